Source: an optimization exercise on an open RTL-to-GDS flow (aim: small area). Production flows keep margins and buffers that such runs may drop. At most, simulation tests tie the RTL to the original design; equivalence was not proved. The runs stand in the order in which they began. Some may have run side by side, so a run need not build on the results above it, and the first need not be the original design. Some runs may be left out. An edit can pass the tests and still lose a function that they never use. The RTL of run 1 was laid out without a check of its function. In runs 9 to 18 the design's own scripts or RTL, not TritonCTS, make the clock network. No driver is modelled on the clock port, so clock power and skew are understated where the tree is cut down; a real chip needs a root buffer or a tree.

[flow/design.v]
module seg_decoder
(
    input[3:0]      bin_data,
    output reg[6:0] seg_data
);
wire A,B,C,D;
assign A = bin_data[3];
assign B = bin_data[2];
assign C = bin_data[1];
assign D = bin_data[0];
always@(*)
begin
	seg_data[6] = (~A&~B&~C) | ~A&B&C&D | A&B&~C&~D;
	seg_data[5] = (~A&~B&D) | (~A&~B&C) | (~A&C&D) | (A&B&~C&D);
	seg_data[4] = (~A&D) | (~A&B&~C) | (~B&~C&D);
	seg_data[3] = (~A&~B&~C&D) | (~A&B&~C&~D) + (B&C&D) + (A&~B&C&~D);
	seg_data[2] = (~A&~B&C&~D) | (A&B&~D) | (A&B&C);
	seg_data[1] = (~A&B&~C&D) | (B&C&~D) | (A&B&~D) | (A&C&D);
	seg_data[0] = (~A&~B&~C&D) | (~A&B&~C&~D) | (A&B&~C&D) | (A&~B&C&D);
end
endmodule
module display(
	input           clk,
	input           rst_n,
	output reg[5:0] seg_sel,       
	output reg[7:0] seg_data,      
	input[7:0]      seg_data_0,
	input[7:0]      seg_data_1
);
parameter SCAN_FREQ = 200;      
parameter CLK_FREQ = 50000000;  
parameter SCAN_COUNT = CLK_FREQ /(SCAN_FREQ * 6) - 1;
reg[31:0] scan_timer;   
reg[3:0] scan_sel;      
always@(posedge clk or negedge rst_n)
begin
	if(rst_n == 1'b0)
	begin
		scan_timer <= 32'd0;
		scan_sel <= 4'd0;
	end
	else if(scan_timer >= SCAN_COUNT)
	begin
		scan_timer <= 32'd0;
		if(scan_sel == 4'd5)
			scan_sel <= 4'd0;
		else
			scan_sel <= scan_sel + 4'd1;
	end
	else
		begin
			scan_timer <= scan_timer + 32'd1;
		end
end
always@(posedge clk or negedge rst_n)
begin
	if(rst_n == 1'b0)
	begin
		seg_sel <= 6'b111111;
		seg_data <= 8'hff;
	end
	else
	begin
		case(scan_sel)
			4'd0:
			begin
				seg_sel <= 6'b11_1110;
				seg_data <= seg_data_0;
			end
			4'd1:
			begin
				seg_sel <= 6'b11_1101;
				seg_data <= seg_data_1;
			end
			default:
			begin
				seg_sel <= 6'b11_1111;
				seg_data <= 8'hff;
			end
		endcase
	end
end
endmodule
module uart_rx(
	input clk,
	input rst_n,
	input rx,
	output done,
	output [7:0] rx_data,
	output [2:0] rx_state
);
parameter IDLE = 3'd0;
parameter START = 3'd1;
parameter TRANSMIT = 3'd2;
parameter STOP = 3'd3;
parameter CLEANUP = 3'd4;
reg[2:0] state;
reg[2:0] bit_index;
reg r_done;
assign done = r_done;
assign rx_state = state;
parameter CLKS_PER_BIT = 434;
reg[11:0] clk_counter;
reg rx_reg;
reg rx_r;
reg [7:0] rx_buffer;
always@(posedge clk or negedge rst_n)
begin
	if(rst_n == 1'b0)
	begin
		rx_r <= 1;
		rx_reg <= 1;
	end
	else
	begin
		rx_r <= rx;
		rx_reg <= rx_r;
	end
end
always@(posedge clk or negedge rst_n)
begin
	if(rst_n == 1'b0)
	begin
		state <= 0;
		r_done <= 0;
		clk_counter <= 0;
		bit_index <= 0;
		rx_buffer <= 0;
	end
	else
	case(state)
		IDLE:
		begin
			r_done <= 0;
			clk_counter <= 0;
			bit_index <= 0;
			if (rx_reg == 0)
				state <= START;
			else
				state <= IDLE;
		end
		START:
		begin
			if(clk_counter == (CLKS_PER_BIT-1)/2)
			begin
				if(rx_reg == 0)
				begin
					clk_counter <= 0;
					state <= TRANSMIT;
				end
				else
					state <= IDLE;
			end
			else
			begin
				clk_counter <= clk_counter + 1;
				state <= START;
			end
		end
		TRANSMIT:
		begin
			if(clk_counter < CLKS_PER_BIT-1)
			begin
				clk_counter <= clk_counter + 1;
				state <= TRANSMIT;
			end
			else
			begin
				clk_counter <= 0;
				rx_buffer[bit_index] <= rx_reg;
				if(bit_index < 7)
				begin
					bit_index <= bit_index + 1;
					state <= TRANSMIT;
				end
				else
				begin
					bit_index <= 0;
					state <= STOP;
				end
			end
		end
		STOP:
		begin
			if(clk_counter < CLKS_PER_BIT-1)
			begin
				clk_counter <= clk_counter + 1;
				state <= STOP;
			end
			else
			begin
				r_done <= 1;
				clk_counter <= 0;
				state <= CLEANUP;
			end
		end
		CLEANUP:
		begin
			rx_buffer <= rx_buffer ^ 8'h11;
			state <= IDLE;
			r_done <= 0;
		end
	endcase
end
assign rx_data = rx_buffer;
endmodule
module uart_tx(
	input clk,
	input rst_n,
	input activate,
	input [7:0] data,
	output reg active,
	output reg tx,
	output reg done,
	output [2:0] tx_state
);
parameter IDLE = 3'd0;
parameter START = 3'd1;
parameter TRANSMIT = 3'd2;
parameter STOP = 3'd3;
parameter CLEANUP = 3'd4;
reg[2:0] state; 
reg[2:0] bit_index;
assign tx_state = state;
reg[7:0] tx_data;
parameter CLKS_PER_BIT = 434;
reg[11:0] clk_counter;
always @(posedge clk or negedge rst_n)
begin
	if(rst_n == 1'b0)
	begin
		state <= IDLE;
		bit_index <= 0;
		tx_data <= 0;
		clk_counter <= 0;
		active <= 0;
		tx <= 1;
		done <= 0;
	end
	else
	case (state)
		IDLE:
		begin
			tx <= 1;
			done <= 0;
			bit_index <= 0;
			clk_counter <= 0;
			if(activate == 1)
			begin
				active <= 1;
				tx_data <= data;
				state <= START;
			end
			else
				state <= IDLE;
		end
		START:
		begin
			tx <= 0;
			if (clk_counter < CLKS_PER_BIT-1)
			begin
				clk_counter <= clk_counter + 1;
				state <= START;
			end
			else
			begin
				clk_counter <= 0;
				state <= TRANSMIT;
			end
		end
		TRANSMIT:
		begin
			tx <= tx_data[bit_index];
			state <= TRANSMIT;
			if (clk_counter < CLKS_PER_BIT-1)
			begin
				clk_counter <= clk_counter + 1;
				state <= TRANSMIT;
			end
			else
			begin
				clk_counter <= 0;
				if(bit_index < 7)
				begin
					bit_index <= bit_index + 1;
					state <= TRANSMIT;
				end
				else
				begin
					bit_index <= 0;
					state <= STOP;
				end	
			end
		end
		STOP:
		begin
			tx <= 1;
			if (clk_counter < CLKS_PER_BIT-1)
			begin
				clk_counter <= clk_counter + 1;
				state <= STOP;
			end
			else
			begin
				clk_counter <= 0;
				done <= 1;
				state <= CLEANUP;
				active <= 0;
			end
		end
		CLEANUP:
		begin
			done <= 1;
			state <= IDLE;
			tx_data <= 0;
		end
		default: 
			state <= IDLE;
	endcase
end
endmodule
module uart_display(
	input 		clk,
	input 		rst_n,
	input			rx,
	input			rx_key,
	output		tx,
	output		done,
	output 		active,
	output[5:0] seg_sel,
	output[7:0]	seg_data
);
wire activate;
wire [7:0] data, data_out;
wire [7:0] key;
uart_rx uart_rx0(
	.clk(clk),
	.rst_n(rst_n),
	.rx(rx),
	.done(activate),
	.rx_data(data),
	.rx_state()
);
uart_rx uart_rx1(
	.clk(clk),
	.rst_n(rst_n),
	.rx(rx_key),
	.done(),
	.rx_data(key),
	.rx_state()
);
uart_tx uart_tx0(
	.clk(clk),
	.rst_n(rst_n),
	.activate(activate),
	.data(data^key),
	.active(active),
	.tx(tx),
	.done(done),
	.tx_state()
);
wire[6:0] seg_data_0;
seg_decoder seg_decoder_m0(
    .bin_data  (data[7:4]),
    .seg_data  (seg_data_0)
);
wire[6:0] seg_data_1;
seg_decoder seg_decoder_m1(
    .bin_data  (data[3:0]),
    .seg_data  (seg_data_1)
);
display seg_scan_m0(
    .clk        (clk),
    .rst_n      (rst_n),
    .seg_sel    (seg_sel),
    .seg_data   (seg_data),
    .seg_data_0 ({1'b1,seg_data_0}),
    .seg_data_1 ({1'b1,seg_data_1})  
);
endmodule
[flow/run.sh]
#!/bin/bash
# synth_recipe.tcl (not shown) runs the flow's synth.tcl, then flattens the netlist and writes it again
# the make line also repeats each setting of config.mk as NAME=value (left out here)
make -C /OpenROAD-flow-scripts/flow DESIGN_CONFIG=/design/flow/config.mk WORK_HOME=/design/flow/orfs CLKGATE_MAP_FILE= SYNTH_SCRIPT=/design/flow/synth_recipe.tcl finish
[flow/config.mk]
export PLATFORM = sky130hd
export DESIGN_NAME = uart_display
export DESIGN_NICKNAME = uart_display
export VERILOG_FILES = /design/flow/design.v
export SDC_FILE = /design/flow/constraint.sdc
export NUM_CORES = 4
export LEC_CHECK = 0
export CAP_MARGIN = 20
export CORE_MARGIN = 2
export CORE_UTILIZATION = 40
export PLACE_DENSITY = 0.6
export SLEW_MARGIN = 20
[flow/constraint.sdc]
create_clock -name core_clock -period 20.0 [get_ports {clk}]
set_input_delay 4.0000 -clock core_clock [delete_from_list [all_inputs] [get_ports {clk}]]
set_output_delay 4.0000 -clock core_clock [all_outputs]
set_load 0.01 [all_outputs]
==> results of run 1 <==
metrics by stage:
stage	setup slack, ns	util	hold WS (ns)	instance area (um2)
floorplan	15.47	-	0.345	7020
global placement	14.48	0.424	0.346	7260
detailed placement	14.43	0.424	0.348	7260
CTS	14.50	0.457	0.356	7830
global route	14.47	0.457	0.362	7830
finish	14.52	0.457	0.355	7830
worst paths after layout:
check	start	to	slack, ns	cells past startpoint
worst max-delay path	uart_tx0.tx	tx	14.52	1
worst min-delay path	uart_rx1.rx_r	uart_rx1.rx_reg	0.36	0
worst max register to register	uart_rx0.clk_counter[0]	uart_rx0.rx_buffer[0]	17.26	7
worst min register to register	uart_rx1.rx_r	uart_rx1.rx_reg	0.36	0
max in group asynchronous	rst_n	uart_tx0.clk_counter[0]	15.01	2
min in group asynchronous	rst_n	uart_rx0.bit_index[2]	3.68	1
cell usage after synthesis (all sizes together), types with 15 or more instances:
master / instances
nand4: 15
dfrtp: 117
ha: 16
a21oi: 29
inv: 34
xnor2: 22
nor3: 17
nand3: 37
clkbuf: 29
nand2: 59
nor4: 15
o21ai: 37
nor2: 70
xor2: 20
buf: 15
or3: 17
layer usage:
metal | share of wire | track usage | vias up | routed length, um
li1 | - | - | 2604 | -
met1 | 0.49 | 0.218 | 2584 | 6660
met2 | 0.47 | 0.253 | 76 | 6420
met3 | 0.029 | 0.0438 | 11 | 401
met4 | 0.010 | 0.0492 | 0 | 138
met5 | 0 | 0 | - | 0
cell type report:
| cell class | instances | area, um2 | share of cell area |
|---|---|---|---|
| multi-input combinational | 533 | 3390 | 0.433 |
| timing repair buffer | 17 | 163 | 0.0208 |
| inverter | 34 | 128 | 0.0163 |
| clock buffer | 18 | 429 | 0.0548 |
| tap | 225 | 282 | 0.0360 |
| clock inverter | 14 | 141 | 0.0181 |
| sequential | 131 | 3300 | 0.421 |
cell families after synthesis:
kind of cell    after synthesis  synth area share
other cells                   2           0.00108
flops                       131             0.475
fa+ha+maj                    16            0.0288
mux                          11            0.0205
buf+inv                      78            0.0476
simple gates                289             0.221
xor+xnor                     42            0.0530
compound gates              154             0.154
==> impl_metrics.tcl, run 1 <==
set metrics [dict create \
    htree_num_levels 4 \
    antenna_found_initial 0 \
    drive_gt1_frac 0.103 \
    track_usage 0.161 \
    largest_reg_flops 32 \
    synth_seq_area_share 0.475 \
    fin_skew_ns 0.0119 \
    num_rows 48 \
    vias 5275 \
    synthArstFlopShare 1.00 \
    synth_edf_count 0 \
    die-area_um2 18400 \
    hold_path.class "flop to flop" \
    rsz0062_at_grt "no" \
    worstSetupEndpointType "output pin" \
    critPathLaunchType "flop" \
    slew-limit-headroom 0.412 \
    detail-route-antenna-nets 0 \
    critPathMaxStageDelay_ns 0.53 \
    io_buffers 15 \
    stdcell_count 972 \
    gr-total-overflow 0 \
    grt_pass1_wl_um 23900 \
    numCtsBuffers 17 \
    final-setup-viol-count 0 \
    grt_max_degree 68 \
    crit_arrival_ns 1.48 \
    ys_top_cells_by_area "dfrtp_1, dfstp_2, nor2_1" \
    drv_slew 0 \
    dieWidth_um 136 \
    io-pin-count 21 \
    place_inst 940 \
    post_cts_buffers 0 \
    nFillCells 1609 \
    syn_inst 723 \
    setup_tns_ns 0 \
    nets 754 \
    crit_path_cell_trace "clkdlybuf4s50_1" \
    initial_utilization 0.406 \
    diodes 0 \
    final_common_cell "dfrtp_1" \
    clk_latency_ns 0.42 \
    place_hpwl_um 9340 \
    wl_um 13600 \
    cp_max_fo 2 \
    cts_tree "done" \
    grt_pass1_vias 4980 \
    areaGrowthSynthToFinish_pct 12.7 \
    cts_sinks 131 \
    netlist.top_cell.by_area "dfrtp_1" \
    vias_per_cell 5.43 \
    critPathTopFamily "flip-flops" \
    path_clk_slew_ns 0.06 \
    worst_pin_slew_ns 0.878 \
    hold_viol 0 \
    synth_area_um2 6940 \
    syn_avg_cell_area_um2 9.60 \
    cp_num_buf_inv 1 \
    holdBufCountCts 0 \
    period_needed_ns 5.48 \
    die_h_um 136 \
    cts_resized 0 \
    finalCritPeriodShare 0.274 \
    cts_buffer_depth 2 \
    cts-root-buf "clkbuf_16" \
    ys_ff_latch 131 \
    dr.pass1.iters 5 \
    required_ns 16.00 \
    routedWlPerCell_um 14.0 \
    top_register "seg_scan_m0.scan_timer" \
    place.gp.congestion 0.812 \
    drc 0 \
    drt_iter0_drc 440 \
    most-common-layout-cells "dfrtp_1, nor2_1, nand2_1, nand3_1, inv_1" \
    fmax_ghz 0.182 \
    synth_top_area_share 0.422 \
    maxCapViolations 0 \
    yosys_warnings 4 \
    criticalPathCategory "flop to output pin" \
    outcome "timing/DRC/antenna clean" \
    cpMaxStageDelayCell "dfstp_2" \
    coreArea_um2 17100 \
    yosysUniqueCellTypes 73 \
    ys.flop_type "dfrtp_1" \
]
Power of run 1 is not shown: the default activity estimate is doubtful for this run.
==> run 2, diff against run 1 <==
==> flow/design.v (replaced) <==
module seg_decoder
(
    input[3:0]      bin_data,
    output reg[6:0] seg_data
);
wire A,B,C,D;
assign A = bin_data[3];
assign B = bin_data[2];
assign C = bin_data[1];
assign D = bin_data[0];
always@(*)
begin
	seg_data[6] = (~A&~B&~C) | ~A&B&C&D | A&B&~C&~D;
	seg_data[5] = (~A&~B&D) | (~A&~B&C) | (~A&C&D) | (A&B&~C&D);
	seg_data[4] = (~A&D) | (~A&B&~C) | (~B&~C&D);
	seg_data[3] = (~A&~B&~C&D) | (~A&B&~C&~D) + (B&C&D) + (A&~B&C&~D);
	seg_data[2] = (~A&~B&C&~D) | (A&B&~D) | (A&B&C);
	seg_data[1] = (~A&B&~C&D) | (B&C&~D) | (A&B&~D) | (A&C&D);
	seg_data[0] = (~A&~B&~C&D) | (~A&B&~C&~D) | (A&B&~C&D) | (A&~B&C&D);
end
endmodule
module display(
	input        clk,
	input        rst_n,
	input  [7:0] data,
	output [5:0] seg_sel,
	output [7:0] seg_data
);
localparam [15:0] TERM = 16'd61807;
reg [15:0] timer;
reg [2:0]  slot;
wire term = timer == TERM;
wire fb   = ~(timer[15] ^ timer[2]);
wire slot0 = ~slot[2] & ~slot[0];
wire slot1 = ~slot[1] & slot[0];
wire [6:0] seg;
seg_decoder dec(
	.bin_data (slot0 ? data[7:4] : data[3:0]),
	.seg_data (seg)
);
assign seg_sel  = {4'b1111, ~slot1, ~slot0};
assign seg_data = {1'b1, (slot0 | slot1) ? seg : 7'h7f};
always @(posedge clk or negedge rst_n)
begin
	if (!rst_n)
	begin
		timer <= TERM;
		slot <= 3'b100;
	end
	else
	begin
		timer <= {timer[14:0], fb ^ term};
		if (term)
			slot <= {slot[1:0], ~slot[2]};
	end
end
endmodule
module uart_rx #(
	parameter SYNC = 2           
)(
	input        clk,
	input        rst_n,
	input        rx,
	output [7:0] rx_data,
	output       last            
);
localparam [8:0] S217 = 9'd261;
reg [SYNC-1:0] sync;
reg [3:0]      phase;
reg [8:0]      cnt;
reg [7:0]      rx_buffer;
wire rxs  = sync[SYNC-1];
wire term = cnt[7:0] == 8'hd5;    
wire fb   = ~(cnt[8] ^ cnt[4]);
wire idle = ~phase[3] & (phase[1:0] == 2'd0);
assign rx_data = rx_buffer;
assign last    = ~phase[3] & (phase[1:0] == 2'd2) & term;
always @(posedge clk or negedge rst_n)
	if (!rst_n)
		sync <= {SYNC{1'b1}};
	else
		sync <= {sync[SYNC-2:0], rx};
always @(posedge clk)
	cnt <= idle ? S217 : {cnt[7:0], fb ^ term};
always @(posedge clk or negedge rst_n)
begin
	if (!rst_n)
	begin
		phase <= 4'd0;
		rx_buffer <= 8'd0;
	end
	else if (phase[3])
	begin
		if (term)
		begin
			rx_buffer[phase[2:0]] <= rxs;
			phase <= (phase[2:0] == 3'd7) ? 4'd2 : phase + 4'd1;
		end
	end
	else
	case (phase[1:0])
		2'd0: if (!rxs) phase <= 4'd1;
		2'd1: if (term) phase <= rxs ? 4'd0 : 4'd8;
		2'd2: if (term) phase <= 4'd3;
		2'd3:
		begin
			rx_buffer <= rx_buffer ^ 8'h11;
			phase <= 4'd0;
		end
	endcase
end
endmodule
module uart_tx(
	input        clk,
	input        rst_n,
	input        activate,
	input  [7:0] data,
	output       active,
	output       tx,
	output       done
);
localparam [8:0] S0 = 9'd426;
reg [3:0] phase;
reg [8:0] cnt;
reg [7:0] tx_data;
wire term = cnt[7:0] == 8'hd5;
wire fb   = ~(cnt[8] ^ cnt[4]);
wire ready = ~phase[3] & ~phase[2] & ~phase[1];    
wire capt  = ~phase[3] & phase[2] & ~phase[0];
wire start = ~phase[3] & phase[2] & phase[0];
wire stop  = ~phase[3] & ~phase[2] & phase[1];
assign tx     = phase[3] ? tx_data[phase[2:0]] : ~start;
assign active = phase[3] | phase[2] | (stop & ~term);
assign done   = (ready & phase[0]) | (stop & term);
always @(posedge clk)
	cnt <= capt ? S0 : {cnt[7:0], fb ^ term};
always @(posedge clk)
	if (ready & activate)
		tx_data <= data;
always @(posedge clk or negedge rst_n)
begin
	if (!rst_n)
		phase <= 4'd0;
	else if (phase[3])
	begin
		if (term)
			phase <= (phase[2:0] == 3'd7) ? 4'd2 : phase + 4'd1;
	end
	else if (ready)
		phase <= activate ? 4'd4 : 4'd0;
	else if (capt)
		phase <= 4'd5;
	else if (term)
		phase <= start ? 4'd8 : 4'd1;
end
endmodule
module uart_display(
	input 		clk,
	input 		rst_n,
	input			rx,
	input			rx_key,
	output		tx,
	output		done,
	output 		active,
	output[5:0] seg_sel,
	output[7:0]	seg_data
);
wire        last;
wire [7:0]  data;
wire [7:0]  key;
uart_rx #(.SYNC(3)) uart_rx0(
	.clk(clk),
	.rst_n(rst_n),
	.rx(rx),
	.rx_data(data),
	.last(last)
);
uart_rx #(.SYNC(2)) uart_rx1(
	.clk(clk),
	.rst_n(rst_n),
	.rx(rx_key),
	.rx_data(key),
	.last()
);
uart_tx uart_tx0(
	.clk(clk),
	.rst_n(rst_n),
	.activate(last),
	.data(data ^ key),
	.active(active),
	.tx(tx),
	.done(done)
);
display seg_scan_m0(
	.clk(clk),
	.rst_n(rst_n),
	.data(data),
	.seg_sel(seg_sel),
	.seg_data(seg_data)
);
endmodule
==> impl_metrics.tcl, run 2 <==
set metrics [dict create \
    cp_max_fo 11 \
    antenna_found_initial 0 \
    netlist.top_cell.by_area "dfrtp_1" \
    synth.most_common_cell "dfrtp_1" \
    die_h_um 107 \
    detail-route-antenna-nets 0 \
    synth_top_area_share 0.207 \
    critPathLaunchType "flop" \
    routedWlPerCell_um 13.9 \
    ys_top_cells_by_count "dfrtp_1, dfxtp_1, nor2_1, nand2_1, o21ai_0" \
    grt_pass1_wl_um 12800 \
    nFillCells 988 \
    maxCapViolations 0 \
    drc 0 \
    most-common-layout-cells "dfrtp_1, dfxtp_1, nor2_1, nand2_1, o21ai_0" \
    finalCritPeriodShare 0.331 \
    finish.utilization 0.446 \
    cts_resized 0 \
    hold_path.class "flop to flop" \
    hold_viol 0 \
    path_clk_slew_ns 0.09 \
    gr-total-overflow 0 \
    nets 420 \
    synth-compound-area-share 0.113 \
    io-pin-count 21 \
    diodes 0 \
    rsz0062_at_grt "no" \
    track_usage 0.141 \
    synth-xor-area-share 0.0477 \
    numCtsBuffers 9 \
    place.gp.congestion 0.873 \
    htree_num_levels 3 \
    io_buffers 15 \
    grt_max_degree 53 \
    clk_latency_ns 0.35 \
    fin_skew_ns 0.0121 \
    areaGrowthSynthToFinish_pct 8.68 \
    holdBufCountCts 0 \
    top_register "seg_scan_m0.timer" \
    worstSetupEndpointType "output pin" \
    synth_top_family_by_area "simple AND/OR/NAND/NOR gates" \
    synthMuxAreaShare 0.0513 \
    fmax_ghz 0.151 \
    ys_ff_latch 87 \
    synth_area_um2 4220 \
    outcome "timing/DRC/antenna clean" \
    period_needed_ns 6.63 \
    ys.flop_type "dfrtp_1" \
    criticalPathCategory "flop to output pin" \
    hold_slack_ns 0.357 \
    syn_avg_cell_area_um2 10.9 \
    drt_iter0_drc 108 \
    cts-root-buf "clkbuf_8" \
    dieWidth_um 107 \
    cts_buffer_depth 2 \
    synth_seq_area_share 0.498 \
    num_rows 37 \
    final_common_cell "dfrtp_1" \
    vias 2803 \
    drv_slew 0 \
    vias_per_cell 5.18 \
    final-setup-viol-count 0 \
    synthAdderAreaFrac 0.0474 \
    synthArstFlopShare 0.598 \
    worst_pin_slew_ns 0.667 \
    place_hpwl_um 5260 \
    post_cts_buffers 0 \
    largest_reg_flops 16 \
    coreArea_um2 10300 \
    wl_um 7540 \
    syn_inst 389 \
    cts_tree "done" \
    ys_top_cells_by_area "dfrtp_1, dfxtp_1, dfstp_2" \
    grt_pass1_vias 2635 \
    initial_utilization 0.411 \
    required_ns 16.00 \
    die-area_um2 11400 \
    yosys_warnings 5 \
    cts_sinks 87 \
    dr.pass1.iters 6 \
    slew-limit-headroom 0.553 \
    yosysUniqueCellTypes 65 \
    crit_arrival_ns 2.63 \
    synth-simple-area-share 0.192 \
    drive_gt1_frac 0.138 \
    synth_edf_count 8 \
    setup_tns_ns 0 \
]
[run 2: cell types whose count changed after synthesis, sizes merged, moves of 12 or more]
cell,previous run,this run
a21oi,29,6
a22o,13,0
clkbuf,29,10
dfrtp,117,35
dfxtp,0,27
inv,34,15
nand2,59,22
nand3,37,17
nand4,15,3
nor2,70,25
o21ai,37,22
or3,17,1
xnor2,22,9
[run 2: path summary, 6_finish.rpt]
check                                         start                    end  slack [ns]  depth (start not counted)
max in group asynchronous                     rst_n      uart_rx1.phase[1]       15.80                          2
worst min register to register     uart_rx0.sync[1]       uart_rx0.sync[2]        0.36                          0
worst max-delay path            seg_scan_m0.slot[0]            seg_data[4]       13.37                          6
worst min-delay path               uart_rx0.sync[1]       uart_rx0.sync[2]        0.36                          0
min in group asynchronous                     rst_n  uart_rx0.rx_buffer[3]        3.74                          2
worst max register to register    uart_rx0.phase[0]      uart_rx0.phase[1]       17.86                          6
[run 2: logic make-up (layout without fill, tap and decap cells)]
kind of cell | Yosys count | count (layout)
and+or+nand+nor | 141 | 141
DFF | 87 | 87
AOI/OAI and AO/OA | 67 | 67
buffers and inverters | 36 | 48
xor gates and xnor gates | 23 | 23
muxes | 18 | 18
adders and majority gates | 16 | 16
other | 1 | 5
[run 2: final cells by class]
cell class	instances	area [um2]	share of cell area
clock buffers	11	131	0.0286
multi-input cells	270	1930	0.421
clock inverters	5	35.0	0.00764
inverters	15	56.3	0.0123
repair buffers	17	160	0.0349
well taps	136	170	0.0371
flip-flops and latches	87	2100	0.458
[run 2: worst max-delay path, cell delays in order (launching register included)]
cell and delay, ns:
dfrtp_1 0.48, nor2_2 0.38, inv_2 0.17, mux2i_1 0.33, inv_1 0.11, o221ai_1 0.22, clkdlybuf4s50_1 0.57
[run 2: through the flow]
stage	instances	setup WS (ns)	cell area [um2]
after floorplan	393	14.51	4240
after global placement	525	13.82	4420
after detailed placement	525	13.79	4420
after CTS	541	13.35	4580
after global routing	541	13.14	4590
final	541	13.37	4590
[run 2: per-layer routing]
metal  global-route usage  part of all wire  vias to the layer above
li1                     -                 -                     1400
met1                0.188              0.50                     1339
met2                0.221              0.44                       53
met3               0.0462             0.041                       11
met4               0.0417             0.012                        0
met5                    0                 0                        -
Power of run 2 is not shown: the default activity estimate is doubtful for this run.
==> run 3, diff against run 2 <==
--- a/flow/config.mk
+++ b/flow/config.mk
@@ -8,5 +8,8 @@
 export CAP_MARGIN = 20
 export CORE_MARGIN = 2
 export CORE_UTILIZATION = 40
+export CTS_BUF_LIST = sky130_fd_sc_hd__clkbuf_16
+export CTS_CLUSTER_DIAMETER = 200
+export CTS_CLUSTER_SIZE = 50
 export PLACE_DENSITY = 0.6
 export SLEW_MARGIN = 20
==> impl_metrics.tcl, run 3 <==
set metrics [dict create \
    htree_num_levels 3 \
    place_hpwl_um 5260 \
    worst_pin_slew_ns 0.692 \
    drv_slew 0 \
    crit_path_cell_trace "nor2_2, inv_2, mux2i_1, inv_1, o221ai_1, clkdlybuf4s50_1" \
    grt_pass1_wl_um 12800 \
    fin_skew_ns 0.00819 \
    coreArea_um2 10300 \
    path_clk_slew_ns 0.06 \
    synth_top_area_share 0.207 \
    hold_depth 0 \
    finalCritPeriodShare 0.330 \
    outcome "timing/DRC/antenna clean" \
    nFillCells 981 \
    dieWidth_um 107 \
    critPathLaunchType "flop" \
    ys_top_cells_by_count "dfrtp_1, dfxtp_1, nor2_1, nand2_1, o21ai_0" \
    track_usage 0.141 \
    synth_edf_count 8 \
    ys_ff_latch 87 \
    post_cts_buffers 0 \
    antenna_found_initial 0 \
    maxCapViolations 0 \
    slew-limit-headroom 0.536 \
    cts_resized 0 \
    initial_utilization 0.411 \
    place.gp.congestion 0.873 \
    vias 2795 \
    drt_iter0_drc 147 \
    die-area_um2 11400 \
    worst_r2r_endpoint "uart_rx0.phase[1]" \
    synth_area_um2 4220 \
    hold_viol 0 \
    cts_buffer_depth 2 \
    holdBufCountCts 0 \
    period_needed_ns 6.61 \
    rrSetupSlack_ns 17.85 \
    reg2reg_depth 6 \
    finish.utilization 0.456 \
    synthArstFlopShare 0.598 \
    yosys_warnings 5 \
    cts_tree "done" \
    required_ns 16.00 \
    detail-route-antenna-nets 0 \
    cts_sinks 87 \
    netlist.top_cell.by_area "dfrtp_1" \
    criticalPathCategory "flop to output pin" \
    r2r-start "uart_rx0.phase[0]" \
    diodes 0 \
    largest_reg_flops 16 \
    most-common-layout-cells "dfrtp_1, dfxtp_1, nor2_1, nand2_1, o21ai_0" \
    gr-total-overflow 0 \
    dr.pass1.iters 4 \
    yosysUniqueCellTypes 65 \
    areaGrowthSynthToFinish_pct 11.1 \
    routedWlPerCell_um 14.0 \
    worstSetupEndpointType "output pin" \
    final_common_cell "dfrtp_1" \
    cp_max_fo 11 \
    crit_arrival_ns 2.61 \
    cpMaxStageDelayCell "clkdlybuf4s50_1" \
    hold_path.class "flop to flop" \
    wl_um 7550 \
    die_h_um 107 \
    drive_gt1_frac 0.138 \
    fmax_ghz 0.151 \
    numCtsBuffers 9 \
    grt_max_degree 53 \
    drc 0 \
    synth.most_common_cell "dfrtp_1" \
    io-pin-count 21 \
    setup.worst_path.end "seg_data[4]" \
    final-setup-viol-count 0 \
    num_rows 37 \
    synth_seq_area_share 0.498 \
    vias_per_cell 5.17 \
    nets 420 \
    setup_tns_ns 0 \
    crit_start "seg_scan_m0.slot[0]" \
    syn_inst 389 \
    grt_pass1_vias 2640 \
    ys_top_cells_by_area "dfrtp_1, dfxtp_1, dfstp_2" \
    clk_latency_ns 0.33 \
    io_buffers 15 \
    hold_start "uart_rx0.sync[1]" \
    top_register "seg_scan_m0.timer" \
    critPathMaxStageDelay_ns 0.58 \
    ys.flop_type "dfrtp_1" \
    rsz0062_at_grt "no" \
    syn_avg_cell_area_um2 10.9 \
    cts-root-buf "clkbuf_16" \
]
run 3: how the worst min path moves through the flow:
| stage | endpoint | slack, ns |
|---|---|---|
| global route | uart_rx0.sync[1] | 0.36 |
| CTS | uart_rx0.sync[1] | 0.36 |
| global placement | uart_rx1.sync[1] | 0.35 |
| detailed placement | uart_rx0.sync[2] | 0.35 |
| finish | uart_rx0.sync[2] | 0.36 |
| floorplan | uart_rx0.sync[1] | 0.35 |
run 3: through the flow:
step	setup WS, ns	area (um2)	std cells	hold slack (ns)
floorplan	14.51	4240	393	0.345
CTS	13.39	4680	541	0.357
finish	13.39	4690	541	0.355
global route	13.18	4690	541	0.359
global placement	13.82	4420	525	0.346
detailed placement	13.79	4420	525	0.347
run 3: critical path, delay by kind of cell, from the launching register on:
kind                   cells  cell delay (ns)
muxes                      1             0.33
AOI/OAI and AO/OA          1             0.23
and+or+nand+nor            1             0.38
buffers and inverters      3             0.86
DFF                        1             0.47
run 3: metal layers:
metal / track usage / vias to the layer above / routed length (um) / share of wire
met5: 0 / - / 0 / 0
met4: 0.0445 / 0 / 80 / 0.011
met3: 0.0426 / 8 / 266 / 0.035
met2: 0.221 / 47 / 3350 / 0.44
met1: 0.188 / 1338 / 3850 / 0.51
li1: - / 1402 / - / -
run 3: area by class of cell:
cell class,count,area [um2],area share
clock buffer,9,225,0.0480
clock inverter,7,42.5,0.00907
inverter,15,56.3,0.0120
multi-input combinational,270,1930,0.412
sequential,87,2100,0.449
tap,136,170,0.0363
timing repair buffer,17,160,0.0342
run 3: cells by family (layout without fill, tap and decap cells):
group                      after synthesis  count (layout)  share of synthesized area
other                                    1               5                   0.000888
AOI/OAI and AO/OA                       67              67                      0.113
and+or+nand+nor                        141             141                      0.192
muxes                                   18              18                     0.0513
adders and majority gates               16              16                     0.0474
buffers and inverters                   36              48                     0.0489
DFF                                     87              87                      0.498
xor gates and xnor gates                23              23                     0.0477
Power of run 3 is not shown: the default activity estimate is doubtful for this run.
==> run 4, diff against run 3 <==
--- a/flow/config.mk
+++ b/flow/config.mk
@@ -8,8 +8,8 @@
 export CAP_MARGIN = 20
 export CORE_MARGIN = 2
 export CORE_UTILIZATION = 40
-export CTS_BUF_LIST = sky130_fd_sc_hd__clkbuf_16
+export CTS_BUF_LIST = sky130_fd_sc_hd__clkbuf_8
 export CTS_CLUSTER_DIAMETER = 200
-export CTS_CLUSTER_SIZE = 50
+export CTS_CLUSTER_SIZE = 30
 export PLACE_DENSITY = 0.6
 export SLEW_MARGIN = 20
==> impl_metrics.tcl, run 4 <==
set metrics [dict create \
    cp_max_fo 11 \
    ys_ff_latch 87 \
    track_usage 0.141 \
    crit_start "seg_scan_m0.slot[0]" \
    netlist.top_cell.by_area "dfrtp_1" \
    io-pin-count 21 \
    gr-total-overflow 0 \
    areaGrowthSynthToFinish_pct 8.68 \
    crit_path_cell_trace "nor2_2, inv_2, mux2i_1, inv_1, o221ai_1, clkdlybuf4s50_1" \
    synth_edf_count 8 \
    worst_pin_slew_ns 0.667 \
    place_hpwl_um 5260 \
    cts_tree "done" \
    clk_latency_ns 0.35 \
    io_buffers 15 \
    post-place-ws_ns 13.79 \
    r2r-start "uart_rx0.phase[0]" \
    dieWidth_um 107 \
    num_rows 37 \
    routedWlPerCell_um 14.0 \
    diodes 0 \
    synthArstFlopShare 0.598 \
    post_cts_buffers 0 \
    layout_setup_ws_ns 13.37 \
    cp_num_buf_inv 3 \
    synth.most_common_cell "dfrtp_1" \
    nets 420 \
    reg2reg_depth 6 \
    cts_resized 0 \
    criticalPathCategory "flop to output pin" \
    cpMaxStageDelayCell "clkdlybuf4s50_1" \
    yosysUniqueCellTypes 65 \
    fmax_ghz 0.151 \
    die_h_um 107 \
    dr.pass1.iters 4 \
    htree_num_levels 3 \
    cts_sinks 87 \
    grt_max_degree 53 \
    setup_tns_ns 0 \
    outcome "timing/DRC/antenna clean" \
    worstSetupEndpointType "output pin" \
    period_needed_ns 6.63 \
    slew-limit-headroom 0.553 \
    drc 0 \
    hold_viol 0 \
    crit_arrival_ns 2.63 \
    stdcell_area_um2 4590 \
    yosys_warnings 5 \
    initial_utilization 0.411 \
    rsz0062_at_grt "no" \
    detail-route-antenna-nets 0 \
    worst_r2r_endpoint "uart_rx0.phase[1]" \
    cts-root-buf "clkbuf_8" \
    finalCritPeriodShare 0.331 \
    critPathTopFamily "buffers and inverters" \
    most-common-layout-cells "dfrtp_1, dfxtp_1, nor2_1, nand2_1, o21ai_0" \
    grt_pass1_vias 2635 \
    top_register "seg_scan_m0.timer" \
    critPathLaunchType "flop" \
    fin_skew_ns 0.0121 \
    required_ns 16.00 \
    wl_um 7550 \
    critPathMaxStageDelay_ns 0.57 \
    cp.depth 6 \
    rrSetupSlack_ns 17.86 \
    dpl_cell_area_um2 4420 \
    antenna_found_initial 0 \
    vias 2798 \
    drv_slew 0 \
    drt_iter0_drc 108 \
    synth_top_area_share 0.207 \
    largest_reg_flops 16 \
    path_clk_slew_ns 0.09 \
    final_common_cell "dfrtp_1" \
    syn_inst 389 \
    drive_gt1_frac 0.138 \
    hold_path.class "flop to flop" \
    final-setup-viol-count 0 \
    setup.worst_path.end "seg_data[4]" \
    maxCapViolations 0 \
    holdBufCountCts 0 \
    ys_top_cells_by_count "dfrtp_1, dfxtp_1, nor2_1, nand2_1, o21ai_0" \
    numCtsBuffers 9 \
    vias_per_cell 5.17 \
    syn_avg_cell_area_um2 10.9 \
    grt_pass1_wl_um 12800 \
    ys.flop_type "dfrtp_1" \
    die-area_um2 11400 \
    synth_seq_area_share 0.498 \
    coreArea_um2 10300 \
    synth_area_um2 4220 \
    ys_top_cells_by_area "dfrtp_1, dfxtp_1, dfstp_2" \
    cts_buffer_depth 2 \
    place.gp.congestion 0.873 \
]
-- run 4: final cells by class --
cell class	count	area, um2
clock buffer	9	124
clock inverter	7	42.5
fill	988	5690
inverter	15	56.3
multi-input combinational	270	1930
sequential	87	2100
tap	136	170
timing repair buffer	17	160
-- run 4: per-layer routing --
layer / track usage / wire (um) / vias to the layer above
met3: 0.0462 / 311 / 11
met1: 0.188 / 3800 / 1332
met4: 0.0417 / 91 / 0
met2: 0.221 / 3340 / 55
met5: 0 / 0 / -
li1: - / - / 1400
-- run 4: metrics by stage --
| stage | std cells | hold WS, ns | utilization |
|---|---|---|---|
| after floorplan | 393 | 0.345 | - |
| after global placement | 525 | 0.346 | 0.430 |
| after detailed placement | 525 | 0.347 | 0.430 |
| after CTS | 541 | 0.361 | 0.446 |
| after global routing | 541 | 0.363 | 0.446 |
| final | 541 | 0.359 | 0.446 |
-- run 4: kinds of logic after synthesis --
kind of cell,synth area share
compound gates,0.113
xor+xnor,0.0477
fa+ha+maj,0.0474
buf+inv,0.0489
flops,0.498
mux,0.0513
other cells,0.000888
simple gates,0.192
-- run 4: worst min-delay path by stage --
stage	from	depth (start not counted)	slack (ns)	to
detailed placement	uart_rx0.sync[1]	0	0.35	uart_rx0.sync[2]
global placement	uart_rx1.sync[0]	0	0.35	uart_rx1.sync[1]
floorplan	uart_rx0.sync[0]	0	0.35	uart_rx0.sync[1]
finish	uart_rx0.sync[1]	0	0.36	uart_rx0.sync[2]
global route	uart_rx0.sync[0]	0	0.36	uart_rx0.sync[1]
CTS	uart_rx1.sync[0]	0	0.36	uart_rx1.sync[1]
Power of run 4 is not shown: the default activity estimate is doubtful for this run.
==> run 5, diff against run 4 <==
==> flow/flow/run.sh (new file) <==
#!/bin/bash
# Own flow: the standard layout (standard.sh), with
#  - synthesis: flow/synth.tcl, the standard synthesis with an area-oriented
#    ABC script (flow/area.abc) for the final mapping;
#  - port buffers: sky130_fd_sc_hd__buf_1 instead of the resizer's default.
# All tool output goes to flow_standard.log here and ORFS's logs under orfs/logs.
set -euo pipefail
W=$(pwd)
bash standard.sh \
  SYNTH_SCRIPT="$W/flow/synth.tcl" \
  AREA_ABC_SCRIPT="$W/flow/area.abc" \
  "BUFFER_PORTS_ARGS=-buffer_cell sky130_fd_sc_hd__buf_1" \
  finish > "$W/flow_standard.log" 2>&1
==> flow/flow/area.abc (new file) <==
strash
&get -n
&deepsyn -T 20
&put
&get -n
&dch -f
&nf -a -R 1000
&put
topo
dnsize -c
==> flow/flow/synth.tcl (new file) <==
# The standard synthesis (synth_recipe.tcl), with the final ABC mapping
# run with an area-oriented script (flow/area.abc) instead of ORFS's speed
# script. Registers are mapped before ABC and are not touched by it.
proc synth {args} { yosys synth -nofsm -noshare {*}$args }
proc abc {args} {
  set i [lsearch -exact $args -script]
  if { $i >= 0 } { lset args [expr { $i + 1 }] $::env(AREA_ABC_SCRIPT) }
  yosys abc {*}$args
}
source $::env(SCRIPTS_DIR)/synth.tcl
# left out here: clear keep_hierarchy, flatten, clean up, hide names made inside functions, write 1_2_yosys.v
==> flow/standard.sh (new file) <==
#!/bin/bash
# synth_recipe.tcl (not shown) runs the flow's synth.tcl, then flattens the netlist and writes it again
# the make line also repeats each setting of config.mk as NAME=value (left out here)
make -C /OpenROAD-flow-scripts/flow DESIGN_CONFIG=/design/flow/config.mk WORK_HOME=/design/flow/orfs CLKGATE_MAP_FILE= SYNTH_SCRIPT=/design/flow/synth_recipe.tcl "${@:-finish}"
--- a/flow/config.mk
+++ b/flow/config.mk
@@ -8,8 +8,5 @@
 export CAP_MARGIN = 20
 export CORE_MARGIN = 2
 export CORE_UTILIZATION = 40
-export CTS_BUF_LIST = sky130_fd_sc_hd__clkbuf_8
-export CTS_CLUSTER_DIAMETER = 200
-export CTS_CLUSTER_SIZE = 30
 export PLACE_DENSITY = 0.6
 export SLEW_MARGIN = 20
removed: flow/run.sh
==> impl_metrics.tcl, run 5 <==
set metrics [dict create \
    outcome "timing/DRC/antenna clean" \
    cts_buffer_depth 2 \
    dr.pass1.iters 4 \
    synth_top_area_share 0.234 \
    num_rows 35 \
    synth-simple-area-share 0.203 \
    cp_max_fo 6 \
    synth_area_um2 3740 \
    hold_path.class "flop to flop" \
    die_h_um 101 \
    antenna_found_initial 0 \
    clk_latency_ns 0.35 \
    hold_viol 0 \
    worst_pin_slew_ns 0.774 \
    path_clk_slew_ns 0.08 \
    yosys_warnings 5 \
    crit_arrival_ns 2.72 \
    cts_sinks 87 \
    ys_ff_latch 87 \
    most-common-layout-cells "nand2_1, dfrtp_1, dfxtp_1, nor2_1, dfstp_2" \
    coreArea_um2 9150 \
    numCtsBuffers 9 \
    final-setup-viol-count 0 \
    crit_path_cell_trace "nor2_1, mux2i_1, xor2_1, clkinv_1, o21ai_0, or2_0, nand2_1, nand2_1, buf_1" \
    nFillCells 843 \
    drt_iter0_drc 91 \
    critPathMaxStageDelay_ns 0.55 \
    setup_tns_ns 0 \
    diodes 0 \
    netlist.top_cell.by_area "dfrtp_1" \
    met1_usage 0.199 \
    io-pin-count 21 \
    initial_utilization 0.409 \
    syn_avg_cell_area_um2 10.8 \
    top_register "seg_scan_m0.timer" \
    place_hpwl_um 4470 \
    drc 0 \
    fmax_ghz 0.149 \
    synth-xor-area-share 0.0304 \
    dieWidth_um 101 \
    areaGrowthSynthToFinish_pct 9.46 \
    fin_skew_ns 0.0108 \
    ys_top_cells_by_count "nand2_1, dfrtp_1, dfxtp_1, nor2_1, dfstp_2" \
    io_buffers 15 \
    htree_num_levels 3 \
    slew-limit-headroom 0.479 \
    drive_gt1_frac 0.0928 \
    met2_usage 0.207 \
    holdBufCountCts 0 \
    final_common_cell "nand2_1" \
    synthArstFlopShare 0.598 \
    synth_top_family_by_area "simple AND/OR/NAND/NOR gates" \
    criticalPathCategory "flop to output pin" \
    top_usage_layer "met2" \
    synthAdderAreaFrac 0.0535 \
    synthMuxAreaShare 0.0227 \
    required_ns 16.00 \
    period_needed_ns 6.72 \
    worstSetupEndpointType "output pin" \
    critPathLaunchType "flop" \
    detail-route-antenna-nets 0 \
    vias_per_cell 5.09 \
    use_met3 0.0437 \
    syn_inst 346 \
    multi_input_area_um2 1570 \
    seq_area_um2 2100 \
    post_cts_buffers 0 \
    ys.flop_type "dfrtp_1" \
    drv_slew 0 \
    wl_um 6470 \
    cts_tree "done" \
    largest_reg_flops 16 \
    nets 392 \
    cts-root-buf "clkbuf_8" \
    maxCapViolations 0 \
    cts_resized 0 \
    ys_top_cells_by_area "dfrtp_1, dfxtp_1, dfstp_2" \
    track_usage 0.143 \
    routedWlPerCell_um 13.3 \
    die-area_um2 10100 \
    grt_max_degree 53 \
    rsz0062_at_grt "no" \
    synth_edf_count 8 \
    grt_pass1_wl_um 11300 \
    synth.most_common_cell "nand2_1" \
    synth-compound-area-share 0.104 \
    cpMostUsedCell "nand2_1" \
    finalCritPeriodShare 0.336 \
    gr-total-overflow 0 \
    synth_seq_area_share 0.562 \
    grt_pass1_vias 2354 \
    yosysUniqueCellTypes 53 \
    cpMaxStageDelayCell "mux2i_1" \
    vias 2486 \
    place.gp.congestion 0.833 \
]
-- run 5: changes by cell type after synthesis, sizes merged, moves of 8 or more --
cell     delta
clkbuf     -10
nand3       -8
inv        -15
nor2b      +11
o2bb2ai     -8
nand2      +24
clkinv     +13
o21ai       -9
-- run 5: cell type report --
type	count	share of cell area
clock buffer	10	0.0311
clock inverter	6	0.0110
inverter	13	0.0119
multi-input combinational	245	0.383
sequential	87	0.513
tap	111	0.0339
timing repair buffer	16	0.0159
-- run 5: final timing paths --
check	endpoint	from	slack (ns)	depth (start not counted)
max	seg_data[5]	seg_scan_m0.slot[0]	13.28	9
min in group asynchronous	seg_scan_m0.slot[1]	rst_n	3.76	2
max reg2reg	uart_rx0.phase[0]	uart_rx0.phase[0]	17.48	7
min reg2reg	uart_rx0.sync[1]	uart_rx0.sync[0]	0.36	0
min	uart_rx0.sync[1]	uart_rx0.sync[0]	0.36	0
max in group asynchronous	uart_tx0.phase[0]	rst_n	15.82	2
-- run 5: per-stage QoR --
| stage | cell area (um2) | util | std cells | hold slack [ns] | worst slack (ns) |
|---|---|---|---|---|---|
| after floorplan | 3760 | - | 350 | 0.345 | 13.89 |
| after global placement | 3930 | 0.429 | 472 | 0.346 | 13.78 |
| after detailed placement | 3930 | 0.429 | 472 | 0.347 | 13.66 |
| after CTS | 4100 | 0.448 | 488 | 0.360 | 13.27 |
| after global routing | 4100 | 0.448 | 488 | 0.363 | 13.03 |
| final | 4100 | 0.448 | 488 | 0.359 | 13.28 |
-- run 5: kinds of logic after synthesis --
family                     count (synthesis)
AOI/OAI and AO/OA                         56
xor gates and xnor gates                  13
adders and majority gates                 16
buffers and inverters                     18
DFF                                       87
muxes                                      7
other                                      1
and+or+nand+nor                          148
-- run 5: worst max-delay path: cells and delay by family (launching register included) --
kind | cells | cell delay [ns]
AO/OA/AOI/OAI | 1 | 0.19
XOR/XNOR | 1 | 0.29
buffers and inverters | 2 | 0.24
flip-flops | 1 | 0.41
multiplexers | 1 | 0.55
AND/OR/NAND/NOR | 4 | 0.70
-- run 5: layer usage --
layer / wire length, um / up-vias / share of wire
li1: - / 1266 / -
met4: 67 / 0 / 0.010
met1: 3360 / 1177 / 0.52
met2: 2840 / 39 / 0.44
met5: 0 / - / 0
met3: 205 / 4 / 0.032
Power of run 5 is not shown: the default activity estimate is doubtful for this run.
==> run 6, diff against run 5 <==
--- a/flow/flow/run.sh
+++ b/flow/flow/run.sh
@@ -10,4 +10,6 @@
   SYNTH_SCRIPT="$W/flow/synth.tcl" \
   AREA_ABC_SCRIPT="$W/flow/area.abc" \
   "BUFFER_PORTS_ARGS=-buffer_cell sky130_fd_sc_hd__buf_1" \
+  ADDER_MAP_FILE= \
+  "CTS_ARGS=-repair_clock_nets -buf_list sky130_fd_sc_hd__clkbuf_16 -root_buf sky130_fd_sc_hd__clkbuf_16" \
   finish > "$W/flow_standard.log" 2>&1
==> impl_metrics.tcl, run 6 <==
set metrics [dict create \
    htree_num_levels 3 \
    syn_inst 312 \
    place_hpwl_um 3980 \
    required_ns 16.00 \
    setup_tns_ns 0 \
    ys_ff_latch 87 \
    maxCapViolations 0 \
    grt_pass1_vias 2149 \
    critPathTopFamily "compound AO/OA/AOI/OAI gates" \
    synth.most_common_cell "dfrtp_1" \
    drt_iter0_drc 102 \
    largest_reg_flops 16 \
    cpMaxStageDelayCell "mux2i_1" \
    synthAdderAreaFrac 0 \
    cts_resized 0 \
    synthMuxAreaShare 0.0606 \
    numCtsBuffers 9 \
    syn_avg_cell_area_um2 11.1 \
    drc 0 \
    setup.worst_path.end "seg_data[6]" \
    critPathLaunchType "flop" \
    dieWidth_um 97.2 \
    slew-limit-headroom 0.245 \
    synth_top_area_share 0.252 \
    cp_max_fo 7 \
    place.gp.congestion 0.826 \
    detail-route-antenna-nets 0 \
    worstSetupEndpointType "output pin" \
    grt_pass1_wl_um 9960 \
    nets 342 \
    reg2reg_depth 4 \
    routedWlPerCell_um 13.1 \
    final_common_cell "dfrtp_1" \
    gr-total-overflow 0 \
    final-setup-viol-count 0 \
    vias 2296 \
    rrSetupSlack_ns 17.72 \
    die_h_um 97.2 \
    ys.flop_type "dfrtp_1" \
    num_rows 33 \
    hold_viol 0 \
    yosys_warnings 5 \
    yosysUniqueCellTypes 42 \
    rsz0062_at_grt "no" \
    grt_max_degree 53 \
    synth-xor-area-share 0.0303 \
    synth-compound-area-share 0.0829 \
    r2r-start "uart_rx0.cnt[4]" \
    netlist.top_cell.by_area "dfrtp_1" \
    finish.utilization 0.472 \
    cts_sinks 87 \
    critPathMaxStageDelay_ns 0.59 \
    fin_skew_ns 0.00912 \
    top_register "seg_scan_m0.timer" \
    areaGrowthSynthToFinish_pct 12.9 \
    synth_edf_count 8 \
    hold_path.class "flop to flop" \
    outcome "timing/DRC/antenna clean" \
    finalCritPeriodShare 0.349 \
    nFillCells 757 \
    path_clk_slew_ns 0.06 \
    post_cts_buffers 0 \
    holdBufCountCts 0 \
    drv_slew 0 \
    cp_num_buf_inv 1 \
    most-common-layout-cells "dfrtp_1, nand2_1, nor2_1, dfxtp_1, nor2b_1" \
    criticalPathCategory "flop to output pin" \
    clk_latency_ns 0.33 \
    drive_gt1_frac 0.0991 \
    wl_um 5880 \
    track_usage 0.132 \
    synthArstFlopShare 0.598 \
    hold_slack_ns 0.357 \
    initial_utilization 0.418 \
    worst_pin_slew_ns 1.12 \
    cts_buffer_depth 2 \
    cts-root-buf "clkbuf_16" \
    cts_tree "done" \
    cpMostUsedCell "nand2_1" \
    synth-simple-area-share 0.201 \
    stdcell_count 448 \
    crit_start "seg_scan_m0.slot[0]" \
    io_buffers 15 \
    ys_top_cells_by_area "dfrtp_1, dfxtp_1, dfstp_2" \
    vias_per_cell 5.13 \
    fmax_ghz 0.143 \
    io-pin-count 21 \
    diodes 0 \
    crit_arrival_ns 2.97 \
    worst_r2r_endpoint "uart_tx0.tx_data[0]" \
    synth_seq_area_share 0.606 \
    die-area_um2 9440 \
    place_inst 432 \
    period_needed_ns 6.97 \
    antenna_found_initial 0 \
    dr.pass1.iters 4 \
    cp.depth 9 \
    ys_top_cells_by_count "dfrtp_1, nand2_1, nor2_1, dfxtp_1, nor2b_1" \
    coreArea_um2 8300 \
    synth_top_family_by_area "simple AND/OR/NAND/NOR gates" \
    synth_area_um2 3470 \
    crit_path_cell_trace "nor2_1, mux2i_1, nand2_1, nand2_1, o211ai_1, o21ai_0, a21oi_1, a311o_1, buf_1" \
]
==> run 6: cell types whose count changed in the layout (fill, tap and decap cells not counted), sizes merged, moves of 3 or more <==
cell and delta:
a22o -6, clkinv -8, o21ai -4, nor2 +6, ha -16, inv +3
and2 -8, a21oi +5, nor2b +4, mux2 +12, o22ai +3, nor3 +4
nand2 -14
==> run 6: cells by family after synthesis <==
kind of cell / after synthesis
xor+xnor: 12
compound gates: 46
flops: 87
other cells: 1
simple gates: 136
buf+inv: 12
mux: 18
==> run 6: how the worst min path moves through the flow <==
stage                      from                to  depth (start not counted)
2_1_floorplan  uart_rx0.sync[0]  uart_rx0.sync[1]                          0
3_3_place_gp   uart_rx1.sync[0]  uart_rx1.sync[1]                          0
3_5_place_dp   uart_rx0.sync[0]  uart_rx0.sync[1]                          0
4_1_cts        uart_rx0.sync[0]  uart_rx0.sync[1]                          0
5_1_grt        uart_rx0.sync[0]  uart_rx0.sync[1]                          0
6_report       uart_rx1.sync[0]  uart_rx1.sync[1]                          0
==> run 6: layout make-up <==
type	count	area [um2]	area share
Clock buffer	9	225	0.0575
Multi-Input combinational cell	217	1320	0.337
Tap cell	105	131	0.0335
Inverter	7	26.3	0.00671
Clock inverter	7	47.5	0.0121
Timing Repair Buffer	16	65.1	0.0166
Sequential cell	87	2100	0.537
==> run 6: per-stage QoR <==
stage	worst slack, ns	instance area, um2
CTS	13.04	3920
detailed placement	13.43	3640
global placement	13.58	3640
global route	12.80	3920
finish	13.03	3920
floorplan	13.88	3490
==> run 6: worst register-to-register path, delay by kind of cell, from the launching register on <==
kind,cells,cell delay (ns)
simple gates,4,1.52
flops,1,0.38
==> run 6: routing by layer <==
layer  track usage  vias to the layer above  routed length (um)  part of all wire
li1              -                     1152                   -                 -
met1         0.184                     1108                2940              0.50
met2         0.192                       28                2650              0.45
met3        0.0374                        8                 173             0.029
met4        0.0574                        0                 109             0.019
met5             0                        -                   0                 0
Power of run 6 is not shown: the default activity estimate is doubtful for this run.
==> run 7, diff against run 6 <==
--- a/flow/flow/run.sh
+++ b/flow/flow/run.sh
@@ -11,5 +11,5 @@
   AREA_ABC_SCRIPT="$W/flow/area.abc" \
   "BUFFER_PORTS_ARGS=-buffer_cell sky130_fd_sc_hd__buf_1" \
   ADDER_MAP_FILE= \
-  "CTS_ARGS=-repair_clock_nets -buf_list sky130_fd_sc_hd__clkbuf_16 -root_buf sky130_fd_sc_hd__clkbuf_16" \
+  "CTS_ARGS=-sink_clustering_enable -repair_clock_nets -buf_list sky130_fd_sc_hd__clkbuf_16 -root_buf sky130_fd_sc_hd__clkbuf_16 -sink_clustering_size 100 -sink_clustering_max_diameter 1000 -distance_between_buffers 1000" \
   finish > "$W/flow_standard.log" 2>&1
==> impl_metrics.tcl, run 7 <==
set metrics [dict create \
    stdcell_area_um2 3920 \
    grt_max_degree 53 \
    coreArea_um2 8300 \
    syn_avg_cell_area_um2 11.1 \
    drive_gt1_frac 0.0991 \
    period_needed_ns 6.97 \
    die-area_um2 9440 \
    cpMostUsedCell "nand2_1" \
    synth.most_common_cell "dfrtp_1" \
    largest_reg_flops 16 \
    nFillCells 757 \
    syn_inst 312 \
    antenna_found_initial 0 \
    drt_iter0_drc 102 \
    worst_r2r_endpoint "uart_tx0.tx_data[0]" \
    dr.pass1.iters 4 \
    cts_tree "done" \
    areaGrowthSynthToFinish_pct 12.9 \
    most-common-layout-cells "dfrtp_1, nand2_1, nor2_1, dfxtp_1, nor2b_1" \
    num_rows 33 \
    hold_end "uart_rx1.sync[1]" \
    critPathLaunchType "flop" \
    ys.flop_type "dfrtp_1" \
    top_register "seg_scan_m0.timer" \
    hold_slack_ns 0.357 \
    hold_start "uart_rx1.sync[0]" \
    setup_tns_ns 0 \
    wl_um 5880 \
    post_cts_buffers 0 \
    r2r-start "uart_rx0.cnt[4]" \
    routedWlPerCell_um 13.1 \
    final_common_cell "dfrtp_1" \
    hold_depth 0 \
    gr-total-overflow 0 \
    htree_num_levels 3 \
    synthArstFlopShare 0.598 \
    cts_buffer_depth 2 \
    criticalPathCategory "flop to output pin" \
    ys_top_cells_by_count "dfrtp_1, nand2_1, nor2_1, dfxtp_1, nor2b_1" \
    drc 0 \
    ys_ff_latch 87 \
    netlist.top_cell.by_area "dfrtp_1" \
    cts-root-buf "clkbuf_16" \
    nets 342 \
    synth_top_area_share 0.252 \
    cp_num_buf_inv 1 \
    outcome "timing/DRC/antenna clean" \
    synth_edf_count 8 \
    rrSetupSlack_ns 17.72 \
    cpMaxStageDelayCell "mux2i_1" \
    critPathMaxStageDelay_ns 0.59 \
    worst_pin_slew_ns 1.12 \
    fmax_ghz 0.143 \
    crit_arrival_ns 2.97 \
    place_hpwl_um 3980 \
    cp_max_fo 7 \
    synth_seq_area_share 0.606 \
    final-setup-viol-count 0 \
    vias_per_cell 5.13 \
    rsz0062_at_grt "no" \
    grt_pass1_wl_um 9960 \
    required_ns 16.00 \
    finish.utilization 0.472 \
    cts_resized 0 \
    synth_area_um2 3470 \
    maxCapViolations 0 \
    finalCritPeriodShare 0.349 \
    worstSetupEndpointType "output pin" \
    ys_top_cells_by_area "dfrtp_1, dfxtp_1, dfstp_2" \
    yosysUniqueCellTypes 42 \
    slew-limit-headroom 0.245 \
    vias 2296 \
    cts_sinks 87 \
    crit_path_cell_trace "nor2_1, mux2i_1, nand2_1, nand2_1, o211ai_1, o21ai_0, a21oi_1, a311o_1, buf_1" \
    io_buffers 15 \
    diodes 0 \
    place.gp.congestion 0.826 \
    holdBufCountCts 0 \
    numCtsBuffers 9 \
    grt_pass1_vias 2149 \
    initial_utilization 0.418 \
    clk_latency_ns 0.33 \
    critPathTopFamily "compound AO/OA/AOI/OAI gates" \
    hold_viol 0 \
    hold_path.class "flop to flop" \
    drv_slew 0 \
    io-pin-count 21 \
    reg2reg_depth 4 \
    dpl_cell_area_um2 3640 \
    path_clk_slew_ns 0.06 \
    track_usage 0.132 \
    die_h_um 97.2 \
    detail-route-antenna-nets 0 \
    yosys_warnings 5 \
    dieWidth_um 97.2 \
    fin_skew_ns 0.00912 \
]
-- run 7: cell counts after synthesis --
No cell type changed its count.
-- run 7: layout make-up --
class,count,area [um2],area share
repair buffers,16,65.1,0.0166
flip-flops and latches,87,2100,0.537
clock inverters,7,47.5,0.0121
inverters,7,26.3,0.00671
multi-input cells,217,1320,0.337
well taps,105,131,0.0335
clock buffers,9,225,0.0575
-- run 7: metrics by stage --
step	std cells	setup slack, ns
floorplan	316	13.88
global placement	432	13.58
detailed placement	432	13.43
CTS	448	13.04
global route	448	12.80
finish	448	13.03
-- run 7: per-layer routing --
metal  GRT usage  part of all wire
met2       0.192              0.45
met1       0.184              0.50
met5           0                 0
met3      0.0374             0.029
met4      0.0574             0.019
-- run 7: cell families (layout without fill, tap and decap cells) --
| kind of cell | after synthesis | after routing | synth area share |
|---|---|---|---|
| AO/OA/AOI/OAI | 46 | 46 | 0.0829 |
| XOR/XNOR | 12 | 12 | 0.0303 |
| buffers and inverters | 12 | 39 | 0.0184 |
| flip-flops | 87 | 87 | 0.606 |
| multiplexers | 18 | 18 | 0.0606 |
| other | 1 | 5 | 0.00108 |
| AND/OR/NAND/NOR | 136 | 136 | 0.201 |
-- run 7: worst max-delay path by stage --
stage                              from          end  slack (ns)  depth (start not counted)
finish              seg_scan_m0.slot[0]  seg_data[6]       13.03                          9
global route        seg_scan_m0.slot[0]  seg_data[6]       12.80                          9
detailed placement  seg_scan_m0.slot[0]  seg_data[6]       13.43                          9
global placement    seg_scan_m0.slot[0]  seg_data[6]       13.58                          9
CTS                 seg_scan_m0.slot[0]  seg_data[6]       13.04                          9
floorplan           seg_scan_m0.slot[0]  seg_data[6]       13.88                          8
Power of run 7 is not shown: the default activity estimate is doubtful for this run.
==> run 8, diff against run 7 <==
==> flow/flow/run.sh (replaced) <==
#!/bin/bash
# Own flow: the standard layout (standard.sh), with
#  - synthesis: flow/synth.tcl, the standard synthesis with an area-oriented
#    ABC script (flow/area.abc) for the final mapping;
#  - no adder extraction before ABC (ADDER_MAP_FILE empty), so ABC maps
#    all of the logic;
#  - port buffers: sky130_fd_sc_hd__buf_1 instead of the resizer's default.
# All tool output goes to flow_standard.log here and ORFS's logs under orfs/logs.
set -euo pipefail
W=$(pwd)
bash standard.sh \
  SYNTH_SCRIPT="$W/flow/synth.tcl" \
  AREA_ABC_SCRIPT="$W/flow/area.abc" \
  "BUFFER_PORTS_ARGS=-buffer_cell sky130_fd_sc_hd__buf_1" \
  ADDER_MAP_FILE= \
  finish > "$W/flow_standard.log" 2>&1
==> impl_metrics.tcl, run 8 <==
set metrics [dict create \
    outcome "timing/DRC/antenna clean" \
    crit_arrival_ns 2.96 \
    critPathMaxStageDelay_ns 0.57 \
    crit_path_cell_trace "nor2_1, mux2i_1, nand2_1, nand2_1, o211ai_1, o21ai_0, a21oi_1, a311o_1, buf_1" \
    worstSetupEndpointType "output pin" \
    numCtsBuffers 9 \
    initial_utilization 0.418 \
    ys.flop_type "dfrtp_1" \
    crit_start "seg_scan_m0.slot[0]" \
    synth_seq_area_share 0.606 \
    synth.most_common_cell "dfrtp_1" \
    hold_viol 0 \
    synth_top_area_share 0.252 \
    hold_start "uart_rx1.sync[0]" \
    syn_inst 312 \
    vias_per_cell 5.13 \
    r2r-start "uart_rx0.cnt[4]" \
    cpMostUsedCell "nand2_1" \
    syn_avg_cell_area_um2 11.1 \
    routedWlPerCell_um 13.1 \
    final-setup-viol-count 0 \
    grt_pass1_vias 2113 \
    finalCritPeriodShare 0.348 \
    nets 342 \
    drc 0 \
    cts_tree "done" \
    place_hpwl_um 3980 \
    setup_tns_ns 0 \
    wl_um 5870 \
    io_buffers 15 \
    maxCapViolations 0 \
    wl_met3_um 231 \
    areaGrowthSynthToFinish_pct 9.95 \
    hold_path.class "flop to flop" \
    place.gp.congestion 0.826 \
    multi_input_area_um2 1320 \
    yosys_warnings 5 \
    worst_pin_slew_ns 1.12 \
    coreArea_um2 8300 \
    drt_iter0_drc 106 \
    rsz0062_at_grt "no" \
    rrSetupSlack_ns 17.71 \
    die_h_um 97.2 \
    fin_skew_ns 0.0140 \
    cp_max_fo 7 \
    routedLengthMet1_um 2910 \
    worst_r2r_endpoint "uart_tx0.tx_data[0]" \
    period_needed_ns 6.96 \
    synth-simple-area-share 0.201 \
    largest_reg_flops 16 \
    grt_pass1_wl_um 9890 \
    fmax_ghz 0.144 \
    io-pin-count 21 \
    synth_area_um2 3470 \
    holdBufCountCts 0 \
    cts-root-buf "clkbuf_8" \
    ys_top_cells_by_area "dfrtp_1, dfxtp_1, dfstp_2" \
    diodes 0 \
    path_clk_slew_ns 0.09 \
    ys_top_cells_by_count "dfrtp_1, nand2_1, nor2_1, dfxtp_1, nor2b_1" \
    cpMaxStageDelayCell "mux2i_1" \
    track_usage 0.131 \
    clk_latency_ns 0.35 \
    htree_num_levels 3 \
    netlist.top_cell.by_area "dfrtp_1" \
    synthArstFlopShare 0.598 \
    dieWidth_um 97.2 \
    drive_gt1_frac 0.0991 \
    grt_max_degree 53 \
    yosysUniqueCellTypes 42 \
    nFillCells 774 \
    die-area_um2 9440 \
    synthAdderAreaFrac 0 \
    cts_sinks 87 \
    num_rows 33 \
    top_register "seg_scan_m0.timer" \
    criticalPathCategory "flop to output pin" \
    drv_slew 0 \
    final_common_cell "dfrtp_1" \
    synth_edf_count 8 \
    synthMuxAreaShare 0.0606 \
    dr.pass1.iters 4 \
    top_layer_used "met4" \
    critPathLaunchType "flop" \
    hold_depth 0 \
    seq_area_um2 2100 \
    reg2reg_depth 4 \
    gr-total-overflow 0 \
    required_ns 16.00 \
    antenna_found_initial 0 \
    synth_top_family_by_area "simple AND/OR/NAND/NOR gates" \
    wl_met2_um 2650 \
    most-common-layout-cells "dfrtp_1, nand2_1, nor2_1, dfxtp_1, nor2b_1" \
    slew-limit-headroom 0.246 \
    post_cts_buffers 0 \
    vias 2300 \
    hold_end "uart_rx1.sync[1]" \
    synth-compound-area-share 0.0829 \
    cts_buffer_depth 2 \
    detail-route-antenna-nets 0 \
    synth-xor-area-share 0.0303 \
    cts_resized 0 \
    ys_ff_latch 87 \
]
run 8: changes by cell type in the layout (fill, tap and decap cells not counted), sizes merged:
cell,delta
clkbuf,+2
inv,-2
run 8: cell families after synthesis:
family / after synthesis
compound gates: 46
other cells: 1
flops: 87
xor+xnor: 12
mux: 18
buf+inv: 12
simple gates: 136
run 8: worst max-delay path by stage:
| stage | cells past startpoint | slack (ns) | end |
|---|---|---|---|
| 2_1_floorplan | 8 | 13.88 | seg_data[6] |
| 4_1_cts | 9 | 13.01 | seg_data[6] |
| 6_report | 9 | 13.05 | seg_data[6] |
| 5_1_grt | 9 | 12.77 | seg_data[6] |
| 3_3_place_gp | 9 | 13.58 | seg_data[6] |
| 3_5_place_dp | 9 | 13.43 | seg_data[6] |
run 8: metrics by stage:
stage	setup WS, ns	util	cell area (um2)	cells	hold WS [ns]
after global routing	12.77	0.460	3820	448	0.365
final	13.05	0.460	3820	448	0.361
after detailed placement	13.43	0.439	3640	432	0.348
after floorplan	13.88	-	3490	316	0.345
after global placement	13.58	0.439	3640	432	0.346
after CTS	13.01	0.460	3820	448	0.361
run 8: critical path, delay by kind of cell, from the launching register on:
family	cells	cell delay (ns)
AO/OA/AOI/OAI	4	0.80
AND/OR/NAND/NOR	3	0.67
multiplexers	1	0.57
flip-flops	1	0.42
buffers and inverters	1	0.15
run 8: cell type report:
type,instances,share of cell area
Inverter,7,0.00689
Timing Repair Buffer,16,0.0170
Clock buffer,11,0.0344
Sequential cell,87,0.551
Tap cell,105,0.0344
Clock inverter,5,0.0105
Multi-Input combinational cell,217,0.346
run 8: routing by layer:
metal / vias up / global-route usage
li1: 1152 / -
met1: 1103 / 0.182
met2: 38 / 0.191
met3: 7 / 0.0417
met4: 0 / 0.0477
met5: - / 0
Power of run 8 is not shown: the default activity estimate is doubtful for this run.
==> run 9, diff against run 8 <==
--- a/flow/flow/run.sh
+++ b/flow/flow/run.sh
@@ -13,4 +13,8 @@
   AREA_ABC_SCRIPT="$W/flow/area.abc" \
   "BUFFER_PORTS_ARGS=-buffer_cell sky130_fd_sc_hd__buf_1" \
   ADDER_MAP_FILE= \
+  PRE_CTS_TCL="$W/flow/clock_tree.tcl" \
+  CLOCK_TREE_NBUF=3 \
+  CLOCK_TREE_BUF=sky130_fd_sc_hd__clkbuf_16 \
+  CLOCK_TREE_ROOT= \
   finish > "$W/flow_standard.log" 2>&1
==> flow/flow/clock_tree.tcl (new file) <==
# Clock tree for this small design, used in place of TritonCTS: sourced as
# PRE_CTS_TCL, it redefines clock_tree_synthesis to build the tree below.
# The flip-flops are split into CLOCK_TREE_NBUF groups by k-means on their
# placed locations; each group is driven by one CLOCK_TREE_BUF buffer at its
# centre. The leaf buffers are driven by the clock port, or, with
# CLOCK_TREE_ROOT set, by one buffer of that type at the centre of the leaves.
# Every flip-flop is the same number of buffers away from the port.
proc clock_tree_kmeans { pts k } {
  # pts: list of {item x y}; returns list of k groups (lists of pts)
  set n [llength $pts]
  set sorted [lsort -integer -index 1 $pts]
  set cents {}
  for { set c 0 } { $c < $k } { incr c } {
    set p [lindex $sorted [expr { ($c * $n + $n / 2) / $k }]]
    lappend cents [list [lindex $p 1] [lindex $p 2]]
  }
  set cap [expr { ($n + $k - 1) / $k + 2 }]
  for { set iter 0 } { $iter < 30 } { incr iter } {
    # balanced assignment: points in order of their best distance, each to
    # the nearest centre with room left
    set cand {}
    foreach p $pts {
      set ds {}
      for { set c 0 } { $c < $k } { incr c } {
        set cx [lindex $cents $c 0]
        set cy [lindex $cents $c 1]
        lappend ds [list $c [expr { abs([lindex $p 1] - $cx) + abs([lindex $p 2] - $cy) }]]
      }
      set ds [lsort -integer -index 1 $ds]
      lappend cand [list $p $ds [lindex $ds 0 1]]
    }
    set cand [lsort -integer -index 2 $cand]
    set groups {}
    set fill {}
    for { set c 0 } { $c < $k } { incr c } {
      lappend groups {}
      lappend fill 0
    }
    foreach e $cand {
      foreach d [lindex $e 1] {
        set c [lindex $d 0]
        if { [lindex $fill $c] < $cap } {
          lset groups $c [concat [lindex $groups $c] [list [lindex $e 0]]]
          lset fill $c [expr { [lindex $fill $c] + 1 }]
          break
        }
      }
    }
    set newc {}
    for { set c 0 } { $c < $k } { incr c } {
      set g [lindex $groups $c]
      if { [llength $g] == 0 } {
        lappend newc [lindex $cents $c]
        continue
      }
      set sx 0
      set sy 0
      foreach p $g {
        incr sx [lindex $p 1]
        incr sy [lindex $p 2]
      }
      lappend newc [list [expr { $sx / [llength $g] }] [expr { $sy / [llength $g] }]]
    }
    if { $newc == $cents } { break }
    set cents $newc
  }
  return $groups
}

proc clock_tree_synthesis { args } {
  set nbuf 4
  if { [info exists ::env(CLOCK_TREE_NBUF)] } { set nbuf $::env(CLOCK_TREE_NBUF) }
  set bufname sky130_fd_sc_hd__clkbuf_8
  if { [info exists ::env(CLOCK_TREE_BUF)] } { set bufname $::env(CLOCK_TREE_BUF) }
  set rootname ""
  if { [info exists ::env(CLOCK_TREE_ROOT)] } { set rootname $::env(CLOCK_TREE_ROOT) }
  set block [ord::get_db_block]
  set master [[ord::get_db] findMaster $bufname]
  set clk_port_net [[$block findBTerm clk] getNet]
  set sinks {}
  foreach it [$clk_port_net getITerms] {
    set inst [$it getInst]
    set box [$inst getBBox]
    lappend sinks [list $it [expr { ([$box xMin] + [$box xMax]) / 2 }] \
      [expr { ([$box yMin] + [$box yMax]) / 2 }]]
  }
  puts "clock tree: [llength $sinks] sinks, $nbuf x $bufname, root '$rootname'"
  set drv_net $clk_port_net
  if { $rootname != "" } {
    set rinst [odb::dbInst_create $block [[ord::get_db] findMaster $rootname] clkbuf_tree_root]
    set drv_net [odb::dbNet_create $block clk_tree_root]
    $drv_net setSigType CLOCK
    [$rinst findITerm A] connect $clk_port_net
    [$rinst findITerm X] connect $drv_net
  }
  set groups [clock_tree_kmeans $sinks $nbuf]
  set bx 0
  set by 0
  set b 0
  foreach group $groups {
    if { [llength $group] == 0 } { continue }
    set inst [odb::dbInst_create $block $master "clkbuf_tree_$b"]
    set net [odb::dbNet_create $block "clk_tree_$b"]
    $net setSigType CLOCK
    set sx 0
    set sy 0
    foreach s $group {
      set it [lindex $s 0]
      $it disconnect
      $it connect $net
      incr sx [lindex $s 1]
      incr sy [lindex $s 2]
    }
    set cnt [llength $group]
    [$inst findITerm A] connect $drv_net
    [$inst findITerm X] connect $net
    set x [expr { $sx / $cnt }]
    set y [expr { $sy / $cnt }]
    $inst setLocation $x $y
    $inst setPlacementStatus PLACED
    incr bx $x
    incr by $y
    puts "clock tree: clkbuf_tree_$b drives $cnt flip-flops"
    incr b
  }
  if { $rootname != "" } {
    $rinst setLocation [expr { $bx / $b }] [expr { $by / $b }]
    $rinst setPlacementStatus PLACED
  }
  set_propagated_clock [all_clocks]
}
==> impl_metrics.tcl, run 9 <==
set metrics [dict create \
    wl_um 5580 \
    place.gp.congestion 0.826 \
    ys_top_cells_by_count "dfrtp_1, nand2_1, nor2_1, dfxtp_1, nor2b_1" \
    final-setup-viol-count 0 \
    setup_tns_ns 0 \
    nFillCells 782 \
    maxCapViolations 0 \
    initial_utilization 0.418 \
    fmax_ghz 0.147 \
    post_cts_buffers 0 \
    holdBufCountCts 0 \
    outcome "timing/DRC/antenna clean" \
    antenna_found_initial 0 \
    critPathLaunchType "flop" \
    synth.most_common_cell "dfrtp_1" \
    coreArea_um2 8300 \
    stdcell_area_um2 3720 \
    hold_path.class "flop to flop" \
    top_register "seg_scan_m0.timer" \
    period_needed_ns 6.79 \
    io-pin-count 21 \
    crit_start "seg_scan_m0.slot[0]" \
    slew-limit-headroom 0.235 \
    worst_pin_slew_ns 1.14 \
    hold_viol 0 \
    gr-total-overflow 0 \
    vias 2228 \
    required_ns 16.00 \
    worstSetupEndpointType "output pin" \
    syn_avg_cell_area_um2 11.1 \
    cp_max_fo 7 \
    hold_depth 0 \
    path_clk_slew_ns 0.11 \
    yosys_warnings 5 \
    die_h_um 97.2 \
    crit_path_cell_trace "nor2_1, mux2i_1, nand2_1, nand2_1, o211ai_1, o21ai_0, a21oi_1, a311o_1, buf_1" \
    dieWidth_um 97.2 \
    ys_ff_latch 87 \
    reg2reg_depth 4 \
    drv_slew 0 \
    cts_resized 0 \
    setup.worst_path.end "seg_data[6]" \
    netlist.top_cell.by_area "dfrtp_1" \
    syn_inst 312 \
    worst_r2r_endpoint "uart_tx0.tx_data[2]" \
    nets 336 \
    ys_top_cells_by_area "dfrtp_1, dfxtp_1, dfstp_2" \
    hold_slack_ns 0.345 \
    crit_arrival_ns 2.79 \
    routedWlPerCell_um 12.8 \
    vias_per_cell 5.12 \
    cp_num_buf_inv 1 \
    dpl_cell_area_um2 3640 \
    track_usage 0.114 \
    r2r-start "uart_rx0.cnt[4]" \
    die-area_um2 9440 \
    drive_gt1_frac 0.0697 \
    synth_top_area_share 0.252 \
    io_buffers 15 \
    final_common_cell "dfrtp_1" \
    cp.depth 9 \
    grt_pass1_wl_um 9410 \
    drc 0 \
    areaGrowthSynthToFinish_pct 7.17 \
    cpMostUsedCell "nand2_1" \
    drt_iter0_drc 81 \
    rrSetupSlack_ns 17.74 \
    finalCritPeriodShare 0.339 \
    dr.pass1.iters 4 \
    grt_max_degree 53 \
    ys.flop_type "dfrtp_1" \
    criticalPathCategory "flop to output pin" \
    most-common-layout-cells "dfrtp_1, nand2_1, nor2_1, dfxtp_1, nor2b_1" \
    num_rows 33 \
    yosysUniqueCellTypes 42 \
    cpMaxStageDelayCell "mux2i_1" \
    grt_pass1_vias 2043 \
    critPathMaxStageDelay_ns 0.56 \
    synth_seq_area_share 0.606 \
    largest_reg_flops 16 \
    synth_area_um2 3470 \
    rsz0062_at_grt "no" \
    synth_edf_count 8 \
    synthArstFlopShare 0.598 \
    fin_skew_ns 0.0183 \
    diodes 0 \
    detail-route-antenna-nets 0 \
    critPathTopFamily "compound AO/OA/AOI/OAI gates" \
    clk_latency_ns 0.17 \
    place_hpwl_um 3980 \
]
## run 9: worst min path at each step
stage                startpoint          endpoint
3_5_place_dp   uart_rx0.sync[0]  uart_rx0.sync[1]
6_report       uart_rx1.sync[0]  uart_rx1.sync[1]
3_3_place_gp   uart_rx1.sync[0]  uart_rx1.sync[1]
4_1_cts        uart_rx0.sync[0]  uart_rx0.sync[1]
2_1_floorplan  uart_rx0.sync[0]  uart_rx0.sync[1]
5_1_grt        uart_rx0.sync[0]  uart_rx0.sync[1]
## run 9: final cells by class
class                   count  area (um2)  share of cell area
plain buffers               3        75.1              0.0202
inverters                   7        26.3             0.00706
multi-input cells         217        1320               0.355
flip-flops and latches     87        2100               0.565
well taps                 105         131              0.0353
repair buffers             16        65.1              0.0175
## run 9: per-layer routing
| metal | share of wire | track usage |
|---|---|---|
| met1 | 0.52 | 0.174 |
| met2 | 0.45 | 0.184 |
| met4 | 0.011 | 0.0119 |
| met3 | 0.024 | 0.00863 |
| met5 | 0 | 0 |
## run 9: worst reg2reg max path, cell delays in order (launching register included)
cell and delay (ns):
dfxtp_1 0.39, and4b_1 0.23, and4_1 0.26, nand3_1 0.15, nor3_1 0.87
## run 9: logic make-up (layout without fill, tap and decap cells)
kind of cell,after synthesis,in the layout,share of synthesized area
buffers and inverters,12,26,0.0184
other,1,5,0.00108
AOI/OAI and AO/OA,46,46,0.0829
xor gates and xnor gates,12,12,0.0303
DFF,87,87,0.606
muxes,18,18,0.0606
and+or+nand+nor,136,136,0.201
## run 9: per-stage QoR
step                      cells  utilization  setup slack (ns)
after global routing        435        0.448             12.94
after floorplan             316            -             13.88
final                       435        0.448             13.21
after global placement      432        0.439             13.58
after CTS                   435        0.448             13.19
after detailed placement    432        0.439             13.43
Power of run 9 is not shown: the default activity estimate is doubtful for this run.
==> run 10, diff against run 9 <==
--- a/flow/flow/run.sh
+++ b/flow/flow/run.sh
@@ -14,7 +14,7 @@
   "BUFFER_PORTS_ARGS=-buffer_cell sky130_fd_sc_hd__buf_1" \
   ADDER_MAP_FILE= \
   PRE_CTS_TCL="$W/flow/clock_tree.tcl" \
-  CLOCK_TREE_NBUF=3 \
-  CLOCK_TREE_BUF=sky130_fd_sc_hd__clkbuf_16 \
+  CLOCK_TREE_NBUF=4 \
+  CLOCK_TREE_BUF=sky130_fd_sc_hd__clkbuf_8 \
   CLOCK_TREE_ROOT= \
   finish > "$W/flow_standard.log" 2>&1
--- a/flow/config.mk
+++ b/flow/config.mk
@@ -7,6 +7,6 @@
 export LEC_CHECK = 0
 export CAP_MARGIN = 20
 export CORE_MARGIN = 2
-export CORE_UTILIZATION = 40
-export PLACE_DENSITY = 0.6
+export CORE_UTILIZATION = 70
+export PLACE_DENSITY = 0.85
 export SLEW_MARGIN = 20
==> impl_metrics.tcl, run 10 <==
set metrics [dict create \
    outcome "timing/DRC/antenna clean" \
    synth_top_area_share 0.252 \
    hold_viol 0 \
    cp_max_fo 7 \
    most-common-layout-cells "dfrtp_1, nand2_1, nor2_1, dfxtp_1, nor2b_1" \
    initial_utilization 0.730 \
    num_rows 25 \
    path_clk_slew_ns 0.12 \
    critPathMaxStageDelay_ns 0.60 \
    cts_resized 0 \
    yosys_warnings 5 \
    die_h_um 74.4 \
    final-setup-viol-count 0 \
    drc 0 \
    place.gp.congestion 1.02 \
    worst_pin_slew_ns 0.830 \
    netlist.top_cell.by_area "dfrtp_1" \
    multi_input_area_um2 1330 \
    cpMaxStageDelayCell "mux2i_1" \
    cp.depth 9 \
    place_hpwl_um 4080 \
    hold_end "uart_rx0.sync[2]" \
    fin_skew_ns 0.0151 \
    coreArea_um2 4750 \
    synth_edf_count 8 \
    hold_depth 0 \
    holdBufCountCts 0 \
    drive_gt1_frac 0.0785 \
    syn_avg_cell_area_um2 11.1 \
    nets 337 \
    areaGrowthSynthToFinish_pct 5.55 \
    fmax_ghz 0.148 \
    vias_per_cell 5.71 \
    place_inst 394 \
    antenna_found_initial 0 \
    finish.utilization 0.771 \
    worst_r2r_endpoint "uart_tx0.tx_data[5]" \
    maxCapViolations 0 \
    dr.pass1.iters 4 \
    wl_um 5650 \
    worstSetupEndpointType "output pin" \
    gr-total-overflow 0 \
    rsz0062_at_grt "no" \
    ys_ff_latch 87 \
    crit_path_cell_trace "nor2_1, mux2i_1, nand2_1, nand2_1, o211ai_1, o21ai_0, a21oi_1, a311o_1, buf_1" \
    clk_latency_ns 0.17 \
    criticalPathCategory "flop to output pin" \
    yosysUniqueCellTypes 42 \
    io-pin-count 21 \
    dieWidth_um 74.4 \
    nFillCells 332 \
    diodes 0 \
    detail-route-antenna-nets 0 \
    finalCritPeriodShare 0.339 \
    hold_path.class "flop to flop" \
    stdcell_count 398 \
    cpMostUsedCell "nand2_1" \
    ys_top_cells_by_count "dfrtp_1, nand2_1, nor2_1, dfxtp_1, nor2b_1" \
    critPathTopFamily "compound AO/OA/AOI/OAI gates" \
    required_ns 16.00 \
    io_buffers 15 \
    hold_start "uart_rx0.sync[1]" \
    top_register "seg_scan_m0.timer" \
    cp_num_buf_inv 1 \
    crit_arrival_ns 2.77 \
    die-area_um2 5540 \
    largest_reg_flops 16 \
    r2r-start "uart_rx0.cnt[4]" \
    seq_area_um2 2100 \
    ys.flop_type "dfrtp_1" \
    crit_start "seg_scan_m0.slot[0]" \
    vias 2272 \
    grt_max_degree 53 \
    post_cts_buffers 0 \
    reg2reg_depth 4 \
    period_needed_ns 6.77 \
    routedWlPerCell_um 14.2 \
    drv_slew 0 \
    ys_top_cells_by_area "dfrtp_1, dfxtp_1, dfstp_2" \
    grt_pass1_vias 2116 \
    synth.most_common_cell "dfrtp_1" \
    slew-limit-headroom 0.442 \
    track_usage 0.210 \
    critPathLaunchType "flop" \
    synthArstFlopShare 0.598 \
    rrSetupSlack_ns 17.99 \
    grt_pass1_wl_um 9360 \
    drt_iter0_drc 220 \
    syn_inst 312 \
    synth_seq_area_share 0.606 \
    setup_tns_ns 0 \
    final_common_cell "dfrtp_1" \
    synth_area_um2 3470 \
]
[run 10: worst reg2reg max path: stages, from the launching register on]
cell and delay (ns):
dfxtp_1 0.39, and4b_1 0.23, and4_1 0.27, nand3_1 0.16
nor3_2 0.59
[run 10: per-layer routing]
layer,vias to the layer above,share of wire,wire length (um),track usage
met5,-,0,0,0
met4,0,0.0081,46,0.0278
met3,3,0.032,178,0.0108
met2,41,0.48,2710,0.359
met1,1096,0.48,2710,0.312
li1,1132,-,-,-
[run 10: stage by stage]
stage          hold WS, ns  cell area, um2  setup slack, ns
6_report             0.365            3660            13.23
5_1_grt              0.367            3660            13.08
4_1_cts              0.365            3650            13.25
3_5_place_dp         0.347            3600            13.46
3_3_place_gp         0.346            3600            13.68
2_1_floorplan        0.345            3490            13.88
[run 10: kinds of logic after synthesis]
family / after synthesis / synth area share
buf+inv: 12 / 0.0184
xor+xnor: 12 / 0.0303
mux: 18 / 0.0606
compound gates: 46 / 0.0829
other cells: 1 / 0.00108
simple gates: 136 / 0.201
flops: 87 / 0.606
[run 10: area by class of cell]
cell class | count | share of cell area
timing repair buffer | 16 | 0.0178
buffer | 4 | 0.0150
inverter | 7 | 0.00717
tap | 67 | 0.0229
sequential | 87 | 0.574
multi-input combinational | 217 | 0.363
[run 10: worst max-delay path by stage]
stage / endpoint / slack (ns)
2_1_floorplan: seg_data[6] / 13.88
5_1_grt: seg_data[6] / 13.08
3_5_place_dp: seg_data[6] / 13.46
6_report: seg_data[6] / 13.23
3_3_place_gp: seg_data[6] / 13.68
4_1_cts: seg_data[6] / 13.25
Power of run 10 is not shown: the default activity estimate is doubtful for this run.
==> run 11, diff against run 10 <==
--- a/flow/flow/run.sh
+++ b/flow/flow/run.sh
@@ -14,7 +14,8 @@
   "BUFFER_PORTS_ARGS=-buffer_cell sky130_fd_sc_hd__buf_1" \
   ADDER_MAP_FILE= \
   PRE_CTS_TCL="$W/flow/clock_tree.tcl" \
-  CLOCK_TREE_NBUF=4 \
-  CLOCK_TREE_BUF=sky130_fd_sc_hd__clkbuf_8 \
+  CLOCK_TREE_NBUF=3 \
+  CLOCK_TREE_BUF=sky130_fd_sc_hd__clkbuf_16 \
   CLOCK_TREE_ROOT= \
+  SKIP_REPAIR_TIE_FANOUT=1 \
   finish > "$W/flow_standard.log" 2>&1
==> impl_metrics.tcl, run 11 <==
set metrics [dict create \
    final-setup-viol-count 0 \
    vias_per_cell 5.78 \
    grt_max_degree 53 \
    initial_utilization 0.730 \
    dieWidth_um 74.4 \
    syn_avg_cell_area_um2 11.1 \
    hold_viol 0 \
    crit_path_cell_trace "nor2_1, mux2i_1, nand2_1, nand2_1, o211ai_1, o21ai_0, a21oi_1, a311o_1, buf_1" \
    met2_usage 0.372 \
    areaGrowthSynthToFinish_pct 5.52 \
    synth_area_um2 3470 \
    path_clk_slew_ns 0.10 \
    finalCritPeriodShare 0.337 \
    worstSetupEndpointType "output pin" \
    track_usage 0.207 \
    coreArea_um2 4750 \
    most-common-layout-cells "dfrtp_1, nand2_1, nor2_1, dfxtp_1, nor2b_1" \
    synth_seq_area_share 0.606 \
    critPathMaxStageDelay_ns 0.57 \
    yosys_warnings 5 \
    fin_skew_ns 0.00544 \
    ys_top_cells_by_count "dfrtp_1, nand2_1, nor2_1, dfxtp_1, nor2b_1" \
    rsz0062_at_grt "no" \
    synth_top_area_share 0.252 \
    cp_max_fo 7 \
    synth.most_common_cell "dfrtp_1" \
    use_met3 0.0149 \
    ys_ff_latch 87 \
    cpMostUsedCell "nand2_1" \
    detail-route-antenna-nets 0 \
    clk_latency_ns 0.16 \
    grt_pass1_vias 2143 \
    nets 333 \
    grt_pass1_wl_um 9250 \
    drive_gt1_frac 0.0734 \
    routedWlPerCell_um 13.8 \
    worst_pin_slew_ns 0.880 \
    critPathTopFamily "compound AO/OA/AOI/OAI gates" \
    largest_reg_flops 16 \
    holdBufCountCts 0 \
    vias 2278 \
    cts_resized 0 \
    io-pin-count 21 \
    antenna_found_initial 0 \
    ys.flop_type "dfrtp_1" \
    dr.pass1.iters 5 \
    outcome "timing/DRC/antenna clean" \
    synthArstFlopShare 0.598 \
    place.gp.congestion 0.803 \
    syn_inst 312 \
    num_rows 25 \
    drc 0 \
    period_needed_ns 6.74 \
    cpMaxStageDelayCell "mux2i_1" \
    critPathLaunchType "flop" \
    diodes 0 \
    slew-limit-headroom 0.408 \
    crit_arrival_ns 2.74 \
    ys_top_cells_by_area "dfrtp_1, dfxtp_1, dfstp_2" \
    drt_iter0_drc 95 \
    required_ns 16.00 \
    gr-total-overflow 0 \
    final_common_cell "dfrtp_1" \
    setup_tns_ns 0 \
    criticalPathCategory "flop to output pin" \
    io_buffers 15 \
    top_register "seg_scan_m0.timer" \
    die-area_um2 5540 \
    synth_edf_count 8 \
    drv_slew 0 \
    maxCapViolations 0 \
    wl_um 5450 \
    post_cts_buffers 0 \
    place_hpwl_um 3840 \
    yosysUniqueCellTypes 42 \
    top_usage_layer "met2" \
    hold_path.class "flop to flop" \
    die_h_um 74.4 \
    met1_usage 0.281 \
    netlist.top_cell.by_area "dfrtp_1" \
    fmax_ghz 0.148 \
    cp_num_buf_inv 1 \
]
## run 11: area by class of cell
type / instances / area (um2)
tap: 67 / 83.8
multi-input combinational: 213 / 1300
inverter: 7 / 26.3
timing repair buffer: 17 / 70.1
fill: 326 / 1090
buffer: 3 / 75.1
sequential: 87 / 2100
## run 11: cells by family (layout without fill, tap and decap cells)
kind of cell | count (synthesis) | count (layout) | share of synthesized area
flops | 87 | 87 | 0.606
compound gates | 46 | 46 | 0.0829
buf+inv | 12 | 27 | 0.0184
simple gates | 136 | 136 | 0.201
xor+xnor | 12 | 12 | 0.0303
mux | 18 | 18 | 0.0606
other cells | 1 | 1 | 0.00108
## run 11: routing by layer
metal | up-vias | share of wire | routed length (um)
met5 | - | 0 | 0
met4 | 0 | 0.014 | 74
met3 | 6 | 0.024 | 129
met2 | 45 | 0.50 | 2740
met1 | 1106 | 0.46 | 2510
li1 | 1121 | - | -
## run 11: per-stage QoR
stage / area, um2 / setup slack (ns) / std cells / hold slack, ns / utilization
4_1_cts: 3660 / 13.31 / 393 / 0.363 / 0.769
3_3_place_gp: 3580 / 13.68 / 390 / 0.347 / 0.753
2_1_floorplan: 3470 / 13.88 / 312 / 0.345 / -
5_1_grt: 3660 / 12.97 / 394 / 0.366 / 0.770
3_5_place_dp: 3580 / 13.51 / 390 / 0.347 / 0.753
6_report: 3660 / 13.26 / 394 / 0.362 / 0.770
## run 11: final timing paths
kind,start,end,slack [ns],cells after the start
max,seg_scan_m0.slot[0],seg_data[6],13.26,9
min,uart_rx0.sync[0],uart_rx0.sync[1],0.36,0
max reg2reg,uart_rx0.cnt[4],uart_tx0.tx_data[4],17.99,5
min reg2reg,uart_rx0.sync[0],uart_rx0.sync[1],0.36,0
max in group asynchronous,rst_n,uart_rx0.rx_buffer[3],15.66,2
min in group asynchronous,rst_n,seg_scan_m0.slot[0],3.93,2
## run 11: worst register-to-register path, stage by stage, from the launching register on
cell and delay [ns]:
dfxtp_1 0.37, and4b_1 0.22, and4_1 0.26, nand3_1 0.15, nor3_1 0.46, clkbuf_2 0.26
Power of run 11 is not shown: the default activity estimate is doubtful for this run.
==> run 12, diff against run 11 <==
--- a/flow/design.v
+++ b/flow/design.v
@@ -26,11 +26,11 @@
 	output [5:0] seg_sel,
 	output [7:0] seg_data
 );
-localparam [15:0] TERM = 16'd61807;
+localparam [15:0] TERM = 16'd16689;
 reg [15:0] timer;
 reg [2:0]  slot;
-wire term = timer == TERM;
-wire fb   = ~(timer[15] ^ timer[2]);
+wire term = {timer[14:8], timer[6:0]} == {TERM[14:8], TERM[6:0]};
+wire fb   = ~(timer[15] ^ timer[8]);
 wire slot0 = ~slot[2] & ~slot[0];
 wire slot1 = ~slot[1] & slot[0];
 wire [6:0] seg;
--- a/flow/flow/run.sh
+++ b/flow/flow/run.sh
@@ -4,7 +4,11 @@
 #    ABC script (flow/area.abc) for the final mapping;
 #  - no adder extraction before ABC (ADDER_MAP_FILE empty), so ABC maps
 #    all of the logic;
-#  - port buffers: sky130_fd_sc_hd__buf_1 instead of the resizer's default.
+#  - port buffers: sky130_fd_sc_hd__buf_1 instead of the resizer's default;
+#  - clock tree: flow/clock_tree.tcl (PRE_CTS_TCL) replaces TritonCTS with
+#    three clkbuf_16 leaf buffers driven by the clock port, each at the
+#    centre of its group of flip-flops;
+#  - one tie cell for all constant outputs (SKIP_REPAIR_TIE_FANOUT).
 # All tool output goes to flow_standard.log here and ORFS's logs under orfs/logs.
 set -euo pipefail
 W=$(pwd)
==> impl_metrics.tcl, run 12 <==
set metrics [dict create \
    holdBufCountCts 0 \
    critPathMaxStageDelay_ns 0.59 \
    ys_ff_latch 87 \
    criticalPathCategory "flop to output pin" \
    synth_seq_area_share 0.607 \
    io_buffers 15 \
    cp_max_fo 8 \
    required_ns 16.00 \
    syn_avg_cell_area_um2 10.9 \
    grt_pass1_vias 2130 \
    drt_iter0_drc 156 \
    largest_reg_flops 16 \
    routedWlPerCell_um 14.9 \
    synth.most_common_cell "dfrtp_1" \
    synthAdderAreaFrac 0 \
    synth-compound-area-share 0.103 \
    vias 2354 \
    hold_viol 0 \
    critPathTopFamily "simple AND/OR/NAND/NOR gates" \
    path_clk_slew_ns 0.11 \
    synthMuxAreaShare 0.0344 \
    gr-total-overflow 0 \
    post_cts_buffers 0 \
    drc 0 \
    areaGrowthSynthToFinish_pct 5.80 \
    hold_path.class "flop to flop" \
    place.gp.congestion 0.913 \
    drive_gt1_frac 0.0542 \
    die-area_um2 5510 \
    netlist.top_cell.by_area "dfrtp_1" \
    cp_num_buf_inv 1 \
    final_common_cell "dfrtp_1" \
    fin_skew_ns 0.0102 \
    rsz0062_at_grt "no" \
    nFillCells 300 \
    place_inst 396 \
    detail-route-antenna-nets 0 \
    crit_arrival_ns 2.88 \
    diodes 0 \
    final-setup-viol-count 0 \
    worstSetupEndpointType "output pin" \
    coreArea_um2 4720 \
    worst_pin_slew_ns 0.935 \
    most-common-layout-cells "dfrtp_1, nand2_1, dfxtp_1, nor2_1, nor2b_1" \
    yosys_warnings 5 \
    stdcell_count 399 \
    place_hpwl_um 4180 \
    setup_tns_ns 0 \
    dieWidth_um 74.2 \
    vias_per_cell 5.90 \
    syn_inst 317 \
    nets 338 \
    top_register "seg_scan_m0.timer" \
    yosysUniqueCellTypes 45 \
    cpMaxStageDelayCell "mux2i_1" \
    die_h_um 74.2 \
    cts_resized 0 \
    ys_top_cells_by_area "dfrtp_1, dfxtp_1, dfstp_2" \
    finalCritPeriodShare 0.344 \
    track_usage 0.222 \
    ys.flop_type "dfrtp_1" \
    synthArstFlopShare 0.598 \
    ys_top_cells_by_count "dfrtp_1, nand2_1, dfxtp_1, nor2_1, nor2b_1" \
    antenna_found_initial 0 \
    drv_slew 0 \
    io-pin-count 21 \
    rrSetupSlack_ns 17.93 \
    finish.utilization 0.773 \
    dr.pass1.iters 5 \
    critPathLaunchType "flop" \
    outcome "timing/DRC/antenna clean" \
    num_rows 25 \
    synth_edf_count 8 \
    synth_area_um2 3450 \
    cpMostUsedCell "nand2_1" \
    fmax_ghz 0.145 \
    initial_utilization 0.731 \
    maxCapViolations 0 \
    crit_path_cell_trace "nor2_1, mux2i_1, nand2b_1, nor2b_1, nand3b_1, o221a_1, nand2_1, nand2_1, o21ai_0, buf_1" \
    synth_top_area_share 0.297 \
    period_needed_ns 6.88 \
    synth-xor-area-share 0.0228 \
    grt_max_degree 47 \
    slew-limit-headroom 0.372 \
    clk_latency_ns 0.16 \
    synth_top_family_by_area "simple AND/OR/NAND/NOR gates" \
    grt_pass1_wl_um 9720 \
    wl_um 5960 \
    synth-simple-area-share 0.216 \
]
run 12: cell types whose count changed after synthesis, sizes merged, moves of 3 or more:
cell    previous run  this run
o22ai              5         1
o21ai              9        16
clkinv             7         4
dfrtp             35        41
nor2              30        26
a221oi             0         3
nor2b             19        24
o221ai             3         0
mux2              14         7
dfstp             17        11
run 12: worst register-to-register path: stages, from the launching register on:
cell and delay [ns]:
dfxtp_1 0.32, nand4b_1 0.20, nor4_2 0.59, nand2_1 0.19, or4_1 0.51, nand2_1 0.08, o21ai_0 0.07
run 12: cell type report:
class | instances | area (um2) | share of cell area
plain buffers | 3 | 75.1 | 0.0206
inverters | 4 | 15.0 | 0.00411
multi-input cells | 221 | 1310 | 0.358
flip-flops and latches | 87 | 2100 | 0.574
well taps | 67 | 83.8 | 0.0230
repair buffers | 17 | 72.6 | 0.0199
run 12: stage by stage:
| step | area [um2] | hold slack (ns) | worst slack (ns) |
|---|---|---|---|
| detailed placement | 3570 | 0.341 | 13.39 |
| floorplan | 3450 | 0.333 | 13.84 |
| CTS | 3640 | 0.361 | 13.18 |
| finish | 3650 | 0.353 | 13.12 |
| global route | 3650 | 0.358 | 12.83 |
| global placement | 3570 | 0.338 | 13.59 |
run 12: path summary, 6_finish.rpt:
path | from | cells after the start | endpoint
worst min register to register | seg_scan_m0.timer[7] | 0 | seg_scan_m0.timer[8]
worst max-delay path | seg_scan_m0.slot[0] | 10 | seg_data[2]
worst min-delay path | seg_scan_m0.timer[7] | 0 | seg_scan_m0.timer[8]
min in group asynchronous | rst_n | 1 | uart_tx0.phase[1]
worst max register to register | uart_rx1.cnt[5] | 6 | uart_rx1.rx_buffer[1]
max in group asynchronous | rst_n | 2 | seg_scan_m0.timer[10]
run 12: metal layers:
layer | part of all wire | vias up | GRT usage
met4 | 0.029 | 0 | 0.0635
met2 | 0.49 | 63 | 0.384
li1 | - | 1146 | -
met5 | 0 | - | 0
met1 | 0.44 | 1130 | 0.309
met3 | 0.040 | 15 | 0.0122
run 12: cells by family after synthesis:
kind of cell	after synthesis
AOI/OAI and AO/OA	57
xor gates and xnor gates	9
buffers and inverters	9
DFF	87
muxes	11
other	1
and+or+nand+nor	143
Power of run 12 is not shown: the default activity estimate is doubtful for this run.
==> run 13, diff against run 12 <==
--- a/flow/flow/run.sh
+++ b/flow/flow/run.sh
@@ -1,7 +1,7 @@
 #!/bin/bash
 # Own flow: the standard layout (standard.sh), with
 #  - synthesis: flow/synth.tcl, the standard synthesis with an area-oriented
-#    ABC script (flow/area.abc) for the final mapping;
+#    ABC script (flow/area.abc) for the final mapping, best of 8 seeds;
 #  - no adder extraction before ABC (ADDER_MAP_FILE empty), so ABC maps
 #    all of the logic;
 #  - port buffers: sky130_fd_sc_hd__buf_1 instead of the resizer's default;
@@ -15,6 +15,7 @@
 bash standard.sh \
   SYNTH_SCRIPT="$W/flow/synth.tcl" \
   AREA_ABC_SCRIPT="$W/flow/area.abc" \
+  "AREA_ABC_SEEDS=0 1 2 3 4 5 6 7" \
   "BUFFER_PORTS_ARGS=-buffer_cell sky130_fd_sc_hd__buf_1" \
   ADDER_MAP_FILE= \
   PRE_CTS_TCL="$W/flow/clock_tree.tcl" \
==> flow/flow/synth.tcl (replaced) <==
# The standard synthesis (synth_recipe.tcl), with the final ABC mapping
# run with an area-oriented script (flow/area.abc) instead of ORFS's speed
# script. The script's &deepsyn step is run once for each random seed in
# AREA_ABC_SEEDS, each from the same starting netlist, and the mapping with
# the smallest cell area is kept. Registers are mapped before ABC and are not
# touched by it.
proc synth {args} { yosys synth -nofsm -noshare {*}$args }
proc abc {args} {
  set i [lsearch -exact $args -script]
  set lib [lindex $args [expr { [lsearch -exact $args -liberty] + 1 }]]
  set template [read [open $::env(AREA_ABC_SCRIPT)]]
  yosys design -save area_abc_start
  set best_area -1
  foreach seed $::env(AREA_ABC_SEEDS) {
    set script $::env(OBJECTS_DIR)/area_abc_seed$seed.abc
    set f [open $script w]
    puts -nonewline $f [string map [list "&deepsyn -T 20" "&deepsyn -T 20 -S $seed"] $template]
    close $f
    lset args [expr { $i + 1 }] $script
    yosys design -load area_abc_start
    yosys abc {*}$args
    set rpt $::env(OBJECTS_DIR)/area_abc_seed$seed.stat
    yosys tee -q -o $rpt stat -liberty $lib
    set area -1
    foreach line [split [read [open $rpt]] "\n"] {
      if { [regexp {Chip area for module.*:\s*([0-9.]+)} $line -> a] } { set area $a }
    }
    puts "area ABC seed $seed: cell area $area"
    if { $area >= 0 && ($best_area < 0 || $area < $best_area) } {
      set best_area $area
      yosys design -save area_abc_best
    }
  }
  yosys design -load area_abc_best
  puts "area ABC: kept the mapping with cell area $best_area"
}
source $::env(SCRIPTS_DIR)/synth.tcl
# left out here: clear keep_hierarchy, flatten, clean up, hide names made inside functions, write 1_2_yosys.v
==> impl_metrics.tcl, run 13 <==
set metrics [dict create \
    synth_area_um2 3410 \
    io-pin-count 21 \
    synth.most_common_cell "dfrtp_1" \
    ys_top_cells_by_area "dfrtp_1, dfxtp_1, dfstp_2" \
    nets 330 \
    setup_tns_ns 0 \
    synth_seq_area_share 0.614 \
    top_register "seg_scan_m0.timer" \
    yosysUniqueCellTypes 44 \
    cpMaxStageDelayCell "mux2i_1" \
    die-area_um2 5450 \
    cts_resized 0 \
    critPathMaxStageDelay_ns 0.52 \
    dr.pass1.iters 4 \
    most-common-layout-cells "dfrtp_1, nor2_1, nand2_1, dfxtp_1, nor2b_1" \
    hold_path.class "flop to flop" \
    cpMostUsedCell "o21ai_0" \
    num_rows 25 \
    ys.flop_type "dfrtp_1" \
    crit_arrival_ns 2.87 \
    rsz0062_at_grt "no" \
    clk_latency_ns 0.17 \
    drc 0 \
    stdcell_count 391 \
    diodes 0 \
    path_clk_slew_ns 0.09 \
    netlist.top_cell.by_area "dfrtp_1" \
    worstSetupEndpointType "output pin" \
    syn_inst 310 \
    vias_per_cell 5.65 \
    grt_pass1_wl_um 9150 \
    die_h_um 73.8 \
    dieWidth_um 73.8 \
    initial_utilization 0.722 \
    drt_iter0_drc 99 \
    ys_ff_latch 87 \
    antenna_found_initial 0 \
    crit_path_cell_trace "nor2_1, mux2i_1, xor2_1, a31oi_1, o21ai_0, a221o_1, o21ai_0, buf_1" \
    largest_reg_flops 16 \
    fmax_ghz 0.146 \
    period_needed_ns 6.87 \
    place_inst 388 \
    routedWlPerCell_um 14.1 \
    ys_top_cells_by_count "dfrtp_1, nor2_1, nand2_1, dfxtp_1, nor2b_1" \
    syn_avg_cell_area_um2 11.0 \
    grt_max_degree 53 \
    drive_gt1_frac 0.0525 \
    io_buffers 15 \
    required_ns 16.00 \
    maxCapViolations 0 \
    nFillCells 295 \
    synth_edf_count 8 \
    holdBufCountCts 0 \
    vias 2209 \
    post_cts_buffers 0 \
    coreArea_um2 4720 \
    post-place-ws_ns 13.36 \
    synth_top_area_share 0.301 \
    worst_pin_slew_ns 0.902 \
    criticalPathCategory "flop to output pin" \
    finalCritPeriodShare 0.343 \
    fin_skew_ns 0.0111 \
    place.gp.congestion 0.828 \
    cp_max_fo 7 \
    place_hpwl_um 4030 \
    track_usage 0.209 \
    layout_setup_ws_ns 13.13 \
    slew-limit-headroom 0.394 \
    hold_viol 0 \
    final_common_cell "dfrtp_1" \
    synthArstFlopShare 0.598 \
    yosys_warnings 5 \
    gr-total-overflow 0 \
    detail-route-antenna-nets 0 \
    final-setup-viol-count 0 \
    areaGrowthSynthToFinish_pct 5.46 \
    outcome "timing/DRC/antenna clean" \
    critPathLaunchType "flop" \
    grt_pass1_vias 2115 \
    wl_um 5510 \
    drv_slew 0 \
]
## run 13: changes by cell type after synthesis, sizes merged, moves of 3 or more
cell    delta
nor2b      -5
nand3      -3
nand4      -3
nor2       +7
clkinv     +4
nor3       -3
## run 13: area by class of cell
type	instances	area (um2)	area share
inverter	8	30.0	0.00834
timing repair buffer	16	65.1	0.0181
buffer	3	75.1	0.0209
tap	67	83.8	0.0233
sequential	87	2100	0.582
multi-input combinational	210	1250	0.347
## run 13: cells by family (layout without fill, tap and decap cells)
group                  count (synthesis)  after routing  synth area share
other                                  1              1           0.00110
AND/OR/NAND/NOR                      133            133             0.197
XOR/XNOR                              12             12            0.0308
AO/OA/AOI/OAI                         50             50            0.0891
flip-flops                            87             87             0.614
multiplexers                          14             14            0.0477
buffers and inverters                 13             27            0.0198
## run 13: stage by stage
step / utilization / hold WS (ns) / instance area (um2)
finish: 0.762 / 0.364 / 3600
global route: 0.762 / 0.367 / 3600
CTS: 0.762 / 0.364 / 3600
detailed placement: 0.746 / 0.345 / 3520
global placement: 0.746 / 0.337 / 3520
floorplan: - / 0.333 / 3410
## run 13: path summary, 6_finish.rpt
check / startpoint / endpoint / slack (ns) / cells after the start
min in group asynchronous: rst_n / seg_scan_m0.timer[2] / 3.93 / 2
worst min register to register: seg_scan_m0.timer[7] / seg_scan_m0.timer[8] / 0.36 / 0
worst max-delay path: seg_scan_m0.slot[0] / seg_data[1] / 13.13 / 8
worst min-delay path: seg_scan_m0.timer[7] / seg_scan_m0.timer[8] / 0.36 / 0
worst max register to register: uart_rx0.cnt[1] / uart_rx0.rx_buffer[0] / 17.72 / 8
max in group asynchronous: rst_n / seg_scan_m0.timer[11] / 15.65 / 2
## run 13: metal layers
| metal | GRT usage | share of wire | vias to the layer above |
|---|---|---|---|
| met1 | 0.275 | 0.46 | 1064 |
| li1 | - | - | 1103 |
| met4 | 0.0384 | 0.012 | 0 |
| met5 | 0 | 0 | - |
| met2 | 0.385 | 0.50 | 36 |
| met3 | 0.0110 | 0.024 | 6 |
## run 13: critical path: cells and delay by family, from the launching register on
family                    cells  cell delay (ns)
AOI/OAI and AO/OA             4             0.99
muxes                         1             0.52
DFF                           1             0.43
buffers and inverters         1             0.17
xor gates and xnor gates      1             0.16
and+or+nand+nor               1             0.45
Power of run 13 is not shown: the default activity estimate is doubtful for this run.
==> run 14, diff against run 13 <==
--- a/flow/config.mk
+++ b/flow/config.mk
@@ -5,8 +5,10 @@
 export SDC_FILE = /design/flow/constraint.sdc
 export NUM_CORES = 4
 export LEC_CHECK = 0
-export CAP_MARGIN = 20
+export CAP_MARGIN = 0
 export CORE_MARGIN = 2
 export CORE_UTILIZATION = 70
+export GPL_ROUTABILITY_DRIVEN = 0
+export GPL_TIMING_DRIVEN = 0
 export PLACE_DENSITY = 0.85
-export SLEW_MARGIN = 20
+export SLEW_MARGIN = 0
==> impl_metrics.tcl, run 14 <==
set metrics [dict create \
    gr-total-overflow 0 \
    detail-route-antenna-nets 0 \
    setup_tns_ns 0 \
    drc 0 \
    grt_pass1_vias 2072 \
    die_h_um 73.8 \
    synth_area_um2 3410 \
    coreArea_um2 4720 \
    cts_resized 0 \
    antenna_found_initial 0 \
    path_clk_slew_ns 0.10 \
    nets 335 \
    drt_iter0_drc 166 \
    top_register "seg_scan_m0.timer" \
    post_cts_buffers 0 \
    vias 2247 \
    initial_utilization 0.722 \
    hold_viol 0 \
    maxCapViolations 0 \
    rsz0062_at_grt "no" \
    wl_um 5560 \
    yosys_warnings 5 \
    fin_skew_ns 0.00796 \
    synthArstFlopShare 0.598 \
    synth.most_common_cell "dfrtp_1" \
    syn_inst 310 \
    synth_seq_area_share 0.614 \
    holdBufCountCts 0 \
    ys_top_cells_by_count "dfrtp_1, nor2_1, nand2_1, dfxtp_1, nor2b_1" \
    cp_max_fo 6 \
    post-place-ws_ns 13.26 \
    routedWlPerCell_um 14.0 \
    synth_top_area_share 0.301 \
    netlist.top_cell.by_area "dfrtp_1" \
    synth_edf_count 8 \
    track_usage 0.209 \
    place_inst 393 \
    largest_reg_flops 16 \
    fmax_ghz 0.145 \
    r2r-start "uart_rx0.cnt[1]" \
    criticalPathCategory "flop to output pin" \
    hold_start "uart_rx0.sync[1]" \
    dr.pass1.iters 4 \
    critPathLaunchType "flop" \
    yosysUniqueCellTypes 44 \
    grt_max_degree 38 \
    final_common_cell "dfrtp_1" \
    finalCritPeriodShare 0.346 \
    dieWidth_um 73.8 \
    hold_path.class "flop to flop" \
    io_buffers 15 \
    crit_arrival_ns 2.92 \
    most-common-layout-cells "dfrtp_1, nor2_1, nand2_1, dfxtp_1, nor2b_1" \
    period_needed_ns 6.92 \
    areaGrowthSynthToFinish_pct 6.93 \
    ys_ff_latch 87 \
    ys_top_cells_by_area "dfrtp_1, dfxtp_1, dfstp_2" \
    ys.flop_type "dfrtp_1" \
    syn_avg_cell_area_um2 11.0 \
    place_hpwl_um 4080 \
    num_rows 25 \
    required_ns 16.00 \
    outcome "timing/DRC/antenna clean" \
    slew-limit-headroom 0.398 \
    final-setup-viol-count 0 \
    drive_gt1_frac 0.0669 \
    die-area_um2 5450 \
    diodes 0 \
    vias_per_cell 5.67 \
    stdcell_count 396 \
    grt_pass1_wl_um 9160 \
    worstSetupEndpointType "output pin" \
    drv_slew 0 \
    hold_slack_ns 0.364 \
    io-pin-count 21 \
    layout_setup_ws_ns 13.08 \
    worst_pin_slew_ns 0.896 \
    crit_start "seg_scan_m0.slot[0]" \
    clk_latency_ns 0.17 \
]
## run 14: cell counts after synthesis
Identical to the previous run, type by type.
## run 14: kinds of logic after synthesis
logic type / Yosys count / synth area share
simple gates: 133 / 0.197
buf+inv: 13 / 0.0198
compound gates: 50 / 0.0891
xor+xnor: 12 / 0.0308
other cells: 1 / 0.00110
mux: 14 / 0.0477
flops: 87 / 0.614
## run 14: layout make-up
class / count / area (um2)
fillers: 315 / 1070
flip-flops and latches: 87 / 2100
multi-input cells: 210 / 1250
well taps: 67 / 83.8
inverters: 8 / 30.0
repair buffers: 16 / 77.6
plain buffers: 8 / 113
## run 14: path summary, 6_finish.rpt
| path | end | slack [ns] | cells past startpoint |
|---|---|---|---|
| max reg2reg | uart_rx0.rx_buffer[0] | 17.71 | 8 |
| min in group asynchronous | uart_tx0.phase[0] | 3.73 | 1 |
| max in group asynchronous | uart_rx1.sync[1] | 15.70 | 2 |
| min | uart_rx0.sync[2] | 0.36 | 0 |
| max | seg_data[1] | 13.08 | 8 |
| min reg2reg | uart_rx0.sync[2] | 0.36 | 0 |
## run 14: critical path, stage by stage, from the launching register on
cell,delay (ns)
dfrtp_1,0.44
nor2_1,0.48
mux2i_1,0.54
xor2_1,0.15
a31oi_1,0.28
o21ai_0,0.17
a221o_1,0.39
o21ai_0,0.15
buf_1,0.17
## run 14: per-layer routing
layer,track usage,vias up,part of all wire
li1,-,1108,-
met1,0.286,1096,0.45
met2,0.379,41,0.51
met3,0.0206,2,0.035
met4,0.0162,0,0.0058
met5,0,-,0
## run 14: through the flow
| step | area, um2 | utilization |
|---|---|---|
| 2_1_floorplan | 3410 | - |
| 3_3_place_gp | 3550 | 0.752 |
| 4_1_cts | 3650 | 0.772 |
| 5_1_grt | 3650 | 0.772 |
| 6_report | 3650 | 0.772 |
| 3_5_place_dp | 3570 | 0.757 |
Power of run 14 is not shown: the default activity estimate is doubtful for this run.
==> run 15, diff against run 14 <==
--- a/flow/config.mk
+++ b/flow/config.mk
@@ -8,7 +8,5 @@
 export CAP_MARGIN = 0
 export CORE_MARGIN = 2
 export CORE_UTILIZATION = 70
-export GPL_ROUTABILITY_DRIVEN = 0
-export GPL_TIMING_DRIVEN = 0
 export PLACE_DENSITY = 0.85
 export SLEW_MARGIN = 0
==> impl_metrics.tcl, run 15 <==
set metrics [dict create \
    outcome "timing/DRC/antenna clean" \
    met1_usage 0.275 \
    use_met3 0.0110 \
    synth-xor-area-share 0.0308 \
    drv_slew 0 \
    yosys_warnings 5 \
    num_rows 25 \
    synth_seq_area_share 0.614 \
    die-area_um2 5450 \
    grt_pass1_vias 2115 \
    path_clk_slew_ns 0.09 \
    layout_setup_ws_ns 13.13 \
    largest_reg_flops 16 \
    clk_latency_ns 0.17 \
    ys.flop_type "dfrtp_1" \
    period_needed_ns 6.87 \
    synthMuxAreaShare 0.0477 \
    syn_inst 310 \
    holdBufCountCts 0 \
    finalCritPeriodShare 0.343 \
    synth_top_family_by_area "simple AND/OR/NAND/NOR gates" \
    antenna_found_initial 0 \
    final_common_cell "dfrtp_1" \
    synth-compound-area-share 0.0891 \
    routedWlPerCell_um 14.1 \
    synth_area_um2 3410 \
    synth_edf_count 8 \
    slew-limit-headroom 0.394 \
    synthArstFlopShare 0.598 \
    drive_gt1_frac 0.0525 \
    coreArea_um2 4720 \
    ys_top_cells_by_area "dfrtp_1, dfxtp_1, dfstp_2" \
    fin_skew_ns 0.0111 \
    vias 2209 \
    syn_avg_cell_area_um2 11.0 \
    hold_slack_ns 0.364 \
    top_register "seg_scan_m0.timer" \
    synthAdderAreaFrac 0 \
    hold_path.class "flop to flop" \
    die_h_um 73.8 \
    track_usage 0.209 \
    final-setup-viol-count 0 \
    worst_pin_slew_ns 0.902 \
    post_cts_buffers 0 \
    io_buffers 15 \
    diodes 0 \
    place_hpwl_um 4030 \
    top_usage_layer "met2" \
    required_ns 16.00 \
    rsz0062_at_grt "no" \
    critPathLaunchType "flop" \
    ys_top_cells_by_count "dfrtp_1, nor2_1, nand2_1, dfxtp_1, nor2b_1" \
    netlist.top_cell.by_area "dfrtp_1" \
    met2_usage 0.385 \
    wl_um 5510 \
    fmax_ghz 0.146 \
    maxCapViolations 0 \
    worstSetupEndpointType "output pin" \
    crit_arrival_ns 2.87 \
    criticalPathCategory "flop to output pin" \
    grt_max_degree 53 \
    place.gp.congestion 0.828 \
    drt_iter0_drc 99 \
    gr-total-overflow 0 \
    initial_utilization 0.722 \
    cp_max_fo 7 \
    vias_per_cell 5.65 \
    setup_tns_ns 0 \
    grt_pass1_wl_um 9150 \
    dr.pass1.iters 4 \
    synth_top_area_share 0.301 \
    io-pin-count 21 \
    synth-simple-area-share 0.197 \
    nets 330 \
    post-place-ws_ns 13.36 \
    cts_resized 0 \
    ys_ff_latch 87 \
    synth.most_common_cell "dfrtp_1" \
    yosysUniqueCellTypes 44 \
    dieWidth_um 73.8 \
    detail-route-antenna-nets 0 \
    areaGrowthSynthToFinish_pct 5.46 \
    most-common-layout-cells "dfrtp_1, nor2_1, nand2_1, dfxtp_1, nor2b_1" \
    hold_viol 0 \
    drc 0 \
]
## run 15: layer usage
metal	part of all wire	vias up	routed length, um
met5	0	-	0
met1	0.46	1064	2530
met3	0.024	6	134
li1	-	1103	-
met2	0.50	36	2780
met4	0.012	0	67
## run 15: metrics by stage
step,cell area (um2),util,instances
6_report,3600,0.762,391
5_1_grt,3600,0.762,391
4_1_cts,3600,0.762,391
3_5_place_dp,3520,0.746,388
3_3_place_gp,3520,0.746,388
2_1_floorplan,3410,-,310
## run 15: cell type report
| class | count | area [um2] |
|---|---|---|
| repair buffers | 16 | 65.1 |
| flip-flops and latches | 87 | 2100 |
| multi-input cells | 210 | 1250 |
| plain buffers | 3 | 75.1 |
| fillers | 295 | 1120 |
| inverters | 8 | 30.0 |
| well taps | 67 | 83.8 |
## run 15: worst paths after layout
path                       slack [ns]  depth (start not counted)                  from                    end
max                             13.13                          8   seg_scan_m0.slot[0]            seg_data[1]
min                              0.36                          0  seg_scan_m0.timer[7]   seg_scan_m0.timer[8]
max reg2reg                     17.72                          8       uart_rx0.cnt[1]  uart_rx0.rx_buffer[0]
min reg2reg                      0.36                          0  seg_scan_m0.timer[7]   seg_scan_m0.timer[8]
max in group asynchronous       15.65                          2                 rst_n  seg_scan_m0.timer[11]
min in group asynchronous        3.93                          2                 rst_n   seg_scan_m0.timer[2]
## run 15: cell families (layout without fill, tap and decap cells)
| group | count (synthesis) | in the layout |
|---|---|---|
| other | 1 | 1 |
| multiplexers | 14 | 14 |
| flip-flops | 87 | 87 |
| buffers and inverters | 13 | 27 |
| AND/OR/NAND/NOR | 133 | 133 |
| XOR/XNOR | 12 | 12 |
| AO/OA/AOI/OAI | 50 | 50 |
## run 15: worst max-delay path: stages (launching register included)
cell and delay (ns):
dfrtp_1 0.43, nor2_1 0.45, mux2i_1 0.52, xor2_1 0.16
a31oi_1 0.26, o21ai_0 0.18, a221o_1 0.41, o21ai_0 0.14
buf_1 0.17
Power of run 15 is not shown: the default activity estimate is doubtful for this run.
==> run 16, diff against run 15 <==
--- a/flow/flow/run.sh
+++ b/flow/flow/run.sh
@@ -1,7 +1,8 @@
 #!/bin/bash
 # Own flow: the standard layout (standard.sh), with
-#  - synthesis: flow/synth.tcl, the standard synthesis with an area-oriented
-#    ABC script (flow/area.abc) for the final mapping, best of 8 seeds;
+#  - synthesis: flow/synth.tcl, the standard synthesis with area-oriented
+#    ABC scripts (flow/area.abc, flow/area2.abc) for the final mapping, best
+#    of 8 seeds each;
 #  - no adder extraction before ABC (ADDER_MAP_FILE empty), so ABC maps
 #    all of the logic;
 #  - port buffers: sky130_fd_sc_hd__buf_1 instead of the resizer's default;
@@ -14,7 +15,7 @@
 W=$(pwd)
 bash standard.sh \
   SYNTH_SCRIPT="$W/flow/synth.tcl" \
-  AREA_ABC_SCRIPT="$W/flow/area.abc" \
+  "AREA_ABC_SCRIPTS=$W/flow/area.abc $W/flow/area2.abc" \
   "AREA_ABC_SEEDS=0 1 2 3 4 5 6 7" \
   "BUFFER_PORTS_ARGS=-buffer_cell sky130_fd_sc_hd__buf_1" \
   ADDER_MAP_FILE= \
==> flow/flow/area2.abc (new file) <==
strash
&get -n
&deepsyn -T 20
&put
dch -f
map -a
&get -n
&dch -f
&nf -a -R 1000
&put
topo
dnsize -c
==> flow/flow/synth.tcl (replaced) <==
# The standard synthesis (synth_recipe.tcl), with the final ABC mapping
# run with area-oriented scripts (AREA_ABC_SCRIPTS) instead of ORFS's speed
# script. Each script is run once for each random seed of its &deepsyn step
# in AREA_ABC_SEEDS, each from the same starting netlist, and the mapping with
# the smallest cell area is kept. Registers are mapped before ABC and are not
# touched by it.
proc synth {args} { yosys synth -nofsm -noshare {*}$args }
proc abc {args} {
  set i [lsearch -exact $args -script]
  set lib [lindex $args [expr { [lsearch -exact $args -liberty] + 1 }]]
  yosys design -save area_abc_start
  set best_area -1
  set k 0
  foreach template_file $::env(AREA_ABC_SCRIPTS) {
  set template [read [open $template_file]]
  incr k
  foreach seed $::env(AREA_ABC_SEEDS) {
    set script $::env(OBJECTS_DIR)/area_abc_${k}_seed$seed.abc
    set f [open $script w]
    puts -nonewline $f [string map [list "&deepsyn -T 20" "&deepsyn -T 20 -S $seed"] $template]
    close $f
    lset args [expr { $i + 1 }] $script
    yosys design -load area_abc_start
    yosys abc {*}$args
    set rpt $::env(OBJECTS_DIR)/area_abc_${k}_seed$seed.stat
    yosys tee -q -o $rpt stat -liberty $lib
    set area -1
    foreach line [split [read [open $rpt]] "\n"] {
      if { [regexp {Chip area for module.*:\s*([0-9.]+)} $line -> a] } { set area $a }
    }
    puts "area ABC [file tail $template_file] seed $seed: cell area $area"
    if { $area >= 0 && ($best_area < 0 || $area < $best_area) } {
      set best_area $area
      yosys design -save area_abc_best
    }
  }
  }
  yosys design -load area_abc_best
  puts "area ABC: kept the mapping with cell area $best_area"
}
source $::env(SCRIPTS_DIR)/synth.tcl
# left out here: clear keep_hierarchy, flatten, clean up, hide names made inside functions, write 1_2_yosys.v
--- a/flow/config.mk
+++ b/flow/config.mk
@@ -5,8 +5,8 @@
 export SDC_FILE = /design/flow/constraint.sdc
 export NUM_CORES = 4
 export LEC_CHECK = 0
-export CAP_MARGIN = 0
+export CAP_MARGIN = 20
 export CORE_MARGIN = 2
 export CORE_UTILIZATION = 70
 export PLACE_DENSITY = 0.85
-export SLEW_MARGIN = 0
+export SLEW_MARGIN = 20
==> impl_metrics.tcl, run 16 <==
set metrics [dict create \
    critPathLaunchType "flop" \
    holdBufCountCts 0 \
    synth_top_area_share 0.302 \
    rsz0062_at_grt "no" \
    hold_slack_ns 0.362 \
    synth-xor-area-share 0.0309 \
    most-common-layout-cells "dfrtp_1, nand2_1, nor2_1, dfxtp_1, a21oi_1" \
    period_needed_ns 6.97 \
    dieWidth_um 73.7 \
    grt_pass1_wl_um 9960 \
    reg2reg_depth 7 \
    fmax_ghz 0.143 \
    areaGrowthSynthToFinish_pct 5.01 \
    synth-compound-area-share 0.103 \
    worst_r2r_endpoint "uart_rx0.rx_buffer[7]" \
    initial_utilization 0.725 \
    r2r-start "uart_rx0.cnt[7]" \
    required_ns 16.00 \
    synth_area_um2 3400 \
    crit_arrival_ns 2.97 \
    final_common_cell "dfrtp_1" \
    place_hpwl_um 4000 \
    gr-total-overflow 0 \
    criticalPathCategory "flop to output pin" \
    drv_slew 0 \
    nets 329 \
    routedWlPerCell_um 15.3 \
    vias 2255 \
    top_register "seg_scan_m0.timer" \
    hold_depth 0 \
    grt_max_degree 53 \
    drc 0 \
    io_buffers 15 \
    cp_num_buf_inv 1 \
    drive_gt1_frac 0.0526 \
    synth_edf_count 8 \
    die_h_um 73.7 \
    largest_reg_flops 16 \
    cp_max_fo 10 \
    maxCapViolations 0 \
    worstSetupEndpointType "output pin" \
    rrSetupSlack_ns 17.92 \
    stdcell_count 377 \
    setup_tns_ns 0 \
    cpMostUsedCell "a21oi_1" \
    finalCritPeriodShare 0.349 \
    diodes 0 \
    io-pin-count 21 \
    drt_iter0_drc 139 \
    yosysUniqueCellTypes 40 \
    outcome "timing/DRC/antenna clean" \
    place_inst 374 \
    ys_top_cells_by_count "dfrtp_1, nand2_1, nor2_1, dfxtp_1, a21oi_1" \
    synth.most_common_cell "dfrtp_1" \
    netlist.top_cell.by_area "dfrtp_1" \
    critPathTopFamily "compound AO/OA/AOI/OAI gates" \
    grt_pass1_vias 2175 \
    critPathMaxStageDelay_ns 0.64 \
    hold_end "uart_rx1.sync[1]" \
    hold_path.class "flop to flop" \
    slew-limit-headroom 0.359 \
    synthMuxAreaShare 0.0416 \
    vias_per_cell 5.98 \
    place.gp.congestion 0.940 \
    track_usage 0.228 \
    syn_inst 309 \
    syn_avg_cell_area_um2 11.0 \
    hold_start "uart_rx1.sync[0]" \
    hold_viol 0 \
    detail-route-antenna-nets 0 \
    ys_ff_latch 87 \
    cpMaxStageDelayCell "mux2i_1" \
    worst_pin_slew_ns 0.955 \
    synthArstFlopShare 0.598 \
    antenna_found_initial 0 \
    die-area_um2 5430 \
    nFillCells 312 \
    fin_skew_ns 0.0142 \
    ys_top_cells_by_area "dfrtp_1, dfxtp_1, dfstp_2" \
    synth-simple-area-share 0.186 \
    num_rows 25 \
    yosys_warnings 5 \
    final-setup-viol-count 0 \
    ys.flop_type "dfrtp_1" \
    cts_resized 0 \
    synthAdderAreaFrac 0 \
    post_cts_buffers 0 \
    coreArea_um2 4690 \
    synth_top_family_by_area "simple AND/OR/NAND/NOR gates" \
    clk_latency_ns 0.16 \
    path_clk_slew_ns 0.10 \
    crit_path_cell_trace "nor2_1, mux2i_1, a21oi_1, a21oi_1, nand2_1, a221o_1, o31ai_1, buf_1" \
    dr.pass1.iters 4 \
    wl_um 5760 \
    synth_seq_area_share 0.616 \
]
## run 16: changes by cell type after synthesis, sizes merged, moves of 2 or more
cell,change
a211oi,+5
and2,+2
a21oi,+4
nor4b,-2
a21o,-3
nor2,-5
nor3b,-2
nand4,+5
nor2b,-2
or4,-2
## run 16: metal layers
metal / track usage / share of wire / vias up
met4: 0.0323 / 0.010 / 0
li1: - / - / 1112
met3: 0.0151 / 0.040 / 7
met1: 0.325 / 0.46 / 1072
met2: 0.398 / 0.49 / 64
met5: 0 / 0 / -
## run 16: worst reg2reg max path: cells and delay by family (launching register included)
kind	cells	cell delay (ns)
AND/OR/NAND/NOR	6	1.28
multiplexers	1	0.35
flip-flops	1	0.34
## run 16: worst max path at each step
stage               slack [ns]           startpoint           to  depth (start not counted)
floorplan                13.50  seg_scan_m0.slot[0]  seg_data[1]                          7
global placement         13.50  seg_scan_m0.slot[0]  seg_data[1]                          8
detailed placement       13.27  seg_scan_m0.slot[0]  seg_data[1]                          8
CTS                      13.08  seg_scan_m0.slot[0]  seg_data[1]                          8
global route             12.80  seg_scan_m0.slot[0]  seg_data[1]                          8
finish                   13.03  seg_scan_m0.slot[0]  seg_data[1]                          8
## run 16: cell type report
| type | instances | area (um2) | share of cell area |
|---|---|---|---|
| Buffer | 3 | 75.1 | 0.0210 |
| Inverter | 9 | 33.8 | 0.00946 |
| Multi-Input combinational cell | 208 | 1230 | 0.345 |
| Sequential cell | 87 | 2100 | 0.587 |
| Tap cell | 54 | 67.6 | 0.0189 |
| Timing Repair Buffer | 16 | 65.1 | 0.0182 |
## run 16: kinds of logic (layout without fill, tap and decap cells)
group | count (synthesis) | after routing
AOI/OAI and AO/OA | 58 | 58
xor gates and xnor gates | 12 | 12
buffers and inverters | 14 | 28
DFF | 87 | 87
muxes | 12 | 12
other | 1 | 1
and+or+nand+nor | 125 | 125
## run 16: per-stage QoR
stage | utilization | cell area (um2) | setup slack [ns]
2_1_floorplan | - | 3400 | 13.50
3_3_place_gp | 0.745 | 3490 | 13.50
3_5_place_dp | 0.745 | 3490 | 13.27
4_1_cts | 0.761 | 3570 | 13.08
5_1_grt | 0.761 | 3570 | 12.80
6_report | 0.761 | 3570 | 13.03
Power of run 16 is not shown: the default activity estimate is doubtful for this run.
==> run 17, diff against run 16 <==
--- a/flow/config.mk
+++ b/flow/config.mk
@@ -7,6 +7,6 @@
 export LEC_CHECK = 0
 export CAP_MARGIN = 20
 export CORE_MARGIN = 2
-export CORE_UTILIZATION = 70
-export PLACE_DENSITY = 0.85
+export CORE_UTILIZATION = 85
+export PLACE_DENSITY = 0.95
 export SLEW_MARGIN = 20
==> impl_metrics.tcl, run 17 <==
set metrics [dict create \
    outcome "timing/DRC/antenna clean" \
    nFillCells 102 \
    period_needed_ns 7.42 \
    yosysUniqueCellTypes 40 \
    synth_top_area_share 0.302 \
    areaGrowthSynthToFinish_pct 4.78 \
    criticalPathCategory "flop to output pin" \
    finalCritPeriodShare 0.371 \
    drive_gt1_frac 0.0526 \
    final_common_cell "dfrtp_1" \
    fin_skew_ns 0.0131 \
    maxCapViolations 0 \
    setup_tns_ns 0 \
    worstSetupEndpointType "output pin" \
    syn_inst 309 \
    netlist.top_cell.by_area "dfrtp_1" \
    seq_area_um2 2100 \
    syn_avg_cell_area_um2 11.0 \
    grt_pass1_wl_um 15100 \
    io-pin-count 21 \
    track_usage 0.474 \
    cpMaxStageDelayCell "mux2i_1" \
    dieWidth_um 67.2 \
    critPathTopFamily "compound AO/OA/AOI/OAI gates" \
    path_clk_slew_ns 0.11 \
    top_register "seg_scan_m0.timer" \
    nets 329 \
    hold_viol 0 \
    final-setup-viol-count 0 \
    place_hpwl_um 5780 \
    drt_iter0_drc 429 \
    cp_num_buf_inv 1 \
    required_ns 16.00 \
    drc 0 \
    cts_resized 0 \
    antenna_found_initial 0 \
    num_rows 22 \
    worst_pin_slew_ns 1.04 \
    ys_top_cells_by_count "dfrtp_1, nand2_1, nor2_1, dfxtp_1, a21oi_1" \
    holdBufCountCts 0 \
    multi_input_area_um2 1230 \
    critPathMaxStageDelay_ns 0.62 \
    yosys_warnings 5 \
    io_buffers 15 \
    rsz0062_at_grt "no" \
    grt_pass1_vias 2684 \
    ys_ff_latch 87 \
    largest_reg_flops 16 \
    crit_path_cell_trace "nor2_1, mux2i_1, xor2_1, a31oi_1, o21ai_0, a221o_1, o31ai_1, buf_1" \
    slew-limit-headroom 0.303 \
    synthArstFlopShare 0.598 \
    grt_max_degree 53 \
    die-area_um2 4520 \
    coreArea_um2 3740 \
    detail-route-antenna-nets 0 \
    dr.pass1.iters 5 \
    vias_per_cell 7.50 \
    diodes 0 \
    hold_path.class "flop to flop" \
    synth_edf_count 8 \
    drv_slew 0 \
    gr-total-overflow 0 \
    cp_max_fo 7 \
    most-common-layout-cells "dfrtp_1, nand2_1, nor2_1, dfxtp_1, a21oi_1" \
    initial_utilization 0.908 \
    ys_top_cells_by_area "dfrtp_1, dfxtp_1, dfstp_2" \
    vias 2783 \
    wl_um 9710 \
    routedWlPerCell_um 26.2 \
    synth_area_um2 3400 \
    clk_latency_ns 0.17 \
    synth.most_common_cell "dfrtp_1" \
    die_h_um 67.2 \
    fmax_ghz 0.135 \
    post_cts_buffers 0 \
    synth_seq_area_share 0.616 \
    ys.flop_type "dfrtp_1" \
    critPathLaunchType "flop" \
    crit_arrival_ns 3.42 \
    place.gp.congestion 0.845 \
]
run 17: cell counts in the layout (fill, tap and decap cells not counted):
No cell type changed its count.
run 17: final cells by class:
class	instances	area share
tap	48	0.0169
inverter	9	0.00948
multi-input combinational	208	0.346
timing repair buffer	16	0.0183
sequential	87	0.588
buffer	3	0.0211
run 17: cell families (layout without fill, tap and decap cells):
| kind of cell | Yosys count | in the layout | share of synthesized area |
|---|---|---|---|
| AND/OR/NAND/NOR | 125 | 125 | 0.186 |
| flip-flops | 87 | 87 | 0.616 |
| AO/OA/AOI/OAI | 58 | 58 | 0.103 |
| buffers and inverters | 14 | 28 | 0.0210 |
| XOR/XNOR | 12 | 12 | 0.0309 |
| multiplexers | 12 | 12 | 0.0416 |
| other | 1 | 1 | 0.00110 |
run 17: worst paths after layout:
path                                       from  depth (start not counted)                    end  slack, ns
max                         seg_scan_m0.slot[0]                          8            seg_data[1]      12.58
min                        seg_scan_m0.timer[7]                          0   seg_scan_m0.timer[8]       0.36
max reg2reg                     uart_rx1.cnt[5]                         10  uart_rx1.rx_buffer[7]      17.36
min reg2reg                seg_scan_m0.timer[7]                          0   seg_scan_m0.timer[8]       0.36
max in group asynchronous                 rst_n                          2  seg_scan_m0.timer[10]      15.64
min in group asynchronous                 rst_n                          2    seg_scan_m0.slot[1]       3.92
run 17: metrics by stage:
step | utilization | hold WS (ns) | area, um2 | std cells | setup WS (ns)
2_1_floorplan | - | 0.333 | 3400 | 309 | 13.50
6_report | 0.952 | 0.362 | 3560 | 371 | 12.58
3_3_place_gp | 0.931 | 0.333 | 3490 | 368 | 13.52
4_1_cts | 0.952 | 0.363 | 3560 | 371 | 12.76
3_5_place_dp | 0.931 | 0.340 | 3490 | 368 | 13.14
5_1_grt | 0.952 | 0.372 | 3560 | 371 | 12.51
run 17: layer usage:
metal,part of all wire,up-vias,global-route usage
met5,0,-,0
met4,0.098,0,0.321
met3,0.11,89,0.120
met2,0.49,296,0.806
met1,0.31,1287,0.526
li1,-,1111,-
Power of run 17 is not shown: the default activity estimate is doubtful for this run.
==> run 18, diff against run 17 <==
--- a/flow/flow/run.sh
+++ b/flow/flow/run.sh
@@ -7,7 +7,7 @@
 #    all of the logic;
 #  - port buffers: sky130_fd_sc_hd__buf_1 instead of the resizer's default;
 #  - clock tree: flow/clock_tree.tcl (PRE_CTS_TCL) replaces TritonCTS with
-#    three clkbuf_16 leaf buffers driven by the clock port, each at the
+#    three buf_12 leaf buffers driven by the clock port, each at the
 #    centre of its group of flip-flops;
 #  - one tie cell for all constant outputs (SKIP_REPAIR_TIE_FANOUT).
 # All tool output goes to flow_standard.log here and ORFS's logs under orfs/logs.
@@ -21,7 +21,7 @@
   ADDER_MAP_FILE= \
   PRE_CTS_TCL="$W/flow/clock_tree.tcl" \
   CLOCK_TREE_NBUF=3 \
-  CLOCK_TREE_BUF=sky130_fd_sc_hd__clkbuf_16 \
+  CLOCK_TREE_BUF=sky130_fd_sc_hd__buf_12 \
   CLOCK_TREE_ROOT= \
   SKIP_REPAIR_TIE_FANOUT=1 \
   finish > "$W/flow_standard.log" 2>&1
--- a/flow/config.mk
+++ b/flow/config.mk
@@ -7,6 +7,6 @@
 export LEC_CHECK = 0
 export CAP_MARGIN = 20
 export CORE_MARGIN = 2
-export CORE_UTILIZATION = 85
-export PLACE_DENSITY = 0.95
+export CORE_UTILIZATION = 70
+export PLACE_DENSITY = 0.85
 export SLEW_MARGIN = 20
==> impl_metrics.tcl, run 18 <==
set metrics [dict create \
    outcome "timing/DRC/antenna clean" \
    vias 2242 \
    synth.most_common_cell "dfrtp_1" \
    netlist.top_cell.by_area "dfrtp_1" \
    vias_per_cell 5.95 \
    coreArea_um2 4690 \
    grt_pass1_vias 2100 \
    finalCritPeriodShare 0.347 \
    hold_viol 0 \
    reg2reg_depth 7 \
    grt_pass1_wl_um 9510 \
    ys.flop_type "dfrtp_1" \
    crit_path_cell_trace "nor2_1, mux2i_1, a21oi_1, a21oi_1, nand2_1, a221o_1, o31ai_1, buf_1" \
    areaGrowthSynthToFinish_pct 4.56 \
    synth_top_area_share 0.302 \
    final_common_cell "dfrtp_1" \
    ys_top_cells_by_count "dfrtp_1, nand2_1, nor2_1, dfxtp_1, a21oi_1" \
    final-setup-viol-count 0 \
    antenna_found_initial 0 \
    ys_top_cells_by_area "dfrtp_1, dfxtp_1, dfstp_2" \
    worstSetupEndpointType "output pin" \
    synth_seq_area_share 0.616 \
    detail-route-antenna-nets 0 \
    io_buffers 15 \
    cpMostUsedCell "a21oi_1" \
    hold_slack_ns 0.361 \
    critPathTopFamily "compound AO/OA/AOI/OAI gates" \
    place_inst 374 \
    largest_reg_flops 16 \
    io-pin-count 21 \
    syn_avg_cell_area_um2 11.0 \
    stdcell_count 377 \
    crit_arrival_ns 2.94 \
    period_needed_ns 6.94 \
    most-common-layout-cells "dfrtp_1, nand2_1, nor2_1, dfxtp_1, a21oi_1" \
    hold_path.class "flop to flop" \
    yosysUniqueCellTypes 40 \
    post_cts_buffers 0 \
    synth_edf_count 8 \
    initial_utilization 0.725 \
    cpMaxStageDelayCell "mux2i_1" \
    setup_tns_ns 0 \
    synthArstFlopShare 0.598 \
    slew-limit-headroom 0.348 \
    cp_max_fo 10 \
    ys_ff_latch 87 \
    rsz0062_at_grt "no" \
    fmax_ghz 0.144 \
    synth_area_um2 3400 \
    nets 329 \
    top_register "seg_scan_m0.timer" \
    cp.depth 8 \
    track_usage 0.216 \
    met1_usage 0.321 \
    syn_inst 309 \
    maxCapViolations 0 \
    critPathLaunchType "flop" \
    drc 0 \
    routedWlPerCell_um 14.5 \
    post-place-ws_ns 13.27 \
    wl_um 5460 \
    dieWidth_um 73.7 \
    cts_resized 0 \
    drive_gt1_frac 0.0526 \
    gr-total-overflow 0 \
    hold_depth 0 \
    holdBufCountCts 0 \
    fin_skew_ns 0.0117 \
    top_usage_layer "met2" \
    die_h_um 73.7 \
    cp_num_buf_inv 1 \
    use_met3 0.0123 \
    required_ns 16.00 \
    num_rows 25 \
    diodes 0 \
    drv_slew 0 \
    dr.pass1.iters 4 \
    drt_iter0_drc 136 \
    place.gp.congestion 0.940 \
    grt_max_degree 53 \
    met2_usage 0.367 \
    place_hpwl_um 4000 \
    layout_setup_ws_ns 13.06 \
    path_clk_slew_ns 0.10 \
    worst_pin_slew_ns 0.970 \
    critPathMaxStageDelay_ns 0.65 \
    yosys_warnings 5 \
    clk_latency_ns 0.14 \
    die-area_um2 5430 \
    criticalPathCategory "flop to output pin" \
]
run 18: changes by cell type in the layout (fill, tap and decap cells not counted):
cell       change
clkbuf_16      -3
buf_12         +3
run 18: kinds of logic (layout without fill, tap and decap cells):
group / count (synthesis) / count (layout) / share of synthesized area
flip-flops: 87 / 87 / 0.616
XOR/XNOR: 12 / 12 / 0.0309
AO/OA/AOI/OAI: 58 / 58 / 0.103
buffers and inverters: 14 / 28 / 0.0210
other: 1 / 1 / 0.00110
AND/OR/NAND/NOR: 125 / 125 / 0.186
multiplexers: 12 / 12 / 0.0416
run 18: area by class of cell:
class	count	area, um2
repair buffers	16	65.1
fillers	320	1140
flip-flops and latches	87	2100
plain buffers	3	60.1
inverters	9	33.8
multi-input cells	208	1230
well taps	54	67.6
run 18: metal layers:
metal	up-vias	share of wire	routed length, um
met2	50	0.48	2640
li1	1111	-	-
met4	0	0.0070	38
met3	4	0.034	188
met1	1077	0.48	2600
met5	-	0	0
run 18: path summary, 6_finish.rpt:
kind,from,endpoint,slack (ns)
worst max-delay path,seg_scan_m0.slot[0],seg_data[1],13.06
worst min-delay path,seg_scan_m0.timer[7],seg_scan_m0.timer[8],0.36
worst max register to register,uart_rx0.cnt[6],uart_rx0.rx_buffer[7],17.92
worst min register to register,seg_scan_m0.timer[7],seg_scan_m0.timer[8],0.36
max in group asynchronous,rst_n,uart_rx1.rx_buffer[3],15.63
min in group asynchronous,rst_n,seg_scan_m0.slot[1],3.95
run 18: through the flow:
| stage | utilization | cell area (um2) |
|---|---|---|
| after floorplan | - | 3400 |
| after global placement | 0.745 | 3490 |
| after detailed placement | 0.745 | 3490 |
| after CTS | 0.758 | 3550 |
| after global routing | 0.758 | 3550 |
| final | 0.758 | 3550 |
run 18: worst reg2reg max path, delay by kind of cell, from the launching register on:
kind,cells,cell delay [ns]
and+or+nand+nor,6,1.29
DFF,1,0.34
muxes,1,0.35
Power of run 18 is not shown: the default activity estimate is doubtful for this run.

==> separate check: timing with driven ports <==
Ports are ideal in the flow. The routed layouts listed here were re-timed in OpenROAD.
Step 1 (the two cells are an assumption about what drives the block):
set clk [get_ports {clk}]
set_driving_cell -lib_cell sky130_fd_sc_hd__clkbuf_16 $clk
set_driving_cell -lib_cell sky130_fd_sc_hd__buf_2 [delete_from_list [all_inputs] $clk]
Step 2, shift: input delay + t, output delay - t, t = (earliest + latest rising clock arrival at the registers) / 2. This alone moves slack from input paths to output paths.
a / b / c = ideal / step 1 / step 2; a / b = the first two.
| run | shift t [ns] | slack for setup (ns) | worst hold slack (ns) | worst setup path after step 2 |
|---|---|---|---|---|
| run 1 | 0.457 | 14.520 / 14.479 / 14.566 | 0.355 / 0.355 / 0.355 | input, reset recovery |
| run 2 | 0.372 | 13.374 / 13.344 / 13.716 | 0.357 / 0.357 / 0.357 | register to output |
| run 3 | 0.360 | 13.390 / 13.355 / 13.715 | 0.355 / 0.355 / 0.355 | register to output |
| run 4 | 0.372 | 13.374 / 13.344 / 13.716 | 0.359 / 0.359 / 0.359 | register to output |
| run 5 | 0.380 | 13.283 / 13.251 / 13.630 | 0.359 / 0.359 / 0.359 | register to output |
| run 6 | 0.362 | 13.028 / 12.993 / 13.355 | 0.357 / 0.357 / 0.357 | register to output |
| run 7 | 0.362 | 13.028 / 12.993 / 13.355 | 0.357 / 0.357 / 0.357 | register to output |
| run 8 | 0.371 | 13.045 / 13.015 / 13.386 | 0.361 / 0.361 / 0.361 | register to output |
| run 9 | 0.223 | 13.212 / 13.150 / 13.372 | 0.345 / 0.345 / 0.345 | register to output |
| run 10 | 0.222 | 13.227 / 13.172 / 13.394 | 0.365 / 0.365 / 0.365 | register to output |
| run 11 | 0.219 | 13.259 / 13.201 / 13.420 | 0.362 / 0.362 / 0.362 | register to output |
| run 12 | 0.218 | 13.119 / 13.061 / 13.279 | 0.353 / 0.353 / 0.353 | register to output |
| run 13 | 0.223 | 13.131 / 13.068 / 13.291 | 0.364 / 0.364 / 0.364 | register to output |
| run 14 | 0.222 | 13.083 / 13.020 / 13.242 | 0.364 / 0.364 / 0.364 | register to output |
| run 15 | 0.223 | 13.131 / 13.068 / 13.291 | 0.364 / 0.364 / 0.364 | register to output |
| run 16 | 0.212 | 13.028 / 12.972 / 13.184 | 0.362 / 0.362 / 0.362 | register to output |
| run 17 | 0.223 | 12.583 / 12.522 / 12.745 | 0.362 / 0.362 / 0.362 | register to output |
| run 18 | 0.197 | 13.060 / 12.994 / 13.190 | 0.361 / 0.361 / 0.361 | register to output |
After both steps setup and hold are still met in every run listed. The worst setup slack also covers recovery checks on asynchronous resets.
